Context: an optimization exercise on an open-source flow, tuned for small area, a short achievable clock period and few clock cycles. The choices shown serve that exercise and are no tape-out recipe. The RTL was checked by simulation tests, not by an equivalence proof against the original design. Runs are listed by start time; runs that overlapped did not see each other's results, and the first one shown may already differ from the original design. Not every run is shown, and edits may drop behaviour that the tests do not exercise. Power and IR drop assume default switching activity.

### design/flow/design.v
module coco_cpu(input clk, reset,
                output [31:0] address, writedata,
                input  [31:0] readdata,
                output WE,
                output [3:0] BE,
                output Req);
wire PrRw;
processor mips(clk, reset, address, writedata, readdata, WE, BE, Req, PrRw,
               1'b1, 5'b00000);
endmodule
module processor(input clk,reset,
                 output [31:0] address,writedata,input [31:0] readdata,
                 output WE,output [3:0] BE,output Req,PrRw,input Ready,
                 input [4:0] HW_Int);
wire [31:0] IR,instr;
wire [3:0] Aluop;
wire [1:0] SHTOp,RFSource,AluSrcB,RegDst,CP0Muxctrl;
wire [2:0] PCSrc,AluOutSrc,DExtFunct; 
wire [5:0] IM;
wire [4:0] PrExcCode;
wire MemWrite,MemRead;
assign instr=readdata;
assign Req=MemRead|MemWrite;
assign PrRw=(MemWrite)?0:1;
Controller ctr(IR[31:26],IR[5:0],IR[20:16],IR[25:21],clk,reset, Zero,Overflow,Compare,Ready,
                   PCWrite,MemRead,MemWrite,IRWrite,RegWrite,ExtFunct,
                   Aluop, SHTOp,
                   MulSelMD,MulStart,MulSelHL,MulWrite,Sign,mulready, 
                   CP0Write, IE,IM,{1'b0,HW_Int}, PrExcEnter, PrExcCode, CP0Muxctrl,
                  IorD,AluSrcA,SHTNumSrc,CP0Src, RFSource,AluSrcB,RegDst,
                   PCSrc,AluOutSrc,DExtFunct);
DataPath    dp(reset,clk,IR,
              PCWrite,MemRead,MemWrite,IRWrite,RegWrite,ExtFunct,
              Aluop,SHTOp,
              MulSelMD,MulStart,MulSelHL,MulWrite,Sign,mulready, 
              CP0Write, IE,IM,PrExcEnter,PrExcCode,HW_Int, CP0Muxctrl,
              IorD,AluSrcA,SHTNumSrc,CP0Src,RFSource,AluSrcB,RegDst,
              PCSrc,AluOutSrc,DExtFunct,
              Zero,Overflow,Compare,
              WE, BE, address,writedata,
              readdata,
              instr);
endmodule
module Controller(input [5:0] op,funct,input [4:0] RT,RS,input clk,reset,input Zero,Overflow,Compare,Ready,
                  output PCEn,MemRead,MemWrite,IRWrite,RegWrite,ExtFunct,
                  output [3:0] Aluop,
                  output [1:0] SHTOp,
                  output MulSelMD,MulStart,MulSelHL,MulWrite,Sign,input mulready, 
                  output CP0Write,input IE,input [5:0]IM,HW_Int,output PrExcEnter,output [4:0] PrExcCode,output [1:0] CP0Muxctrl,
                  output IorD,AluSrcA,SHTNumSrc,CP0Src,output[1:0] RFSource,AluSrcB,RegDst,
                  output[2:0] PCSrc,AluOutSrc,DExtFunct);
wire [3:0] Alufun;
wire PCWrite,BR,Branch;
assign PCEn=PCWrite|Branch;
Mainctrl  mctrl(op,funct,RT,RS, clk,reset,Ready,
                PCWrite,MemRead,MemWrite,IRWrite,RegWrite,ExtFunct,
                CP0Write,IE,IM,HW_Int, PrExcEnter, PrExcCode, CP0Muxctrl,
                Branch,
                IorD,AluSrcA,SHTNumSrc,CP0Src,RFSource,AluSrcB,RegDst,
                PCSrc,AluOutSrc,
                Alufun,DExtFunct,
                MulSelMD,MulStart,MulSelHL,MulWrite,Sign,mulready,
                Zero,Compare);               
Aludec  aludec(op,funct,Alufun,Aluop,
               SHTOp); 
endmodule
module Mainctrl(input [5:0] op,funct,input [4:0] RT,RS,input clk,reset,Ready,
                output PCWrite,MemRead,MemWrite,IRWrite,RegWrite,ExtFunct,
                output CP0Write,input IE,input [5:0]IM,HW_Int,output PrExcEnter,output [4:0] PrExcCode,output [1:0] CP0Muxctrl,
                output BrEn,
                output IorD,AluSrcA,SHTNumSrc,CP0Src,output[1:0] RFSource,AluSrcB,RegDst,
                output[2:0] PCSrc,AluOutSrc,
                output [3:0] Alufun,output [2:0] DExtFunct,
                output MulMode,MulStart,MulSelHL,MulWrite,Sign,input mulready, 
                input Zero,Compare);
parameter FetchMuxC=16'b0000_0001_000_00_000,DecMuxC=16'b0000_0011_000_00_000,
          FetchMctr=11'b1101_000_0000,DecMctr=11'b0000_000_0000,
          MemAdrMuxc=16'b0100_0010_000_00_000,MemAdrctr=11'b0000_000_0000,
          RTExeMuxc=16'b0100_0000_000_00_000,RTExectrl=11'b0000_000_1111,
          BEQMuxc=16'b0100_0000_000_00_001,BEQctrl=11'b0000_001_0010,
          JMuxc=16'b0000_0000_000_00_010,Jctrl=11'b1000_000_0000,
          MemWBmc=16'b0000_0100_000_00_000,MemWBc=11'b0000_100_0000,
          Fetch=8'h00,
          Dec=8'h01,
          MemAdr=8'h02,
         Exe=8'h05,ADDIE=8'h06,BEQ=8'h08,Jump=8'h09,MemRB=8'h03,
         SaveM=8'h0d,RFinsh=8'h0f,IRFinsh=8'h10,MemRx=8'h11,Interupt=8'h12,SC=8'h13,BP=8'h14;
wire Breq,Brne,Brbgtz,Brbgez,Brblez,Brbltz,Inrupt;                   
reg [7:0] state;  
wire [4:0] Brctl;        
wire [10:0] Mctrl;
wire [15:0] Muxctrl;
wire [4:0] mulctrl;
reg [26:0] ctrl;
assign BrEn=(Breq&Zero)|(Brne&~Zero)|((Brbgtz|Brbgez|Brblez|Brbltz)&Compare);
assign {PCWrite,MemRead,MemWrite,IRWrite,RegWrite,CP0Write,Breq,Alufun}=Mctrl;
assign {IorD,AluSrcA,SHTNumSrc,CP0Src,RFSource,AluSrcB,AluOutSrc,RegDst,PCSrc}=Muxctrl;
assign {MulMode,MulStart,MulSelHL,MulWrite,Sign}=mulctrl;
assign {Brne,Brbgtz,Brbgez,Brblez,Brbltz}=Brctl;
assign {Mctrl,Muxctrl}=ctrl;
assign Inrupt=IE&
((HW_Int[5]&IM[5])|(HW_Int[4]&IM[4])|(HW_Int[3]&IM[3])|(HW_Int[2]&IM[2])|(HW_Int[1]&IM[1])|(HW_Int[0]&IM[0]));
always @(posedge clk)
 if(reset)
   begin
   state<=Fetch;
   end
 else
   case(state)
     Fetch:
     if(Ready)
     state<=Dec;
     else state<=Fetch;
     Dec:
     begin
     if(op==6'b100011||op==6'b101011||op==6'b100100||op==6'b100000||op==6'b100101||op==6'b100001||op==6'b101000||op==6'b101001)
         state<=MemAdr;
     if(op==6'b000000&&funct!=6'b001000&&funct!=6'b001001&&funct!=6'b001101&&funct!=6'b001100) 
         state<=Exe;
     if(op==6'b000100||op==6'b000001||op==6'b000111||op==6'b000110||op==6'b000101) 
        state<=BEQ;
     if(op==6'b001000||op==6'b001100||op==6'b001101||op==6'b001110||op==6'b001010||op==6'b001011||op==6'b001001
        ||op==6'b001111||(op==6'b010000&&RS==5'b00000)||(op==6'b010000&&RS==5'b00100))
       state<=ADDIE;
     if(op==6'b000010||op==6'b000011||(op==6'b000000&&funct==6'b001000)||(op==6'b000000&&funct==6'b001001)||(op==6'b010000&&RS==5'b10000)) 
         state<=Jump;
     if(op==6'b000000&&funct==6'b001101) 
       state<=BP;
     if(op==6'b000000&&funct==6'b001100) 
       state<=SC;
     end
    MemAdr:
      if(op==6'b100011||op==6'b100100||op==6'b100000||op==6'b100101||op==6'b100001) 
        state<=MemRx;
      else
      state<=SaveM;
    MemRx:
    if(Ready)
      state<=MemRB;
    else state<=MemRx;
    Exe:
    state<=((funct==6'b011010||funct==6'b011011||funct==6'b011000||funct==6'b011001)&&~mulready)?state:RFinsh;
    ADDIE:
    state<=IRFinsh;
  MemRB:
  if(Inrupt)
    state<=Interupt;
  else
  state<=Fetch;
  SaveM:
  if(Ready)
    begin
      if(Inrupt)
        state<=Interupt;
      else
        state<=Fetch;
      end
  else
  state<=SaveM;
  RFinsh:
  if(Inrupt)
    state<=Interupt;
  else
  state<=Fetch;
  IRFinsh:
  if(Inrupt)
    state<=Interupt;
  else
  state<=Fetch;
  BEQ:
  if(Inrupt)
    state<=Interupt;
  else
  state<=Fetch;
  Jump:
  if(Inrupt)
    state<=Interupt;
  else
  state<=Fetch;
  default: state<=Fetch;
  endcase
  always @(*)
  case (state)
    Fetch:
    ctrl<={FetchMctr,FetchMuxC};
    Dec:
    ctrl<={DecMctr,DecMuxC};
    MemAdr:
    ctrl<={MemAdrctr,MemAdrMuxc};
    RFinsh:
    case(funct)
      6'b010000:ctrl<={11'b0000_100_0000,16'b0000_0000_000_01_000}; 
      6'b010010:ctrl<={11'b0000_100_0000,16'b0000_0000_000_01_000}; 
      6'b010001:ctrl<={11'b0000_000_0000,16'b0000_0000_000_00_000}; 
      6'b010011:ctrl<={11'b0000_000_0000,16'b0000_0000_000_00_000}; 
    default:
    ctrl<={11'b0000_100_0000,16'b0000_0000_000_01_000};
    endcase
    IRFinsh:
    if(op==6'b010000&&RS==5'b00000)  ctrl<={11'b0000_100_0000,16'b0001_0000_000_00_000}; 
    else if(op==6'b010000&&RS==5'b00100) ctrl<={11'b0000_010_0000,16'b0001_0000_000_00_000}; 
    else
    ctrl<={11'b0000_100_0000,16'b0000_0000_000_00_000};
    Jump:
    case(op)
      6'b000011: ctrl<={11'b1000_100_0000,16'b0000_1000_000_10_010}; 
      6'b000010: ctrl<={Jctrl,JMuxc};
      default:
      if(funct==6'b001000)
        ctrl<={11'b1000_000_0000,16'b0000_0000_000_00_011}; 
      else if(funct==6'b001001)
        ctrl<={11'b1000_100_0000,16'b0000_1000_000_10_011}; 
      else if((op==6'b010000&&RS==5'b10000))
        ctrl<={11'b1000_000_0000,16'b0000_0000_000_00_111}; 
      else
       ctrl<={Jctrl,JMuxc};
    endcase
    ADDIE:
    case(op)
      6'b001100: ctrl<={11'b0000_000_0100,16'b0100_0010_000_00_000}; 
      6'b001101: ctrl<={11'b0000_000_0101,16'b0100_0010_000_00_000}; 
      6'b001110: ctrl<={11'b0000_000_0111,16'b0100_0010_000_00_000}; 
      6'b001010: ctrl<={11'b0000_000_1001,16'b0100_0010_000_00_000}; 
      6'b001011: ctrl<={11'b0000_000_1000,16'b0100_0010_000_00_000}; 
      6'b001001: ctrl<={11'b0000_000_0000,16'b0100_0010_000_00_000}; 
      6'b001111: ctrl<={11'b0000_000_1110,16'b0100_0010_000_00_000}; 
      6'b010000: if(RS==5'b00000) ctrl<={11'b0000_000_0000,16'b0001_0000_100_00_000}; 
      else ctrl<={11'b0000_000_0000,16'b0001_0000_100_00_000};
      default:
    ctrl<={11'b0000_000_0001,16'b0100_0010_000_00_000}; 
    endcase
    BEQ:
    case(op)
      6'b000001: ctrl<=(RT==5'b00001)?{11'b0000_000_1101,BEQMuxc}:{11'b0000_000_1010,BEQMuxc}; 
      6'b000111: ctrl<={11'b0000_000_1100,BEQMuxc};
      6'b000110: ctrl<={11'b0000_000_1011,BEQMuxc};
      6'b000101: ctrl<={11'b0000_000_0010,BEQMuxc};
    default:
           ctrl<={BEQctrl,BEQMuxc};
    endcase
    Exe:
    case(funct)
    6'b000000: ctrl<={11'b0000_000_1111,16'b0010_0000_001_00_000};
    6'b000010: ctrl<={11'b0000_000_1111,16'b0010_0000_001_00_000};
    6'b000011: ctrl<={11'b0000_000_1111,16'b0010_0000_001_00_000}; 
    6'b000110: ctrl<={11'b0000_000_1111,16'b0000_0000_001_00_000};
    6'b000111: ctrl<={11'b0000_000_1111,16'b0000_0000_001_00_000};
    6'b000100: ctrl<={11'b0000_000_1111,16'b0000_0000_001_00_000};
    6'b010001: ctrl<={11'b0000_000_1111,16'b0000_0000_001_00_000}; 
    6'b010011: ctrl<={11'b0000_000_1111,16'b0000_0000_001_00_000}; 
    6'b010010: ctrl<={11'b0000_000_1111,16'b0000_0000_010_00_000}; 
    6'b010000: ctrl<={11'b0000_000_1111,16'b0000_0000_010_00_000}; 
    6'b011010: ctrl<={11'b0000_000_1111,16'b0000_0000_000_00_000}; 
    6'b011011: ctrl<={11'b0000_000_1111,16'b0000_0000_000_00_000}; 
    6'b011000: ctrl<={11'b0000_000_1111,16'b0000_0000_000_00_000}; 
    6'b011001: ctrl<={11'b0000_000_1111,16'b0000_0000_000_00_000}; 
    default:
    ctrl<={RTExectrl,RTExeMuxc};
    endcase
    MemAdr:
    ctrl<={MemAdrctr,MemAdrMuxc};
    MemRB:
    ctrl<={MemWBc,MemWBmc}; 
    MemRx:
    case(op)     
     default
     ctrl<={11'b0100_000_0000,16'b1000_0000_0000_0000};
    endcase
    SaveM:
    ctrl<={11'b0010_000_0000,16'b1000_0000_0000_0000};
    Interupt:
    ctrl<={Jctrl,16'b0000_0000_000_00_100};
    BP:
    ctrl<={Jctrl,16'b0000_0000_000_00_100};
    SC:
    ctrl<={Jctrl,16'b0000_0000_000_00_100};
    default:
    ctrl<={FetchMctr,FetchMuxC};
    endcase 
    assign DExtFunct=(state==MemRx)?((op==6'b100100)?3'b001:
                                (op==6'b100000)?3'b011:
                                (op==6'b100101)?3'b010:
                                (op==6'b100001)?3'b100:3'b111):3'b111;
    assign ExtFunct=(op==6'b001100||op==6'b001101||op==6'b001110)?0:1;
    assign mulctrl=(state==Exe)?((funct==6'b011010)?5'b11001: 
                                 (funct==6'b011011)?5'b11000: 
                                 (funct==6'b011000)?5'b01001: 
                                 (funct==6'b011001)?5'b01000: 
                                 (funct==6'b010000)?5'b00100: 
                                 5'b00000): 
                                 (state==RFinsh)?(
                                 (funct==6'b010001)?5'b00110: 
                                 (funct==6'b010011)?5'b00010:5'b00000):5'b00000; 
    assign  CP0Muxctrl=(state==IRFinsh&&op==6'b010000&&RS==5'b00100)?2'b00:2'b01; 
    assign  PrExcEnter=(state==Interupt||state==SC||state==BP)?1:0;
    assign  PrExcCode=(state==Interupt)?5'b00000:(state==BP)?5'b01001:(state==SC)?5'b01000:5'b00000;
    assign Brctl=(state==BEQ)?((op==6'b000001)?((RT==5'b00001)?5'b00100:(RT==5'b00000)?5'b00001:5'b00000):
                               (op==6'b000111)?5'b01000:
                               (op==6'b000110)?5'b00010:
                               (op==6'b000101)?5'b10000:5'b00000):5'b00000;
endmodule
module Aludec(input [5:0] op,funct,input [3:0] Alufun,output [3:0] Aluop,
              output reg [1:0] SHTOp); 
reg [3:0] controls;
assign Aluop=controls;
always@(*)
begin
controls=4'b1111;
SHTOp=2'b00;
case (Alufun)
  4'b0000:controls=4'b0000; 
  4'b0001:controls=4'b0001; 
  4'b0010:controls=4'b0010; 
  4'b0100:controls=4'b0100; 
  4'b0101:controls=4'b0101; 
  4'b0111:controls=4'b0111; 
  4'b1001:controls=4'b1001; 
  4'b1000:controls=4'b1000; 
  4'b1110:controls=4'b1110; 
  4'b1010:controls=4'b1010;
  4'b1011:controls=4'b1011;
  4'b1100:controls=4'b1100;
  4'b1101:controls=4'b1101;
  default: case (funct)
    6'b100000:controls=4'b0001; 
    6'b100001:controls=4'b0000; 
    6'b100010:controls=4'b0011; 
    6'b100011:controls=4'b0010; 
    6'b100100:controls=4'b0100; 
    6'b100101:controls=4'b0101; 
    6'b101010:controls=4'b1001; 
    6'b101011:controls=4'b1000; 
    6'b100110:controls=4'b0111; 
    6'b100111:controls=4'b0110; 
    6'b000000:SHTOp=2'b01;
    6'b000100:SHTOp=2'b01;  
    6'b000010:SHTOp=2'b10;
    6'b000110:SHTOp=2'b10; 
    6'b000011:SHTOp=2'b11;
    6'b000111:SHTOp=2'b11; 
    default controls=4'b1111;
  endcase
endcase
end
endmodule
module DataPath(input reset,clk,output [31:0] IR,
                input PCWrite,MemRead,MemWrite,IRWrite,RegWrite,ExtFunct,
                input [3:0] Aluop,
                input [1:0] SHTOp,
                input MulSelMD,MulStart,MulSelHL,MulWrite,Sign,output mulready, 
                input CP0Write,output SR_IE,output [5:0]IM,input PrExcEnter,input [4:0] PrExcCode,HW_Int,input [1:0] CP0Muxctrl,
                input IorD,AluSrcA,SHTNumSrc,CP0Src,input[1:0] RFSource,AluSrcB,RegDst,
                input [2:0] PCSrc,AluOutSrc,DExtFunct,
                output Zero,Overflow,Compare,
                output WE,output [3:0] BE,output [31:0] address,writedata,
                input [31:0] readdata,
                input[31:0] instr);
wire [31:0] RFB,PC,PCOut,MemW;
wire [31:0] NextPC,AluOut,WData,RData1,RData2,ExtOut,RFA,aluA,aluB,Dataout,DExtout,
           SHout,MulDout,CPOut,AluIn,AluoutF,ExtVector,EPC,CPWriteData,CP0Out;
wire [4:0] RD,shift,CP0Index,ExcCode,HWInt;
wire [7:0] SR_IM;
wire [1:0] A1_A0; 
assign WE=MemWrite;
assign writedata=MemW; 
assign address=(IRWrite)?PCOut:AluoutF;
assign A1_A0=AluoutF[1:0];
assign BE=(IR[31:26]==6'b101011)?4'b1111: 
          (IR[31:26]==6'b101001)?(AluoutF[1]?4'b1100:4'b0011): 
          (IR[31:26]==6'b101000)?( 
          (AluoutF[0]&&AluoutF[1])?4'b1000:
          (~AluoutF[0]&&AluoutF[1])?4'b0100:
          (AluoutF[0]&&~AluoutF[1])?4'b0010:
          (~AluoutF[0]&&~AluoutF[1])?4'b0001:
          4'b0000):4'b0000;
MemExtion MExt(RFB,BE,MemW);          
MUX2 #(32) MUX1(PC,AluoutF,IorD,PCOut);          
ProgramCounter  pc(clk,reset,PCWrite,NextPC,PC); 
InstructionRegister  IRf(clk,reset,IRWrite,instr,IR);
mux3 #(32) MUX3(AluoutF,DExtout,PC,RFSource,WData);
mux3 #(5)  MUX2(IR[20:16],IR[15:11],5'b11111,RegDst,RD);
RegisterFile rf(clk,reset,RegWrite,IR[25:21],IR[20:16],RD,WData,RData1,RData2);  
Extension   Ext(IR[15:0],ExtFunct,ExtOut);  
flopr #(32) rfA(clk,reset,RData1,RFA); 
flopr #(32) rfB(clk,reset,RData2,RFB); 
MUX2  #(32) MUX4(PC,RFA,AluSrcA,aluA);
mux4  MUX5(RFB,32'b00000000000000000000000000000100,ExtOut,ExtOut<<2,AluSrcB,aluB);
DataExtension  DEt(readdata,DExtFunct,A1_A0,Dataout); 
flopr #(32) DataR(clk,reset,Dataout,DExtout);
MUX2 #(5) MUX6(RFA[4:0],IR[10:6],SHTNumSrc,shift);
Shifter shifter(SHTOp,shift,RFB,SHout);
MulDiv  muldiv(clk,reset,RFA,RFB,MulSelMD,MulStart,MulSelHL,MulWrite,Sign,MulDout,mulready);  
ALU alu(aluA,aluB,Aluop,AluOut,Zero,Overflow,Compare); 
mux5 MUX7(AluOut,SHout,MulDout,ExtOut,CP0Out,AluOutSrc,AluIn);
flopr #(32) AluFF(clk,reset,AluIn,AluoutF);
MUX2 #(5) MUX8(5'b01110,IR[15:11],CP0Src,CP0Index);
mux8 MUX9(AluOut,AluoutF,{PC[31:28],IR[27:0]<<2},RFA,ExtVector,EPC,EPC,EPC,PCSrc,NextPC);
mux3 #(32) MUX10(RFB,PC,PC,CP0Muxctrl,CPWriteData);
Vector   vect(PrExcCode,ExtVector);
CP0 cp0(clk,reset,CP0Write,PrExcEnter, CPWriteData,CP0Index,PrExcCode,HW_Int, CP0Out,EPC, SR_IM,SR_IE);
assign IM=SR_IM[6:2];
endmodule
module ALU(input [31:0] A,B,input [3:0] Ctrl,output [31:0] C,output Zero,Overflow,Compare);
  assign C=(Ctrl==4'b1110)?{B[15:0],16'h0000}: 
           (Ctrl==4'b0000)?(A+B):
           (Ctrl==4'b0001)?(A+B):
           (Ctrl==4'b0010)?(A-B):
           (Ctrl==4'b0011)?(A-B):
           (Ctrl==4'b0100)?A&B:
           (Ctrl==4'b0101)?A|B:
           (Ctrl==4'b0110)?~(A|B): 
           (Ctrl==4'b0111)?A^B:
           (Ctrl==4'b1000)?((A<B)?1:0):  
           (Ctrl==4'b1001)?    
           (((A[31]==0&&B[31]==0)||(A[31]==1&&B[31]==1))?((A<B)?32'h00000001:32'h00000000):
           (A[31]==1&&B[31]==0)?32'h00000001:
           (A[31]==0&&B[31]==1)?32'h00000000:32'hffffffff)
           :32'hffffffff;
  assign Compare=(Ctrl==4'b1010)?((A[31]==1)?1:0):
                 (Ctrl==4'b1011)?(((A[31]==1)||(|A[31:0]==0))?1:0):
                 (Ctrl==4'b1100)?(((A[31]==0)&&(|A[31:0]!=0))?1:0):
                 (Ctrl==4'b1101)?((A[31]==0)?1:0):0;
  assign Zero=~(|C[31:0]);
  assign Overflow=(Ctrl==4'b0001)?(((A[31]==0&&B[31]==0&&C[31]==1)||(A[31]==1&&B[31]==1&&C[31]==0))?1:0):
                  (Ctrl==4'b0011)?(((A[31]==0&&B[31]==1&&C[31]==1)||(A[31]==1&&B[31]==0&&C[31]==1))?1:0):0;
endmodule
module CP0(input clk,reset,we,ExcEnter,input [31:0] Din,input [4:0] CP0Index,ExcCode,HWInt,
          output [31:0] DOut,EPC,output [7:0] SR_IM,output SR_IE);
reg [31:0] SR,cause,EPCreg,PRId;
assign SR_IM={SR[15:10] ,SR[1],SR[0]};  
assign SR_IE=SR[0];    
assign EPC=EPCreg;
assign DOut=(CP0Index==5'b01100)?{16'h0000,SR[15:10],8'b00000000,SR[1:0]}:
            (CP0Index==5'b01101)?{16'h0000,cause[15:10],3'b000,cause[6:2],2'b00}:
            (CP0Index==5'b01110)?EPC:
            (CP0Index==5'b01111)?PRId:32'h11111111;
always @(posedge clk)
if(reset)
  begin
  PRId<=32'h00000000;
  SR<=32'h0000ffff;
  cause<=32'h00000000;
  EPCreg<=32'h00000000;
  end
else
  if(we)   
    case(CP0Index)
      5'b01100: SR<=Din;
      5'b01101: cause<=Din;
      5'b01110: EPCreg<=Din;
      5'b01111: PRId<=Din;
    endcase
  else if(ExcEnter)
    begin
      cause[6:2]<=ExcCode; 
      SR[0]<=0; 
       if(ExcCode!=5'd0) SR[1]<=1; 
         else SR[1]<=0; 
      cause[14:10]<=HWInt; 
      EPCreg<=Din;            
    end
endmodule
module MulDiv(input clk,reset,input [31:0] a,b,input MorD,Start,MulSelHL,MulWrite,sign,output [31:0] Cout,output ready);
reg [63:0] HILO;
wire [31:0] temp,temp1,a1,b1;
assign a1=(sign)?(a[31]?(~a+32'h00000001):a):a; 
assign b1=(sign)?(b[31]?(~b+32'h00000001):b):b;
assign temp=HILO[63:32]+b1;
assign Cout=(MulSelHL)?HILO[63:32]:HILO[31:0];
assign temp1=HILO[63:32]-b1;
integer i;
assign ready=(i<=35&&MorD)?0:(i<=33&&~MorD)?0:1;
always @(posedge clk)
if(reset)
  begin
  HILO<=0;
  i=0;
  end
else
  begin
     HILO<=Start?((~MorD)?((Start&&i==0)?{32'h00000000,a1}: 
     (Start&&i!=0&&i<=32&&~ready)?({HILO[0]?temp:HILO[63:32],HILO[31:0]}>>1'b1):
     (i==33&&sign&&(a[31]^b[31]))?(~HILO+64'h0000000000000001):HILO):
     ((Start&&i==0&&~ready)?{32'h00000000,a1}: 
      (Start&&i!=0&&i<=33&&~ready)?
      (temp1[31]?HILO<<1'b1:{{temp1[30:0],HILO[31:0]},1'b1}):
      (i==34)?
      ({HILO[63:32]>>1'b1,HILO[31:0]}):
      (i==35&&sign&&(a[31]^b[31]))?
      ({(a[31]?(~HILO[63:32]+32'h00000001):HILO[63:32]),~HILO[31:0]+32'h00000001}):
      HILO)):
      (MulWrite)?(MulSelHL?{a,HILO[31:0]}:{HILO[63:32],a}):HILO; 
     i=Start?((~MorD)?((i<=33)?i+1:i):(i<=35)?i+1:i):0;
  end
endmodule
module Shifter(input [1:0] SHTOp,input [4:0] shift,input [31:0] a,output[31:0] out);
  wire [31:0] temp;
  wire [31:0] tem;
  assign tem=32'hfffffffe;
  assign temp=a>>shift;
  assign out=(SHTOp==2'b00)?32'h00000000:
             (SHTOp==2'b01)?a<<shift:
             (SHTOp==2'b10)?temp:
             (SHTOp==2'b11)?((a[31])?(temp|(tem<<~(shift))):temp)
             :32'h11111111;
endmodule
module DataExtension(input [31:0] Din,input [2:0] ExtFunct,input [1:0] A1_A0,output [31:0] ExtDout);
  assign ExtDout=(ExtFunct==3'b001)?
                ((A1_A0==2'b00)?{24'b00000000_00000000_00000000,Din[7:0]}:
                (A1_A0==2'b01)?{24'b00000000_00000000_00000000,Din[15:8]}:
                (A1_A0==2'b10)?{24'b00000000_00000000_00000000,Din[23:16]}:
                (A1_A0==2'b11)?{24'b00000000_00000000_00000000,Din[31:24]}:Din)
                :
                (ExtFunct==3'b010)?
                ((A1_A0==2'b00)?{16'b00000000_00000000,Din[15:0]}:
                (A1_A0==2'b10)?{16'b00000000_00000000,Din[31:16]}:Din)
                :
                (ExtFunct==3'b011)?
                ((A1_A0==2'b00)?{{24{Din[7]}},Din[7:0]}:
                (A1_A0==2'b01)?{{24{Din[15]}},Din[15:8]}:
                (A1_A0==2'b10)?{{24{Din[23]}},Din[23:16]}:
                (A1_A0==2'b11)?{{24{Din[31]}},Din[31:24]}:Din)
                :
                (ExtFunct==3'b100)?
                ((A1_A0==2'b00)?{{16{Din[15]}},Din[15:0]}:
                (A1_A0==2'b10)?{{16{Din[31]}},Din[31:16]}:Din)
                :Din;           
endmodule
module Extension(input [15:0] Imm16w,input ExtFunct,output [31:0] ExtImm32);
  assign ExtImm32=(ExtFunct==0)?{16'b0000_0000_0000_0000,Imm16w}:
  (Imm16w[15]==0)?{16'b0000_0000_0000_0000,Imm16w}:
  {16'b1111_1111_1111_1111,Imm16w};
endmodule
module flopr #(parameter WIDTH=8)
  (input clk,reset,input[WIDTH-1:0] d,output reg [WIDTH-1:0] q);
  always@(posedge clk)
  if(reset)
    q<=0;
  else
    q<=d;
  endmodule
module InstructionRegister(input clk,reset,IRWr,input [31:0] IMData,output reg [31:0] IR);
 always @(posedge clk)
 if(reset)
   IR<=0;
else
  if(IRWr)
    IR<=IMData;
 endmodule   
module MUX2 #(parameter WIDTH=8)
            (input [WIDTH-1:0] In0,In1,
             input sel,output [WIDTH-1:0] Out);
assign Out=sel ? In1:In0;
endmodule
module mux3 #(parameter WIDTH=8)
            (input [WIDTH-1:0] In0,In1,In2,
             input [1:0]  sel,output [WIDTH-1:0] Out);
  assign Out=(sel==2'b00)?In0:
             (sel==2'b01)?In1:
             (sel==2'b10)?In2:In0;
  endmodule
module mux4(input [31:0] In0,In1,In2,In3,input [1:0] sel,output [31:0] out);
  assign out=(sel==2'b00)?In0:
             (sel==2'b01)?In1:
             (sel==2'b10)?In2:
             (sel==2'b11)?In3:In0;
  endmodule
module mux8(input [31:0] In0,In1,In2,In3,In4,In5,In6,In7,input [2:0] sel,output [31:0] out);
  assign out=(sel==3'b000)?In0:
             (sel==3'b001)?In1:
             (sel==3'b010)?In2:
             (sel==3'b011)?In3:
             (sel==3'b100)?In4:
             (sel==3'b101)?In5:
             (sel==3'b110)?In6:
             (sel==3'b111)?In7:In0;
endmodule
module mux5(input [31:0] In0,In1,In2,In3,In4,input [2:0] sel,output [31:0] out);
  assign out=(sel==3'b000)?In0:
             (sel==3'b001)?In1:
             (sel==3'b010)?In2:
             (sel==3'b011)?In3:
             (sel==3'b100)?In4:In0;
endmodule
module Vector(input [4:0] ExcCode,output [31:0] ExtVector);
  assign ExtVector=(ExcCode==5'b00000)?32'hbfc00400:
                   (ExcCode==5'b01000||ExcCode==5'b01001||ExcCode==5'b01010)?32'hbfc00380:
                   32'hbfc00380;
endmodule
module MemExtion(input [31:0] a,input [3:0] BE,output [31:0] c);
  assign c=(BE==4'b0001)?{24'h000000,a[7:0]}:
           (BE==4'b0010)?{16'h0000,a[7:0],8'h00}:
           (BE==4'b0100)?{8'h00,a[7:0],16'h00}:
           (BE==4'b1000)?{a[7:0],24'h000000}:
           (BE==4'b0011)?{16'h0000,a[15:0]}:
           (BE==4'b1100)?{a[15:0],16'h0000}:
           a;
 endmodule
module ProgramCounter(input clk,reset,PCWr,input [31:0] NextPC,output reg [31:0] PC);
  always@(posedge clk)
  if(reset)
    PC<=32'b1011_1111_1100_00000000000000000000;
  else
    if(PCWr)
      PC<=NextPC;
endmodule
module RegisterFile(input clk,reset,regwrite,input [4:0] RS1,RS2,RD,
                  input [31:0] WData,output [31:0] RData1,RData2);
reg [31:0] rf[31:0];
integer i;
always @(posedge clk)
begin
if(reset)
  for(i=0;i<32;i=i+1)
  rf[i]<=0;
else
if(regwrite)
  rf[RD]<=WData;
end
assign RData1=(RS1!=0)?rf[RS1]:0;
assign RData2=(RS2!=0)?rf[RS2]:0;
endmodule
### design/flow/run.sh
#!/bin/bash
# synth_recipe.tcl (not shown) runs the flow's synth.tcl, then flattens the netlist and writes it again
# the make line also repeats each setting of config.mk as NAME=value (left out here)
make -C /OpenROAD-flow-scripts/flow DESIGN_CONFIG=/design/flow/config.mk WORK_HOME=/design/flow/orfs CLKGATE_MAP_FILE= SYNTH_SCRIPT=/design/flow/synth_recipe.tcl finish
### design/flow/config.mk
export PLATFORM = sky130hd
export DESIGN_NAME = coco_cpu
export DESIGN_NICKNAME = coco_cpu
export VERILOG_FILES = /design/flow/design.v
export SDC_FILE = /design/flow/constraint.sdc
export NUM_CORES = 4
export LEC_CHECK = 0
export CAP_MARGIN = 20
export CORE_MARGIN = 2
export CORE_UTILIZATION = 40
export SLEW_MARGIN = 20
### design/flow/constraint.sdc
create_clock -name core_clock -period 10.0 [get_ports {clk}]
set_input_delay 2.0000 -clock core_clock [delete_from_list [all_inputs] [get_ports {clk}]]
set_output_delay 2.0000 -clock core_clock [all_outputs]
set_load 0.01 [all_outputs]
==> results of run 1 <==
==> placed cells by master, fill, tap and decap left out, types with 136 or more instances in the layout <==
master and n:
clkbuf_16 161, nand2_1 752, o211ai_1 143, xnor2_1 136, nor2_1 1737, ha_1 162, edfxtp_1 1024, inv_1 175
mux4_2 648, buf_4 294, dfxtp_1 366, a21oi_1 487, mux2i_1 302, o21ai_0 351, nor3_1 141
==> state kept, by name, summed over array words and instances, names as in the netlist, named ones only <==
| register | cells |
|---|---|
| mips.dp.cp0.SR | 8 |
| mips.dp.muldiv.i | 32 |
| mips.dp.muldiv.HILO | 64 |
| mips.dp.pc.PC | 32 |
| mips.ctr.mctrl.state | 5 |
| mips.dp.rfB.q | 32 |
| mips.dp.cp0.EPCreg | 32 |
| mips.dp.cp0.PRId | 32 |
| mips.dp.AluFF.q | 32 |
| mips.dp.cp0.cause | 11 |
| mips.dp.DataR.q | 32 |
| mips.dp.rf.rf | 1024 |
| mips.dp.rfA.q | 32 |
| mips.dp.IRf.IR | 32 |
==> routing by layer <==
metal	vias up	wire length, um
met2	5683	176800
met3	1307	53260
met4	20	31270
met1	38806	149700
li1	32088	-
met5	-	495
==> power groups by stage <==
stage                     sequential (uW)  clock (uW)  combinational [uW]
after global routing                 7600        6250               19300
final                                7610        6010               18700
after detailed placement             7670           0               17700
after global placement               7660           0               17700
after floorplan                      7020           0               11000
after CTS                            7550        6030               17800
==> path summary, 6_finish.rpt <==
path                           start              endpoint  slack, ps  cells past startpoint
max          mips.ctr.mctrl.state[4]      mips.dp.pc.PC[2]        690                     27
min             mips.dp.cp0.PRId[25]  mips.dp.cp0.PRId[25]        460                      2
max reg2reg  mips.ctr.mctrl.state[4]      mips.dp.pc.PC[2]        690                     27
min reg2reg     mips.dp.cp0.PRId[25]  mips.dp.cp0.PRId[25]        460                      2
==> tightest hold or removal path, cell delays in order, from the launching register on <==
cell	delay [ps]
dfxtp_1	310
nand2_1	50
a21oi_1	50
==> per-stage QoR <==
step / cell area [um^2] / hold slack, ps / setup WS, ps / instances
global route: 99710 / 483.7 / 294.7 / 11642
detailed placement: 94050 / 449.1 / 910.3 / 11328
finish: 99770 / 460.1 / 692.7 / 11665
floorplan: 89360 / 435.7 / 3236 / 8802
global placement: 93960 / 441.6 / 1038 / 11325
CTS: 99330 / 457.1 / 955.1 / 11620
==> area by class of cell <==
type	instances	area [um^2]	area share, %
Timing Repair Buffer	418	3757	3.766
Clock inverter	72	858.3	0.8603
Tap cell	2975	3722	3.731
Multi-Input combinational cell	6359	47730	47.84
Antenna cell	31	77.57	0.07776
Inverter	180	678.2	0.6797
Clock buffer	220	4420	4.431
Sequential cell	1410	38520	38.61
==> logic make-up after synthesis <==
group           Yosys count  share of synthesized area [%]
mux                     970                          19.96
compound gates         1762                          12.67
simple gates           3226                          15.27
buf+inv                1033                          4.374
fa+ha+maj               166                          2.358
flops                  1410                          43.06
xor+xnor                235                          2.312
==> impl_metrics.csv, run 1 <==
group,metric,value,unit
status,status,"no timing/DRC/antenna violations",
timing,maxSlewViolCount,0,
clock_network,root_buffer,"clkbuf_16",
timing,slew_headroom,14.63,%
die,die_h,476.7,um
power,internal_power,16340,uW
logic_synthesis,synthArstFlopShare,0,%
clock_network,cts_sinks,1410,
timing,fin_crit_sh,93.07,%
placed_design,gp_congestion,1.033,
power,p_sw_share,49.49,%
logic_synthesis,ys.flop_type,"edfxtp_1",
global_routing,grt_antenna_before_repair,31,
global_routing,grt_max_degree,174,
critical_path,critPathRequiredTime,10690,ps
min_path,hp-class,"reg2reg",
timing,setup_tns,0,ps
drt,routed_wl,411600,um
power,fin_total_pwr,32350,uW
drt,vias,77904,
clock_network,clock_latency,860,ps
timing,fin_crit,9307,ps
drt,drc_errors,0,
global_routing,use_met2,51.58,%
critical_path,path_buf_inv,3,
clock_network,cts_hold_buffers,0,
critical_path,critPathLaunchType,"flop",
layout,area_growth,11.64,%
global_routing,grt.overflow.total,0,
timing,worstMarginPinSlew,1269,ps
power,power.density,324.3,mW/mm^2
drt,vias_per_cell,6.678,
die,die_w,476.7,um
power,pwr-share-comb,57.9,%
placed_design,io_buffer_count,103,
logic_synthesis,synth_area,0.08936,mm^2
timing,finalHoldViolations,0,
logic_synthesis,synthTopCellsByArea,"edfxtp_1 34%, mux4_2 16%, dfxtp_1 8.6%",
global_routing,grt.busiest_layer,"met2",
power,peakVddDrop,0.2512,mV
logic_synthesis,ys_ff_latch,1410,
critical_path,critPathTopFamily,"compound AO/OA/AOI/OAI gates",
layout,drive_gt1_share,16.38,%
logic_synthesis,synth.distinct_cells,100,
layout,nFillCells,20758,
clock_network,clkSlewWorstSetupHoldPaths,60,ps
die,pin_count,104,
clock_network,cts_resized,0,
timing,setup_viol,0,
timing,rsz0062_at_grt,"no",
global_routing,grt_use_total,35.14,%
logic_synthesis,synthDominantCellAreaShare,34.41,%
logic_synthesis,synthCells,8802,
power,sequentialPowerShare,23.5,%
critical_path,critical_path_arrival,10000,ps
critical_path,slowest_stage,"a41oi_1",
logic_synthesis,synth_edf_count,1024,
die,start_util,40.24,%
global_routing,grt_pass1_wl,569800,um
clock_network,cts_max_level,4,
critical_path,critPathKind,"reg2reg",
logic_synthesis,synth.most_common_cell,"nor2_1",
die,rows,173,
critical_path,crit_fanout,39,
power,leakage,0.03392,uW
logic_synthesis,yosys-top-cells-count,"1,744 x nor2_1, 1,024 x edfxtp_1, 816 x nand2_1, 730 x clkbuf_1, 648 x mux4_2",
power,switching_power,16010,uW
drt,wl_per_cell,35.28,um
logic_synthesis,synth.net_count,9002,
logic_synthesis,seq_area_frac_synth,43.06,%
die,dieArea,0.2272,mm^2
placed_design,dp_hpwl,272700,um
global_routing,met1_usage,44.80,%
layout,fin_util,44.92,%
critical_path,critPathMaxStageDelay,650,ps
clock_network,cts_tree,"done",
logic_synthesis,yosysTopAreaCell,"edfxtp_1",
global_routing,met3_usage,10.60,%
clock_network,clockBufferDepth,3,
clock_network,numCtsBuffers,159,
global_routing,grt_pass1_vias,73932,
power,clkPwrFrac,18.6,%
clock_network,cts_setup_buffers,0,
flow_run,maxCapViolCount,0,
layout,final_nets,8728,
drt,drtPass1Iterations,10,
drt,postRouteAntennaNets,0,
logic_synthesis,avgSynthCellArea,10.15,um^2
logic_synthesis,yosys_warnings,28,
critical_path,cp-end-kind,"flop",
die,coreArea,0.2221,mm^2
timing,skew,87.01,ps
timing,max_freq,107.4,MHz
drt,initialDrtViolationCount,11720,
critical_path,cp_common_cell,"a21oi_1",
Testbench counts, summed over its fixed seeds: cycles 123,702.
==> run 2: changes to the inputs <==
==> design/flow/design.v (replaced) <==
module coco_cpu(input clk, reset,
                output [31:0] address, writedata,
                input  [31:0] readdata,
                output WE,
                output [3:0] BE,
                output Req);
reg  [31:0] pc;           
reg  [31:0] ir;           
reg         iv;           
reg  [31:0] ra, rb;       
reg         mcyc;         
reg         mload;        
reg         mwr;          
reg  [2:0]  mtype;        
reg  [4:0]  mrt;
reg  [31:0] mar, sdr;
reg         e_wr;         
reg  [4:0]  e_wreg;
reg         e_imm, e_zext, e_sub;
reg  [3:0]  e_rsel;
reg         e_mem, e_store, e_md, e_br, e_j, e_jr, e_eret, e_exc;
reg         e_mthi, e_mtlo, e_mtc0;
localparam R_ADD=4'd0, R_SLT=4'd1, R_SLTU=4'd2, R_AND=4'd3, R_OR=4'd4, R_XOR=4'd5,
           R_NOR=4'd6, R_SH=4'd7, R_LUI=4'd8, R_LINK=4'd9, R_HI=4'd10, R_LO=4'd11,
           R_CP0=4'd12;
wire [31:0] fi = readdata;
wire [5:0]  f_op = fi[31:26], f_fn = fi[5:0];
wire [4:0]  f_rs = fi[25:21], f_rt = fi[20:16], f_rd = fi[15:11];
wire f_R     = f_op == 6'b000000;
wire f_alur  = f_R & (f_fn[5:3] == 3'b100 | f_fn == 6'b101010 | f_fn == 6'b101011);
wire f_shift = f_R & (f_fn[5:3] == 3'b000) & (f_fn[1:0] != 2'b01);
wire f_jr    = f_R & f_fn == 6'b001000;
wire f_jalr  = f_R & f_fn == 6'b001001;
wire f_sys   = f_R & f_fn == 6'b001100;
wire f_brk   = f_R & f_fn == 6'b001101;
wire f_mfhi  = f_R & f_fn == 6'b010000;
wire f_mthi  = f_R & f_fn == 6'b010001;
wire f_mflo  = f_R & f_fn == 6'b010010;
wire f_mtlo  = f_R & f_fn == 6'b010011;
wire f_mdop  = f_R & f_fn[5:2] == 4'b0110;
wire f_alui  = f_op[5:3] == 3'b001;
wire f_load  = f_op == 6'b100000 | f_op == 6'b100001 | f_op == 6'b100011 |
               f_op == 6'b100100 | f_op == 6'b100101;
wire f_store = f_op == 6'b101000 | f_op == 6'b101001 | f_op == 6'b101011;
wire f_br    = f_op == 6'b000001 | f_op[5:2] == 4'b0001;
wire f_j     = f_op == 6'b000010;
wire f_jal   = f_op == 6'b000011;
wire f_cop0  = f_op == 6'b010000;
wire f_mfc0  = f_cop0 & f_rs == 5'b00000;
wire f_mtc0  = f_cop0 & f_rs == 5'b00100;
wire f_eret  = f_cop0 & f_rs == 5'b10000;
wire f_wrd   = f_alur | f_shift | f_mfhi | f_mflo;
wire f_wrt   = f_alui | f_mfc0;
wire f_w31   = f_jal | f_jalr;
wire [4:0] f_wreg = f_w31 ? 5'd31 : f_wrd ? f_rd : f_rt;
wire f_wr    = f_w31 | (f_wrd & f_rd != 5'd0) | (f_wrt & f_rt != 5'd0);
reg [3:0] f_rsel;
always @(*) begin
  f_rsel = R_ADD;
  if (f_alur)
    case (f_fn)
      6'b100100: f_rsel = R_AND;
      6'b100101: f_rsel = R_OR;
      6'b100110: f_rsel = R_XOR;
      6'b100111: f_rsel = R_NOR;
      6'b101010: f_rsel = R_SLT;
      6'b101011: f_rsel = R_SLTU;
      default:   f_rsel = R_ADD;
    endcase
  else if (f_alui)
    case (f_op[2:0])
      3'b010: f_rsel = R_SLT;
      3'b011: f_rsel = R_SLTU;
      3'b100: f_rsel = R_AND;
      3'b101: f_rsel = R_OR;
      3'b110: f_rsel = R_XOR;
      3'b111: f_rsel = R_LUI;
      default: f_rsel = R_ADD;
    endcase
  else if (f_shift) f_rsel = R_SH;
  else if (f_w31)   f_rsel = R_LINK;
  else if (f_mfhi)  f_rsel = R_HI;
  else if (f_mflo)  f_rsel = R_LO;
  else if (f_mfc0)  f_rsel = R_CP0;
end
wire f_sub = (f_alur & (f_fn == 6'b100010 | f_fn == 6'b100011 | f_fn == 6'b101010 | f_fn == 6'b101011)) |
             (f_alui & f_op[2:1] == 2'b01);
wire        rf_we;
wire [4:0]  rf_wa;
wire [31:0] rf_wd;
wire [31:0] rf_q [0:31];
assign rf_q[0] = 32'd0;
wire [31:0] rf_wd0 = rf_wd & {32{~reset}};
genvar gi;
generate
  for (gi = 1; gi < 32; gi = gi + 1) begin : regs
    reg [31:0] r;
    always @(posedge clk)
      if (reset | (rf_we & rf_wa == gi)) r <= rf_wd0;
    assign rf_q[gi] = r;
  end
endgenerate
wire [5:0]  e_op = ir[31:26];
wire [4:0]  e_rs = ir[25:21], e_rt = ir[20:16];
wire [31:0] immx = {{16{ir[15] & ~e_zext}}, ir[15:0]};
wire [31:0] opb  = e_imm ? immx : rb;
wire [31:0] opbx = opb ^ {32{e_sub}};
wire [32:0] sum  = {1'b0, ra} + {1'b0, opbx} + {32'd0, e_sub};
wire        lt_u = ~sum[32];
wire        lt_s = (ra[31] ^ opb[31]) ? ra[31] : sum[31];
wire [1:0]  shop = ir[1:0];                   
wire [4:0]  shamt = ir[2] ? ra[4:0] : ir[10:6];
wire        shl = shop == 2'b00;
wire [31:0] shin;
genvar gj;
generate for (gj = 0; gj < 32; gj = gj + 1) begin : rev1
  assign shin[gj] = shl ? rb[31-gj] : rb[gj];
end endgenerate
wire        shfill = (shop == 2'b11) & rb[31];
wire [63:0] shx = {{32{shfill}}, shin} >> shamt;
wire [31:0] shr = shx[31:0];
wire [31:0] shout;
generate for (gj = 0; gj < 32; gj = gj + 1) begin : rev2
  assign shout[gj] = shl ? shr[31-gj] : shr[gj];
end endgenerate
reg  [31:0] hi, lo, mb;
reg  [2:0]  mdph;
reg  [5:0]  mdcnt;
reg         md_div, md_s, md_a31, md_c;
wire        md_busy = mdph != 3'd0;
reg  [5:0]  sr_h;        
reg  [1:0]  sr_l;        
reg  [5:0]  ca_h;        
reg  [4:0]  ca_x;        
reg  [31:0] epc, prid;
wire [4:0]  cp0i = ir[15:11];
wire [31:0] cp0out = cp0i == 5'd12 ? {16'h0, sr_h, 8'h0, sr_l} :
                     cp0i == 5'd13 ? {16'h0, ca_h, 3'b000, ca_x, 2'b00} :
                     cp0i == 5'd14 ? epc :
                     cp0i == 5'd15 ? prid : 32'h11111111;
reg [31:0] eres;
always @(*)
  case (e_rsel)
    R_ADD:  eres = sum[31:0];
    R_SLT:  eres = {31'd0, lt_s};
    R_SLTU: eres = {31'd0, lt_u};
    R_AND:  eres = ra & opb;
    R_OR:   eres = ra | opb;
    R_XOR:  eres = ra ^ opb;
    R_NOR:  eres = ~(ra | opb);
    R_SH:   eres = shout;
    R_LUI:  eres = {ir[15:0], 16'h0};
    R_LINK: eres = pc;
    R_HI:   eres = hi;
    R_LO:   eres = lo;
    default: eres = cp0out;
  endcase
wire a_eq_b = ra == rb;
wire a_zero = ra == 32'd0;
reg  br_t;
always @(*)
  case (e_op[2:0])
    3'b100: br_t = a_eq_b;                        
    3'b101: br_t = ~a_eq_b;                       
    3'b110: br_t = ra[31] | a_zero;               
    3'b111: br_t = ~ra[31] & ~a_zero;             
    default: br_t = (e_rt == 5'd0) ? ra[31] : (e_rt == 5'd1) ? ~ra[31] : 1'b0;  
  endcase
wire        stall  = iv & e_md & md_busy;
wire        go     = ~mcyc & ~stall;          
wire        ex     = go & iv;                 
wire        take   = e_br & br_t;
wire        redir  = ex & (take | e_j | e_jr | e_eret | e_exc);
wire [31:0] brtgt  = pc + {{14{ir[15]}}, ir[15:0], 2'b00};
wire [31:0] tgt    = e_exc  ? 32'hBFC00380 :
                     e_eret ? epc :
                     e_jr   ? ra :
                     e_j    ? {pc[31:28], ir[25:0], 2'b00} : brtgt;
wire [7:0]  ldb = mar[1] ? (mar[0] ? readdata[31:24] : readdata[23:16])
                         : (mar[0] ? readdata[15:8]  : readdata[7:0]);
wire [15:0] ldh = mar[1] ? readdata[31:16] : readdata[15:0];
wire [31:0] ldext = mtype[1] ? {{24{ldb[7] & ~mtype[0]}}, ldb} :
                    mtype[2] ? {{16{ldh[15] & ~mtype[0]}}, ldh} : readdata;
wire        mldw = mcyc & mwr;
assign rf_we = mldw | (ex & e_wr);
assign rf_wa = mcyc ? mrt : e_wreg;
assign rf_wd = mcyc ? ldext : eres;
wire        fwa = ex & e_wr & (e_wreg == f_rs);
wire        fwb = ex & e_wr & (e_wreg == f_rt);
wire [31:0] rda = fwa ? eres : rf_q[f_rs];
wire [31:0] rdb = fwb ? eres : rf_q[f_rt];
always @(posedge clk) begin
  if (reset) begin
    pc   <= 32'hBFC00000;
    iv   <= 1'b0;
    mcyc <= 1'b0;
  end else begin
    if (go) begin
      pc <= redir ? tgt : {pc[31:2] + 30'd1, pc[1:0]};
      iv <= ~redir;
    end
    mcyc <= ex & e_mem;
  end
end
always @(posedge clk) begin
  if (go) begin
    ir      <= readdata;
    ra      <= rda;
    rb      <= rdb;
    e_wr    <= f_wr;
    e_wreg  <= f_wreg;
    e_imm   <= f_alui | f_load | f_store;
    e_zext  <= f_alui & f_op[2];
    e_sub   <= f_sub;
    e_rsel  <= f_rsel;
    e_mem   <= f_load | f_store;
    e_store <= f_store;
    e_md    <= f_mdop | f_mfhi | f_mflo | f_mthi | f_mtlo;
    e_br    <= f_br;
    e_j     <= f_j | f_jal;
    e_jr    <= f_jr | f_jalr;
    e_eret  <= f_eret;
    e_exc   <= f_sys | f_brk;
    e_mthi  <= f_mthi;
    e_mtlo  <= f_mtlo;
    e_mtc0  <= f_mtc0;
  end else if (mcyc & mwr) begin
    if (ir[25:21] == mrt) ra <= ldext;
    if (ir[20:16] == mrt) rb <= ldext;
  end
  if (ex & e_mem) begin
    mar   <= sum[31:0];
    mload <= ~e_store;
    mwr   <= ~e_store & (e_rt != 5'd0);
    mrt   <= e_rt;
    mtype <= {e_op[1:0] == 2'b01, e_op[1:0] == 2'b00, e_op[2]};
    sdr   <= e_op[1:0] == 2'b00 ? {4{rb[7:0]}} :
             e_op[1:0] == 2'b01 ? {2{rb[15:0]}} : rb;
  end
end
assign address   = mcyc ? mar : pc;
assign writedata = sdr;
assign WE        = mcyc & ~mload;
assign BE        = mtype[1] ? (4'b0001 << mar[1:0]) :
                   mtype[2] ? (mar[1] ? 4'b1100 : 4'b0011) : 4'b1111;
assign Req       = 1'b1;
always @(posedge clk) begin
  if (reset) begin
    sr_h <= 6'h3f; sr_l <= 2'b11; ca_h <= 6'd0; ca_x <= 5'd0;
    epc <= 32'd0; prid <= 32'd0;
  end else if (ex & e_mtc0) begin
    case (cp0i)
      5'd12: begin sr_h <= rb[15:10]; sr_l <= rb[1:0]; end
      5'd13: begin ca_h <= rb[15:10]; ca_x <= rb[6:2]; end
      5'd14: epc <= rb;
      5'd15: prid <= rb;
      default: ;
    endcase
  end else if (ex & e_exc) begin
    ca_x    <= ir[0] ? 5'd9 : 5'd8;
    ca_h[4:0] <= 5'd0;
    sr_l    <= 2'b10;
    epc     <= pc;
  end
end
localparam P_IDLE=3'd0, P_NEGA=3'd1, P_STEP=3'd2, P_MNL=3'd3, P_MNH=3'd4,
           P_DSH=3'd5, P_DNH=3'd6, P_DNL=3'd7;
wire        md_negb = md_s & mb[31];
wire        md_fix  = md_s & (md_a31 ^ mb[31]);
wire        st      = mdph == P_STEP;
wire [31:0] mx      = st ? hi : 32'd0;
wire [31:0] my      = st ? mb : (mdph == P_MNH || mdph == P_DNH) ? hi : lo;
wire        minv    = st ? (md_div ^ md_negb) : 1'b1;
wire        mcin    = st ? minv : (mdph == P_MNH) ? md_c : 1'b1;
wire [32:0] msum    = {1'b0, mx} + {1'b0, my ^ {32{minv}}} + {32'd0, mcin};
wire [31:0] mhsel   = lo[0] ? msum[31:0] : hi;
wire        mlast   = md_div ? (mdcnt == 6'd32) : (mdcnt == 6'd31);
wire        e_mdgo  = ex & e_md;
always @(posedge clk) begin
  if (reset) begin
    hi <= 32'd0; lo <= 32'd0; mdph <= P_IDLE;
  end else if (e_mdgo & e_mthi) hi <= ra;
  else if (e_mdgo & e_mtlo) lo <= ra;
  else if (e_mdgo & ir[3]) begin       
    hi     <= 32'd0;
    lo     <= ra;
    mb     <= rb;
    md_div <= ir[1];
    md_s   <= ~ir[0];
    md_a31 <= ra[31];
    mdcnt  <= 6'd0;
    mdph   <= (~ir[0] & ra[31]) ? P_NEGA : P_STEP;
  end else
    case (mdph)
      P_NEGA: begin lo <= msum[31:0]; mdph <= P_STEP; end
      P_STEP: begin
        mdcnt <= mdcnt + 6'd1;
        if (md_div) begin
          if (msum[31]) begin hi <= {hi[30:0], lo[31]};    lo <= {lo[30:0], 1'b0}; end
          else          begin hi <= {msum[30:0], lo[31]};  lo <= {lo[30:0], 1'b1}; end
        end else begin
          hi <= {1'b0, mhsel[31:1]};
          lo <= {mhsel[0], lo[31:1]};
        end
        if (mlast) mdph <= md_div ? P_DSH : (md_fix ? P_MNL : P_IDLE);
      end
      P_MNL: begin lo <= msum[31:0]; md_c <= msum[32]; mdph <= P_MNH; end
      P_MNH: begin hi <= msum[31:0]; mdph <= P_IDLE; end
      P_DSH: begin hi <= {1'b0, hi[31:1]}; mdph <= md_fix ? (md_a31 ? P_DNH : P_DNL) : P_IDLE; end
      P_DNH: begin hi <= msum[31:0]; mdph <= P_DNL; end
      P_DNL: begin lo <= msum[31:0]; mdph <= P_IDLE; end
      default: ;
    endcase
end
endmodule
==> impl_metrics.csv, run 2 <==
group,metric,value,unit
die,die_w,441.8,um
critical_path,startpoint,"mdph[0]",
layout,multi_input_area,0.03451,mm^2
layout,nFillCells,17409,
min_path,worstHoldStart,"prid[20]",
drt,vias_per_cell,7.531,
critical_path,r2r-end,"hi[9]",
critical_path,r2r_start,"mdph[0]",
timing,slew_headroom,-2.062,%
logic_synthesis,synthArstFlopShare,0,%
layout,regArea,0.04047,mm^2
drt,initialDrtViolationCount,16297,
timing,skew,44.68,ps
placed_design,gp_congestion,1.054,
flow_run,maxCapViolCount,1,
critical_path,cp-end-kind,"flop",
die,start_util,40.30,%
power,leakage,0.03045,uW
timing,rsz0062_at_grt,"no",
critical_path,critPathLaunchType,"flop",
logic_synthesis,ys_ff_latch,1409,
layout,final_common_cell,"edfxtp_1",
power,peakVddDrop,0.2013,mV
die,rows,160,
timing,fin_crit_sh,70.51,%
layout,largest_reg_flops,992,
critical_path,r2r_setup_slack,2950,ps
clock_network,cts_tree,"done",
placed_design,dp_hpwl,247300,um
timing,fin_crit,7051,ps
global_routing,grt_max_degree,68,
global_routing,grt_pass1_vias,67323,
logic_synthesis,synthTopCellsByArea,"edfxtp_1 48%, dfxtp_1 4.8%, a22oi_1 4.2%",
die,dieArea,0.1951,mm^2
critical_path,critical_path_arrival,7710,ps
clock_network,clock_latency,850,ps
clock_network,cts_max_level,4,
logic_synthesis,synth.net_count,7221,
logic_synthesis,synth.most_common_cell,"edfxtp_1",
layout,fin_util,45.84,%
critical_path,critPathRequiredTime,10660,ps
status,status,"failed layout checks",
clock_network,cts_sinks,1409,
logic_synthesis,synthCells,7026,
logic_synthesis,yosys_warnings,1,
critical_path,reg2reg_depth,19,
drt,postRouteAntennaNets,0,
timing,setup_viol,0,
logic_synthesis,avgSynthCellArea,10.91,um^2
layout,fin_area,0.08718,mm^2
drt,drtPass1Iterations,11,
logic_synthesis,synth_edf_count,1225,
drt,drc_errors,0,
timing,max_freq,141.8,MHz
status,so.violations,"capacitance limit, slew limit",
drt,routed_wl,405000,um
die,pin_count,104,
logic_synthesis,ys.flop_type,"edfxtp_1",
clock_network,clockBufferDepth,3,
layout,final_nets,7221,
layout,drive_gt1_share,11.87,%
logic_synthesis,seq_area_frac_synth,52.80,%
min_path,hp-class,"reg2reg",
logic_synthesis,synthDominantCellAreaShare,47.99,%
placed_design,io_buffer_count,102,
min_path,hold_path_depth,2,
critical_path,crit_fanout,26,
global_routing,grt_use_total,39.76,%
logic_synthesis,synth_area,0.07665,mm^2
critical_path,critPathKind,"reg2reg",
logic_synthesis,yosysTopAreaCell,"edfxtp_1",
timing,setup_tns,0,ps
timing,worstMarginPinSlew,1519,ps
global_routing,grt_antenna_before_repair,33,
clock_network,root_buffer,"clkbuf_16",
drt,vias,72912,
layout,area_growth,13.73,%
min_path,min_to,"prid[20]",
clock_network,numCtsBuffers,155,
clock_network,clkSlewWorstSetupHoldPaths,60,ps
layout,mostFrequentLayoutCells,"1,225 x edfxtp_1, 589 x nand2_1, 464 x a21oi_1",
drt,wl_per_cell,41.83,um
clock_network,cts_setup_buffers,0,
timing,maxSlewViolCount,3,
global_routing,grt_pass1_wl,546700,um
clock_network,cts_resized,0,
logic_synthesis,synth.distinct_cells,92,
timing,finalHoldViolations,0,
die,coreArea,0.1902,mm^2
power,power.density,271.1,mW/mm^2
global_routing,grt.overflow.total,0,
die,die_h,441.8,um
layout,top_register,"regs.r",
logic_synthesis,yosys-top-cells-count,"1,225 x edfxtp_1, 615 x nand2_1, 474 x clkbuf_1, 473 x a21oi_1, 464 x nor2_1",
clock_network,cts_hold_buffers,0,
placed_design,placed_area,0.08188,mm^2
-- run 2: changes by cell type after synthesis, sizes merged, moves of 138 or more --
cell and change:
dfxtp -202, edfxtp +201, nand4 +138, a221oi +261
nand2 -205, clkbuf -255, nor2 -1280, a22oi +373
a22o +294, mux4 -603
-- run 2: critical path: stages (launching register included) --
cell,delay [ps]
dfxtp_1,880
clkinv_1,490
nand2_1,820
buf_4,400
nand2_1,80
a21oi_1,170
a21oi_1,70
xor2_1,200
fa_1,490
a211oi_1,270
o21ai_1,210
o211ai_1,330
nand3_1,220
nand3_1,120
nor4b_2,540
or2_1,480
buf_4,450
mux2_2,380
a21oi_1,140
o22ai_1,100
-- run 2: worst max-delay path by stage --
| stage | depth (start not counted) | to | slack, ps |
|---|---|---|---|
| 6_report | 19 | hi[9] | 2950 |
| 2_1_floorplan | 4 | mb[0] | 3510 |
| 3_3_place_gp | 9 | ra[24] | 2760 |
| 4_1_cts | 19 | hi[14] | 3200 |
| 5_1_grt | 19 | hi[14] | 2390 |
| 3_5_place_dp | 19 | hi[20] | 3220 |
-- run 2: layout make-up --
class                      instances  share of cell area [%]
sequential                      1409                   46.42
multi-input combinational       4918                   39.58
clock buffer                     194                   4.784
timing repair buffer             412                   3.894
tap                             2511                   3.604
clock inverter                    91                   1.104
inverter                         130                  0.5655
antenna                           16                 0.04593
-- run 2: report_power, final --
| part | switching, uW | leakage (uW) | internal [uW] |
|---|---|---|---|
| registers | 1280 | 0.0140 | 8710 |
| clock network | 2640 | 0.00251 | 3260 |
| logic | 5530 | 0.0140 | 2210 |
| total | 9450 | 0.0305 | 14200 |
-- run 2: kinds of logic after synthesis --
| logic type | synth area share [%] |
|---|---|
| AND/OR/NAND/NOR | 10.69 |
| AO/OA/AOI/OAI | 22.99 |
| XOR/XNOR | 2.377 |
| other | 0.004892 |
| buffers and inverters | 3.519 |
| flip-flops | 52.80 |
| adder cells (fa/ha/maj) | 2.667 |
| multiplexers | 4.949 |
-- run 2: layer usage --
metal  routed length, um  track usage (%)  up-vias
met1              134900            47.43    34882
met5                 328            1.343        -
met2              163100            56.52     7703
li1                    -                -    27952
met4               42880            32.17       26
met3               63800            15.69     2349
-- run 2: per-stage QoR --
stage	hold slack, ps	setup WS (ps)	power, uW	instances
5_1_grt	465.5	2392	24070	9669
6_report	450.7	2949	23630	9681
2_1_floorplan	420.6	3506	13540	7026
3_5_place_dp	442.8	3223	17200	9377
3_3_place_gp	433.8	2764	17160	9376
4_1_cts	450.2	3198	23000	9662
Testbench counts for the RTL of run 2, summed over its fixed seeds: cycles 44,984.
==> run 3: changes to the inputs <==
==> design/flow/design.v (replaced) <==
module coco_cpu(input clk, reset,
                output [31:0] address, writedata,
                input  [31:0] readdata,
                output WE,
                output [3:0] BE,
                output Req);
reg  [31:0] pc;           
reg  [31:0] ir;           
reg         iv;           
reg  [31:0] ra, rb;       
reg  [31:0] rbx;          
reg         mcyc;         
reg         mwe;          
reg  [3:0]  mbe;          
reg         mwr;          
reg  [2:0]  mtype;        
reg  [4:0]  mrt;
reg  [31:0] abus;         
reg  [31:0] sdr;
reg         e_wr;         
reg  [4:0]  e_wreg;
reg         e_imm, e_sub;
reg  [4:0]  e_sham;        
reg         e_shl, e_sra;
reg  [3:0]  e_rsel;
reg         e_mem, e_store, e_md, e_br, e_jr, e_eret, e_exc;
reg         e_mthi, e_mtlo, e_mtc0, e_link, e_mdw;
localparam R_ADD=4'd0, R_SLT=4'd1, R_SLTU=4'd2, R_AND=4'd3, R_OR=4'd4, R_XOR=4'd5,
           R_NOR=4'd6, R_SH=4'd7, R_LUI=4'd8, R_LINK=4'd9, R_HI=4'd10, R_LO=4'd11,
           R_CP0=4'd12;
wire [31:0] fi = readdata;
wire [5:0]  f_op = fi[31:26], f_fn = fi[5:0];
wire [4:0]  f_rs = fi[25:21], f_rt = fi[20:16], f_rd = fi[15:11];
wire f_R     = f_op == 6'b000000;
wire f_alur  = f_R & (f_fn[5:3] == 3'b100 | f_fn == 6'b101010 | f_fn == 6'b101011);
wire f_shift = f_R & (f_fn[5:3] == 3'b000) & (f_fn[1:0] != 2'b01);
wire f_jr    = f_R & f_fn == 6'b001000;
wire f_jalr  = f_R & f_fn == 6'b001001;
wire f_sys   = f_R & f_fn == 6'b001100;
wire f_brk   = f_R & f_fn == 6'b001101;
wire f_mfhi  = f_R & f_fn == 6'b010000;
wire f_mthi  = f_R & f_fn == 6'b010001;
wire f_mflo  = f_R & f_fn == 6'b010010;
wire f_mtlo  = f_R & f_fn == 6'b010011;
wire f_mdop  = f_R & f_fn[5:2] == 4'b0110;
wire f_alui  = f_op[5:3] == 3'b001;
wire f_load  = f_op == 6'b100000 | f_op == 6'b100001 | f_op == 6'b100011 |
               f_op == 6'b100100 | f_op == 6'b100101;
wire f_store = f_op == 6'b101000 | f_op == 6'b101001 | f_op == 6'b101011;
wire f_br    = f_op == 6'b000001 | f_op[5:2] == 4'b0001;
wire f_j     = f_op == 6'b000010;
wire f_jal   = f_op == 6'b000011;
wire f_cop0  = f_op == 6'b010000;
wire f_mfc0  = f_cop0 & f_rs == 5'b00000;
wire f_mtc0  = f_cop0 & f_rs == 5'b00100;
wire f_eret  = f_cop0 & f_rs == 5'b10000;
wire f_wrd   = f_alur | f_shift | f_mfhi | f_mflo;
wire f_wrt   = f_alui | f_mfc0;
wire f_w31   = f_jal | f_jalr;
wire [4:0] f_wreg = f_w31 ? 5'd31 : f_wrd ? f_rd : f_rt;
wire f_wr    = f_w31 | (f_wrd & f_rd != 5'd0) | (f_wrt & f_rt != 5'd0);
reg [3:0] f_rsel;
always @(*) begin
  f_rsel = R_ADD;
  if (f_alur)
    case (f_fn)
      6'b100100: f_rsel = R_AND;
      6'b100101: f_rsel = R_OR;
      6'b100110: f_rsel = R_XOR;
      6'b100111: f_rsel = R_NOR;
      6'b101010: f_rsel = R_SLT;
      6'b101011: f_rsel = R_SLTU;
      default:   f_rsel = R_ADD;
    endcase
  else if (f_alui)
    case (f_op[2:0])
      3'b010: f_rsel = R_SLT;
      3'b011: f_rsel = R_SLTU;
      3'b100: f_rsel = R_AND;
      3'b101: f_rsel = R_OR;
      3'b110: f_rsel = R_XOR;
      3'b111: f_rsel = R_LUI;
      default: f_rsel = R_ADD;
    endcase
  else if (f_shift) f_rsel = R_SH;
  else if (f_w31)   f_rsel = R_LINK;
  else if (f_mfhi)  f_rsel = R_HI;
  else if (f_mflo)  f_rsel = R_LO;
  else if (f_mfc0)  f_rsel = R_CP0;
end
wire f_imm  = f_alui | f_load | f_store;
wire [31:0] f_immx = {{16{fi[15] & ~(f_alui & f_op[2])}}, fi[15:0]};
wire f_sub = (f_alur & (f_fn == 6'b100010 | f_fn == 6'b100011 | f_fn == 6'b101010 | f_fn == 6'b101011)) |
             (f_alui & f_op[2:1] == 2'b01);
wire        rf_we;
wire [4:0]  rf_wa;
wire [31:0] rf_wd;
wire [31:0] rf_q [0:31];
assign rf_q[0] = 32'd0;
wire [31:0] rf_wd0 = rf_wd & {32{~reset}};
genvar gi;
generate
  for (gi = 1; gi < 32; gi = gi + 1) begin : regs
    reg [31:0] r;
    always @(posedge clk)
      if (reset | (rf_we & rf_wa == gi)) r <= rf_wd0;
    assign rf_q[gi] = r;
  end
endgenerate
wire [5:0]  e_op = ir[31:26];
wire [4:0]  e_rs = ir[25:21], e_rt = ir[20:16];
wire [32:0] sum  = {1'b0, ra} + {1'b0, rbx} + {32'd0, e_sub};
wire        lt_u = ~sum[32];
wire        lt_s = (ra[31] ^ rbx[31] ^ e_sub) ? ra[31] : sum[31];
wire [4:0]  shamt = e_sham;
wire        shl = e_shl;
wire [31:0] shin;
genvar gj;
generate for (gj = 0; gj < 32; gj = gj + 1) begin : rev1
  assign shin[gj] = shl ? rb[31-gj] : rb[gj];
end endgenerate
wire        shfill = e_sra & rb[31];
wire [63:0] shx = {{32{shfill}}, shin} >> shamt;
wire [31:0] shr = shx[31:0];
wire [31:0] shout;
generate for (gj = 0; gj < 32; gj = gj + 1) begin : rev2
  assign shout[gj] = shl ? shr[31-gj] : shr[gj];
end endgenerate
reg  [31:0] hi, lo, mbx;
reg  [2:0]  mdph;
reg  [5:0]  mdcnt;
reg         md_div, md_s, md_a31, md_b31;
reg         m_st, m_inv;        
reg         m_xn, m_yl, m_cin;  
reg         pend_v, pend_hi;     
reg  [31:0] pend_d;
wire        md_busy = mdph != 3'd0;
reg  [5:0]  sr_h;        
reg  [1:0]  sr_l;        
reg  [5:0]  ca_h;        
reg  [4:0]  ca_x;        
reg  [31:0] epc, prid;
wire [4:0]  cp0i = ir[15:11];
wire [31:0] cp0out = cp0i == 5'd12 ? {16'h0, sr_h, 8'h0, sr_l} :
                     cp0i == 5'd13 ? {16'h0, ca_h, 3'b000, ca_x, 2'b00} :
                     cp0i == 5'd14 ? epc :
                     cp0i == 5'd15 ? prid : 32'h11111111;
reg [31:0] eres;
always @(*)
  case (e_rsel)
    R_ADD:  eres = sum[31:0];
    R_SLT:  eres = {31'd0, lt_s};
    R_SLTU: eres = {31'd0, lt_u};
    R_AND:  eres = ra & rbx;      
    R_OR:   eres = ra | rbx;
    R_XOR:  eres = ra ^ rbx;
    R_NOR:  eres = ~(ra | rbx);
    R_SH:   eres = shout;
    R_LUI:  eres = {ir[15:0], 16'h0};
    R_LINK: eres = rb;
    R_HI:   eres = hi;
    R_LO:   eres = lo;
    default: eres = cp0out;
  endcase
wire a_eq_b = ra == rb;
wire a_zero = ra == 32'd0;
reg  br_t;
always @(*)
  case (e_op[2:0])
    3'b100: br_t = a_eq_b;                        
    3'b101: br_t = ~a_eq_b;                       
    3'b110: br_t = ra[31] | a_zero;               
    3'b111: br_t = ~ra[31] & ~a_zero;             
    default: br_t = (e_rt == 5'd0) ? ra[31] : (e_rt == 5'd1) ? ~ra[31] : 1'b0;  
  endcase
wire        stall  = iv & ((e_mdw & ~e_mthi & ~e_mtlo & (md_busy | pend_v)) |
                           ((e_mthi | e_mtlo) & pend_v));
wire        go     = ~mcyc & ~stall;          
wire        ex     = go & iv;                 
wire        nottk  = e_br & ~br_t;               
wire        redir  = ex & (nottk | e_jr | e_eret);
wire        f_eretf = f_eret & ~(iv & (e_mtc0 | e_exc));
wire [31:0] pc4    = {pc[31:2] + 30'd1, pc[1:0]};
wire        fjump  = f_j | f_jal;                
wire [31:0] fbtgt  = pc4 + {{14{fi[15]}}, fi[15:0], 2'b00};    
wire [31:0] tgt    = e_eret ? epc :
                     e_jr   ? ra : rbx;         
wire [7:0]  ldb = abus[1] ? (abus[0] ? readdata[31:24] : readdata[23:16])
                          : (abus[0] ? readdata[15:8]  : readdata[7:0]);
wire [15:0] ldh = abus[1] ? readdata[31:16] : readdata[15:0];
wire [31:0] ldext = mtype[1] ? {{24{ldb[7] & ~mtype[0]}}, ldb} :
                    mtype[2] ? {{16{ldh[15] & ~mtype[0]}}, ldh} : readdata;
wire        mldw = mcyc & mwr;
assign rf_we = mldw | (ex & e_wr);
assign rf_wa = mcyc ? mrt : e_wreg;
assign rf_wd = mcyc ? ldext : eres;
wire        fwa = ex & e_wr & (e_wreg == f_rs);
wire        fwb = ex & e_wr & (e_wreg == f_rt);
wire [31:0] rda = fwa ? eres : rf_q[f_rs];
wire [31:0] rdb = fwb ? eres : rf_q[f_rt];
wire        f_pcx = f_br | f_sys | f_brk;    
wire        s_jmp  = ~redir & fjump;
wire        s_br   = ~redir & f_br;
wire        s_exc  = ~redir & (f_sys | f_brk);
wire        s_ert  = ~redir & f_eretf;
wire        s_seq  = ~redir & ~fjump & ~f_br & ~f_sys & ~f_brk & ~f_eretf;
wire [31:0] pcn_e  = ({32{redir}} & tgt) | ({32{s_jmp}} & {pc4[31:28], fi[25:0], 2'b00}) |
                     ({32{s_exc}} & 32'hBFC00380) | ({32{s_ert}} & epc) | ({32{s_seq}} & pc4);
wire [31:0] pcn    = pcn_e | ({32{s_br}} & fbtgt);
wire        a_m    = ex & e_mem;           
wire        a_go   = go & ~a_m;
wire [31:0] abusn  = ({32{a_m}} & sum[31:0]) | ({32{~go}} & pc) | ({32{a_go}} & pcn_e) |
                     ({32{a_go & s_br}} & fbtgt);
always @(posedge clk) begin
  if (reset) begin
    pc   <= 32'hBFC00000;
    abus <= 32'hBFC00000;
    iv   <= 1'b0;
    mcyc <= 1'b0;
    mwe  <= 1'b0;
  end else begin
    if (go) begin
      pc <= pcn;
      iv <= ~redir;
    end
    abus <= abusn;
    mcyc <= ex & e_mem;
    mwe  <= ex & e_mem & e_store;
  end
end
always @(posedge clk) begin
  if (go) begin
    ir      <= readdata;
    ra      <= rda;
    rb      <= f_w31 ? pc4 : rdb;      
    e_wr    <= f_wr;
    e_wreg  <= f_wreg;
    e_imm   <= f_imm;
    e_sham  <= fi[2] ? rda[4:0] : fi[10:6];
    e_shl   <= fi[1:0] == 2'b00;
    e_sra   <= fi[1:0] == 2'b11;
    rbx     <= ({32{f_pcx}} & pc4) | ({32{f_imm}} & (f_immx ^ {32{f_sub}})) |
               ({32{~f_pcx & ~f_imm}} & (rdb ^ {32{f_sub}}));
    e_sub   <= f_sub;
    e_rsel  <= f_rsel;
    e_mem   <= f_load | f_store;
    e_store <= f_store;
    e_md    <= f_mdop | f_mfhi | f_mflo | f_mthi | f_mtlo;
    e_mdw   <= f_mfhi | f_mflo | f_mthi | f_mtlo;
    e_br    <= f_br;
    e_jr    <= f_jr | f_jalr;
    e_eret  <= f_eret & ~f_eretf;
    e_exc   <= f_sys | f_brk;
    e_mthi  <= f_mthi;
    e_mtlo  <= f_mtlo;
    e_mtc0  <= f_mtc0;
    e_link  <= f_w31;
  end else if (mcyc & mwr) begin
    if (ir[25:21] == mrt) ra <= ldext;
    if (ir[25:21] == mrt & ir[2]) e_sham <= ldext[4:0];
    if (ir[20:16] == mrt & ~e_link) rb <= ldext;
    if (ir[20:16] == mrt & ~e_link & ~e_imm & ~e_br & ~e_exc) rbx <= ldext ^ {32{e_sub}};
  end
  begin    
    mbe   <= e_op[1:0] == 2'b00 ? (4'b0001 << sum[1:0]) :
             e_op[1:0] == 2'b01 ? (sum[1] ? 4'b1100 : 4'b0011) : 4'b1111;
    mwr   <= ~e_store & (e_rt != 5'd0);
    mrt   <= e_rt;
    mtype <= {e_op[1:0] == 2'b01, e_op[1:0] == 2'b00, e_op[2]};
    sdr   <= e_op[1:0] == 2'b00 ? {4{rb[7:0]}} :
             e_op[1:0] == 2'b01 ? {2{rb[15:0]}} : rb;
  end
end
assign address   = abus;
assign writedata = sdr;
assign WE        = mwe;
assign BE        = mbe;
assign Req       = 1'b1;
always @(posedge clk) begin
  if (reset) begin
    sr_h <= 6'h3f; sr_l <= 2'b11; ca_h <= 6'd0; ca_x <= 5'd0;
    epc <= 32'd0; prid <= 32'd0;
  end else if (ex & e_mtc0) begin
    case (cp0i)
      5'd12: begin sr_h <= rb[15:10]; sr_l <= rb[1:0]; end
      5'd13: begin ca_h <= rb[15:10]; ca_x <= rb[6:2]; end
      5'd14: epc <= rb;
      5'd15: prid <= rb;
      default: ;
    endcase
  end else if (ex & e_exc) begin
    ca_x    <= ir[0] ? 5'd9 : 5'd8;
    ca_h[4:0] <= 5'd0;
    sr_l    <= 2'b10;
    epc     <= rbx;      
  end
end
localparam P_IDLE=3'd0, P_NEGA=3'd1, P_STEP=3'd2, P_MNL=3'd3, P_MNH=3'd4,
           P_DSH=3'd5, P_DNH=3'd6, P_DNL=3'd7;
wire        md_fix  = md_s & (md_a31 ^ md_b31);
wire [31:0] mx      = ({32{m_st}} & hi) | ({32{m_xn}} & ~hi);
wire [31:0] myx     = ({32{m_st}} & mbx) | ({32{m_yl}} & ~lo);
wire [32:0] msum    = {1'b0, mx} + {1'b0, myx} + {32'd0, m_cin};
wire        i_inv   = ir[1] ^ (~ir[0] & rb[31]);
wire [31:0] mhsel   = lo[0] ? msum[31:0] : hi;
wire        mlast   = md_div ? (mdcnt == 6'd32) : (mdcnt == 6'd31);
wire        e_mdgo  = ex & e_md;
wire        md_iss  = e_mdgo & ir[3];                   
wire        md_mv   = e_mdgo & (e_mthi | e_mtlo);       
wire        md_app  = pend_v & ~md_busy;                
reg  [2:0]  nph;
always @(*) begin
  nph = mdph;
  if (md_iss) nph = (~ir[0] & ra[31]) ? P_NEGA : P_STEP;
  else if (~md_mv & ~md_app)
    case (mdph)
      P_NEGA: nph = P_STEP;
      P_STEP: if (mlast) nph = md_div ? P_DSH : (md_fix ? P_MNL : P_IDLE);
      P_MNL:  nph = P_MNH;
      P_DSH:  nph = md_fix ? (md_a31 ? P_DNH : P_DNL) : P_IDLE;
      P_DNH:  nph = P_DNL;
      default: nph = P_IDLE;       
    endcase
end
always @(posedge clk) begin
  if (reset) begin
    mdph <= P_IDLE; m_st <= 1'b0; m_xn <= 1'b0; m_yl <= 1'b0; m_cin <= 1'b1;
  end else begin
    mdph  <= nph;
    m_st  <= nph == P_STEP;
    m_xn  <= nph == P_MNH || nph == P_DNH;
    m_yl  <= nph == P_NEGA || nph == P_MNL || nph == P_DNL;
    m_cin <= nph == P_STEP ? (md_iss ? i_inv : m_inv) :
             nph == P_MNH  ? msum[32] : 1'b1;
  end
end
wire        c_run   = ~md_mv & ~md_iss & ~md_app;
wire        c_step  = c_run & (mdph == P_STEP);
wire        h_ra    = md_mv & ~md_busy & e_mthi;
wire        l_ra    = (md_mv & ~md_busy & ~e_mthi) | md_iss;
wire        h_pd    = md_app & ~md_mv & ~md_iss & pend_hi;
wire        l_pd    = md_app & ~md_mv & ~md_iss & ~pend_hi;
wire        h_sum   = c_run & (mdph == P_MNH || mdph == P_DNH);
wire        l_sum   = c_run & (mdph == P_NEGA || mdph == P_MNL || mdph == P_DNL);
wire        h_sh    = c_run & (mdph == P_DSH);
wire        h_dv    = c_step & md_div;
wire        h_ml    = c_step & ~md_div;
wire        h_hold  = ~(h_ra | h_pd | h_sum | h_sh | c_step | md_iss);
wire        l_hold  = ~(l_ra | l_pd | l_sum | c_step);
wire [31:0] div_hi  = msum[31] ? {hi[30:0], lo[31]} : {msum[30:0], lo[31]};
wire [31:0] hin     = ({32{h_ra}} & ra) | ({32{h_pd}} & pend_d) | ({32{h_sh}} & {1'b0, hi[31:1]}) |
                      ({32{h_hold}} & hi) | ({32{h_sum}} & msum[31:0]) |
                      ({32{h_ml}} & {1'b0, mhsel[31:1]}) | ({32{h_dv}} & div_hi);
wire [31:0] lin     = ({32{l_ra}} & ra) | ({32{l_pd}} & pend_d) | ({32{l_hold}} & lo) |
                      ({32{l_sum}} & msum[31:0]) |
                      ({32{h_ml}} & {mhsel[0], lo[31:1]}) | ({32{h_dv}} & {lo[30:0], ~msum[31]});
always @(posedge clk) begin
  if (reset) begin
    hi <= 32'd0; lo <= 32'd0; pend_v <= 1'b0;
  end else begin
    hi <= hin;
    lo <= lin;
    if (md_mv & md_busy) begin
      pend_v  <= 1'b1;
      pend_hi <= e_mthi;
      pend_d  <= ra;
    end else if (md_iss | md_app) pend_v <= 1'b0;
  end
end
always @(posedge clk) begin
  if (md_iss) begin
    mbx    <= rb ^ {32{i_inv}};
    m_inv  <= i_inv;
    md_b31 <= rb[31];
    md_div <= ir[1];
    md_s   <= ~ir[0];
    md_a31 <= ra[31];
    mdcnt  <= 6'd0;
  end else if (c_step)
    mdcnt <= mdcnt + 6'd1;
end
endmodule
==> design/flow/flow/run.sh (new file) <==
#!/bin/bash
set -euo pipefail
bash standard.sh SETUP_SLACK_MARGIN=6 "BUFFER_PORTS_ARGS=-buffer_cell sky130_fd_sc_hd__buf_4" finish > make_finish.log 2>&1
==> design/flow/standard.sh (new file) <==
#!/bin/bash
# synth_recipe.tcl (not shown) runs the flow's synth.tcl, then flattens the netlist and writes it again
# the make line also repeats each setting of config.mk as NAME=value (left out here)
make -C /OpenROAD-flow-scripts/flow DESIGN_CONFIG=/design/flow/config.mk WORK_HOME=/design/flow/orfs CLKGATE_MAP_FILE= SYNTH_SCRIPT=/design/flow/synth_recipe.tcl "${@:-finish}"
--- a/design/flow/config.mk
+++ b/design/flow/config.mk
@@ -5,7 +5,8 @@
 export SDC_FILE = /design/flow/constraint.sdc
 export NUM_CORES = 4
 export LEC_CHECK = 0
+export ABC_CLOCK_PERIOD_IN_PS = 4000
 export CAP_MARGIN = 20
 export CORE_MARGIN = 2
-export CORE_UTILIZATION = 40
+export CORE_UTILIZATION = 50
 export SLEW_MARGIN = 20
removed: design/flow/run.sh
==> impl_metrics.csv, run 3 <==
group,metric,value,unit
critical_path,critPathKind,"in2reg",
logic_synthesis,yosys-top-cells-count,"1,217 x edfxtp_1, 932 x a22oi_1, 871 x nand2_1, 524 x clkbuf_1, 445 x nor2_1",
layout,final_nets,8133,
logic_synthesis,synthArstFlopShare,0,%
critical_path,r2r_setup_slack,5750,ps
placed_design,dp_hpwl,275800,um
critical_path,crit_fanout,11,
min_path,min_to,"mrt[4]",
logic_synthesis,synth_edf_count,1217,
global_routing,grt_use_total,54.64,%
placed_design,gp_congestion,1.074,
clock_network,cts_sinks,1491,
die,start_util,50.19,%
layout,final_common_cell,"edfxtp_1",
timing,max_freq,233.5,MHz
timing,rsz0062_at_grt,"yes",
clock_network,root_buffer,"clkbuf_16",
status,status,"no timing/DRC/antenna violations",
logic_synthesis,avgSynthCellArea,10.72,um^2
timing,skew,38.21,ps
drt,initialDrtViolationCount,19615,
critical_path,r2r-end,"rbx[20]",
critical_path,critical_path_arrival,4810,ps
global_routing,grt_max_degree,105,
logic_synthesis,seq_area_frac_synth,51.62,%
drt,drtPass1Iterations,17,
timing,maxSlewViolCount,0,
power,clkPwrFrac,27.0,%
flow_run,maxCapViolCount,0,
power,leakage,0.03663,uW
critical_path,critPathRequiredTime,10530,ps
min_path,hold_path_depth,0,
logic_synthesis,synthCells,7598,
timing,fin_crit_sh,42.83,%
layout,drive_gt1_share,23.73,%
layout,area_growth,23.98,%
clock_network,clkSlewWorstSetupHoldPaths,60,ps
critical_path,cp-end-kind,"flop",
critical_path,critPathLaunchType,"input pin",
critical_path,r2r_start,"e_rsel[3]",
timing,slew_headroom,13.49,%
die,rows,148,
layout,top_register,"regs.r",
timing,worstMarginPinSlew,1293,ps
power,internal_power,15360,uW
logic_synthesis,synth_area,0.08142,mm^2
drt,vias_per_cell,8.037,
die,die_w,407.5,um
die,pin_count,104,
global_routing,grt_pass1_vias,74319,
drt,routed_wl,477200,um
die,dieArea,0.1661,mm^2
timing,setup_tns,0,ps
die,die_h,407.5,um
min_path,worstHoldStart,"ir[20]",
clock_network,clock_latency,880,ps
power,fin_total_pwr,24940,uW
drt,wl_per_cell,46.24,um
global_routing,grt_pass1_wl,626000,um
drt,postRouteAntennaNets,0,
power,sequentialPowerShare,38.5,%
power,pwr-share-comb,34.5,%
layout,largest_reg_flops,992,
logic_synthesis,synthDominantCellAreaShare,44.89,%
logic_synthesis,yosysTopAreaCell,"edfxtp_1",
power,p_sw_share,38.43,%
global_routing,grt_antenna_before_repair,43,
logic_synthesis,yosys_warnings,1,
logic_synthesis,synth.distinct_cells,106,
logic_synthesis,synthTopCellsByArea,"edfxtp_1 45%, a22oi_1 8.6%, dfxtp_1 6.7%",
power,peakVddDrop,0.2632,mV
drt,vias,82930,
timing,fin_crit,4283,ps
clock_network,clockBufferDepth,3,
logic_synthesis,synth.most_common_cell,"edfxtp_1",
critical_path,reg2reg_depth,12,
min_path,hp-class,"reg2reg",
global_routing,grt.overflow.total,0,
power,switching_power,9587,uW
power,power.density,247.1,mW/mm^2
placed_design,io_buffer_count,102,
logic_synthesis,ys.flop_type,"edfxtp_1",
logic_synthesis,synth.net_count,7763,
drt,drc_errors,0,
clock_network,cts_tree,"done",
logic_synthesis,ys_ff_latch,1491,
die,coreArea,0.1622,mm^2
clock_network,cts_max_level,4,
layout,mostFrequentLayoutCells,"1,217 x edfxtp_1, 909 x a22oi_1, 846 x nand2_1",
timing,setup_viol,0,
clock_network,cts_hold_buffers,0,
clock_network,numCtsBuffers,164,
timing,finalHoldViolations,0,
## run 3: cell count changes in the layout (fill, tap and decap cells not counted), moves of 108 or more
cell / before / now
buf_12: 0 / 108
a22oi_1: 426 / 909
buf_4: 306 / 554
a221oi_1: 320 / 90
a22o_1: 296 / 53
nand2_1: 589 / 846
a21oi_1: 464 / 263
## run 3: power groups by stage
stage	Clock (uW)	Combinational [uW]	Sequential, uW
after floorplan	0	3150	9340
after global placement	0	6160	9710
after detailed placement	0	6180	9720
after CTS	6670	7500	9500
after global routing	6920	8510	9650
final	6730	8600	9610
## run 3: cell type report
| cell class | instances | area [um^2] |
|---|---|---|
| Antenna cell | 44 | 110.1 |
| Clock buffer | 195 | 4431 |
| Clock inverter | 103 | 1438 |
| Fill cell | 13098 | 61270 |
| Inverter | 142 | 571.8 |
| Multi-Input combinational cell | 5359 | 40990 |
| Sequential cell | 1491 | 42070 |
| Tap cell | 2175 | 2721 |
| Timing Repair Buffer | 809 | 8600 |
| Timing Repair inverter | 1 | 8.758 |
## run 3: how the worst max path moves through the flow
stage	start	to	slack, ps	cells after the start
finish	readdata[22]	e_sham[0]	5720	11
global route	pc[4]	abus[31]	5700	19
CTS	ra[2]	regs[19].r[13]	5830	12
detailed placement	readdata[21]	e_sham[0]	4090	11
global placement	readdata[21]	e_sham[0]	4130	11
floorplan	readdata[28]	abus[15]	5530	12
## run 3: cells by family after synthesis
logic type / after synthesis / share of synthesized area (%)
and+or+nand+nor: 2018 / 11.24
AOI/OAI and AO/OA: 2529 / 22.33
buffers and inverters: 775 / 3.776
xor gates and xnor gates: 271 / 2.915
adders and majority gates: 131 / 2.059
muxes: 382 / 6.046
other: 1 / 0.004606
DFF: 1491 / 51.62
## run 3: per-stage QoR
stage	hold slack (ps)	setup slack, ps	cells	utilization (%)	cell area, um^2
final	410.3	5717	10319	62.23	100900
after global routing	421.6	5699	10285	62.18	100900
after CTS	404.9	5828	10136	60.25	97730
after detailed placement	401.2	4093	9525	53.03	86030
after global placement	392.3	4131	9521	52.99	85960
after floorplan	346.2	5533	7598	-	82280
## run 3: per-layer routing
metal  wire length (um)  track usage (%)  vias to the layer above  part of all wire, %
li1                   -                -                    30753                    -
met4              59820            49.55                       44                   13
met2             188400            76.12                     9492                   39
met1             148800            62.44                    39390                   31
met3              79490            24.70                     3251                   17
met5                719            2.328                        -                 0.15
## run 3: critical path, stage by stage
cell and delay, ps:
buf_4 180, or2_4 370, nor2_4 320, buf_6 300, a22oi_1 110, nand4_1 110, nor3_2 60, nand2_2 200
a22o_1 190, nand2_1 80, o211ai_1 820
## run 3: repair_timing
item	in CTS	in global routing
endpoints found under the setup margin	2261	2034
gates cloned	38	15
gates resized for setup	558	360
setup buffers	275	122
hold endpoints to repair	0	0
pin swaps	164	117
Testbench counts for the RTL of run 3, summed over its fixed seeds: cycles 36,222.
==> run 4: changes to the inputs <==
==> design/flow/run.sh (new file) <==
#!/bin/bash
# synth_recipe.tcl (not shown) runs the flow's synth.tcl, then flattens the netlist and writes it again
# the make line also repeats each setting of config.mk as NAME=value (left out here)
make -C /OpenROAD-flow-scripts/flow DESIGN_CONFIG=/design/flow/config.mk WORK_HOME=/design/flow/orfs CLKGATE_MAP_FILE= SYNTH_SCRIPT=/design/flow/synth_recipe.tcl finish
--- a/design/flow/config.mk
+++ b/design/flow/config.mk
@@ -9,4 +9,5 @@
 export CAP_MARGIN = 20
 export CORE_MARGIN = 2
 export CORE_UTILIZATION = 50
+export SETUP_SLACK_MARGIN = 5
 export SLEW_MARGIN = 20
removed: design/flow/flow/run.sh
removed: design/flow/standard.sh
==> impl_metrics.csv, run 4 <==
group,metric,value,unit
critical_path,critPathRequiredTime,10640,ps
clock_network,cts_hold_buffers,0,
drt,postRouteAntennaNets,0,
min_path,hp-class,"reg2reg",
clock_network,clockBufferDepth,3,
timing,max_freq,192.3,MHz
logic_synthesis,synthCells,7598,
placed_design,gp_congestion,1.084,
logic_synthesis,synth.most_common_cell,"edfxtp_1",
power,clkPwrFrac,26.2,%
timing,fin_crit_sh,52.00,%
critical_path,crit_fanout,31,
power,peakVddDrop,0.2121,mV
drt,wl_per_cell,45.99,um
clock_network,clkSlewWorstSetupHoldPaths,60,ps
clock_network,cts_tree,"done",
drt,vias,80072,
layout,mostFrequentLayoutCells,"1,217 x edfxtp_1, 927 x a22oi_1, 868 x nand2_1",
power,switching_power,9109,uW
timing,fin_crit,5200,ps
timing,slew_headroom,13.71,%
layout,final_common_cell,"edfxtp_1",
power,p_sw_share,39.47,%
critical_path,critPathLaunchType,"flop",
placed_design,dp_hpwl,295600,um
min_path,hold_path_depth,0,
drt,drtPass1Iterations,15,
layout,drive_gt1_share,14.88,%
logic_synthesis,synth.distinct_cells,106,
clock_network,root_buffer,"clkbuf_16",
die,start_util,50.19,%
power,fin_total_pwr,23080,uW
logic_synthesis,yosys-top-cells-count,"1,217 x edfxtp_1, 932 x a22oi_1, 871 x nand2_1, 524 x clkbuf_1, 445 x nor2_1",
global_routing,grt_pass1_vias,73533,
logic_synthesis,seq_area_frac_synth,51.62,%
placed_design,place_ws,3542,ps
critical_path,r2r_setup_slack,4800,ps
timing,rsz0062_at_grt,"yes",
clock_network,cts_max_level,4,
placed_design,dp_cells,9588,
critical_path,cp_cell_sequence,"buf_4 > inv_1 > ha_1 > inv_1 > o31ai_1 > a31o_2 > xor2_1 > a21oi_1 > o22ai_1 > nor2_1 > a211oi_4 > buf_4",
drt,routed_wl,460200,um
global_routing,grt_pass1_wl,615000,um
die,coreArea,0.1622,mm^2
die,die_h,407.5,um
global_routing,grt_use_total,53.46,%
power,power.density,247.1,mW/mm^2
logic_synthesis,synthDominantCellAreaShare,44.89,%
drt,initialDrtViolationCount,19846,
logic_synthesis,synthArstFlopShare,0,%
logic_synthesis,ys.flop_type,"edfxtp_1",
power,sequentialPowerShare,42.8,%
clock_network,clock_latency,880,ps
clock_network,cts_sinks,1491,
logic_synthesis,avgSynthCellArea,10.72,um^2
drt,vias_per_cell,8.002,
die,pin_count,104,
timing,setup_tns,0,ps
layout,final_nets,7840,
critical_path,cp-end-kind,"flop",
global_routing,grt.overflow.total,0,
logic_synthesis,yosysTopAreaCell,"edfxtp_1",
min_path,worstHoldStart,"ir[18]",
flow_run,maxCapViolCount,0,
logic_synthesis,synthTopCellsByArea,"edfxtp_1 45%, a22oi_1 8.6%, dfxtp_1 6.7%",
layout,area_growth,14.73,%
timing,maxSlewViolCount,0,
layout,top_register,"regs.r",
critical_path,critPathKind,"reg2reg",
status,status,"no timing/DRC/antenna violations",
global_routing,grt_antenna_before_repair,44,
power,leakage,0.03372,uW
placed_design,io_buffer_count,102,
clock_network,numCtsBuffers,158,
die,rows,148,
logic_synthesis,yosys_warnings,1,
critical_path,r2r-end,"regs[23].r[9]",
min_path,min_to,"mrt[2]",
die,die_w,407.5,um
critical_path,critical_path_arrival,5840,ps
power,internal_power,13970,uW
timing,skew,62.31,ps
drt,drc_errors,0,
critical_path,r2r_start,"ra[4]",
critical_path,reg2reg_depth,12,
layout,fin_util,57.58,%
layout,instances_no_fill,10006,
global_routing,grt_max_degree,150,
logic_synthesis,synth_area,0.08142,mm^2
logic_synthesis,synth_edf_count,1217,
timing,setup_viol,0,
logic_synthesis,ys_ff_latch,1491,
timing,worstMarginPinSlew,1294,ps
die,dieArea,0.1661,mm^2
timing,fin_ws,4800,ps
logic_synthesis,synth.net_count,7763,
critical_path,slowest_stage,"o22ai_1",
critical_path,critPathMaxStageDelay,800,ps
timing,finalHoldViolations,0,
power,pwr-share-comb,31.0,%
layout,largest_reg_flops,992,
[run 4: worst max path at each step]
stage / startpoint / endpoint / slack (ps) / cells after the start
after floorplan: readdata[15] / regs[10].r[23] / 5190 / 6
after global placement: readdata[19] / rbx[11] / 3550 / 12
after detailed placement: readdata[19] / rbx[11] / 3540 / 12
after CTS: ra[10] / regs[20].r[31] / 4990 / 12
after global routing: ra[10] / rbx[27] / 4740 / 13
final: ra[4] / regs[23].r[9] / 4800 / 12
[run 4: per-layer routing]
metal	track usage [%]	share of wire, %
met1	60.41	31
met2	75.08	40
met3	23.32	16
met4	50.24	13
met5	2.443	0.25
[run 4: power groups by stage]
stage | Sequential, uW | Combinational, uW | Clock, uW
2_1_floorplan | 9340 | 3070 | 0
3_3_place_gp | 9910 | 6120 | 0
3_5_place_dp | 9870 | 6150 | 0
4_1_cts | 9750 | 6400 | 5990
5_1_grt | 9880 | 7070 | 6250
6_report | 9890 | 7150 | 6040
[run 4: layout make-up]
type	instances	area [um^2]
Clock buffer	204	4248
Fill cell	13729	68810
Inverter	142	545.5
Timing Repair Buffer	540	4589
Multi-Input combinational cell	5342	38230
Sequential cell	1491	42040
Tap cell	2175	2721
Clock inverter	83	958.4
Antenna cell	29	72.57
[run 4: critical path, delay by kind of cell, from the launching register on]
kind	cells	cell delay, ps
adders and majority gates	1	420
buffers and inverters	4	800
xor gates and xnor gates	1	580
AOI/OAI and AO/OA	5	2410
DFF	1	520
and+or+nand+nor	1	200
[run 4: kinds of logic (layout without fill, tap and decap cells)]
kind of cell	Yosys count	after routing	share of synthesized area, %
buf+inv	775	969	3.776
fa+ha+maj	131	131	2.059
simple gates	2018	2023	11.24
mux	382	382	6.046
xor+xnor	271	271	2.915
other cells	1	30	0.004606
compound gates	2529	2534	22.33
flops	1491	1491	51.62
[run 4: timing repair]
item                                    in CTS  in global routing
hold endpoints to repair                     0                  0
pin swaps                                   29                 24
endpoints found under the setup margin     958                771
buffers inserted                            47                 45
cloned                                       9                  1
gates resized for setup                     96                 85
[run 4: per-stage QoR]
step                hold WS, ps  instance area, um^2
global route              419.1                93350
floorplan                 346.2                81480
finish                    408.3                93410
CTS                       411.9                92500
detailed placement        399.8                86390
global placement          396.1                86360

-- re-timing with driven ports --
Ports are ideal in the flow. The routed layouts listed here were re-timed in OpenROAD.
Step 1, drivers: a clkbuf_16 drives clk and a buf_2 each remaining input, both assumed.
Step 2, shift: input delay + t, output delay - t, t = (earliest + latest rising clock arrival at the registers) / 2. This alone moves slack from input paths to output paths.
Three values: ideal, step 1, step 2; two values: the first two.
| run | t (ns) | slack for setup (ns) | worst register clock-pin slew, ns | cell pins on the clock port's net |
|---|---|---|---|---|
| run 1 | 0.903 | 0.693 / 0.693 / 0.693 | 0.08 / 0.08 | 1 |
| run 2 | 0.914 | 2.949 / 2.949 / 2.949 | 0.08 / 0.08 | 1 |
| run 3 | 0.952 | 5.717 / 5.750 / 4.836 | 0.07 / 0.07 | 1 |
| run 4 | 0.935 | 4.800 / 4.800 / 3.928 | 0.07 / 0.07 | 1 |
For run 3, which loses most, drivers alone change the setup slack by +0.033 ns; drivers and shift together by -0.881 ns.
